From an optimization exercise on the open Yosys and OpenROAD flow, aimed at small area; shortcuts taken in it are not production practice.
Only simulation tests tie the RTL to the original design; equivalence was not proved.
Order is by start time. A run may have started before the one above it ended, and the first run may already hold edits.
Some runs may be left out. An edit can pass the tests and still lose a function that they never use.
Power figures rest on the tool's default switching activity, not on a simulated workload.

File: run.sh
#!/bin/bash
# synth_recipe.tcl (not shown) runs the flow's synth.tcl, then flattens the netlist and writes it again
# the make line also repeats each setting of config.mk as NAME=value (left out here)
make -C /OpenROAD-flow-scripts/flow DESIGN_CONFIG=/design/flow/config.mk WORK_HOME=/design/flow/orfs CLKGATE_MAP_FILE= SYNTH_SCRIPT=/design/flow/synth_recipe.tcl finish
File: config.mk
export PLATFORM = sky130hd
export DESIGN_NAME = tlb_16
export DESIGN_NICKNAME = tlb_16
export VERILOG_FILES = /design/flow/design.v
export SDC_FILE = /design/flow/constraint.sdc
export NUM_CORES = 4
export LEC_CHECK = 0
export CAP_MARGIN = 20
export CORE_MARGIN = 2
export CORE_UTILIZATION = 30
export SLEW_MARGIN = 30
File: constraint.sdc
create_clock -name core_clock -period 10.0 [get_ports {clk}]
set_input_delay 2.0000 -clock core_clock [delete_from_list [all_inputs] [get_ports {clk}]]
set_output_delay 2.0000 -clock core_clock [all_outputs]
set_load 0.01 [all_outputs]
File: design.v
module tlb_16(
    input clk,
    input rst,
    input   [18:0]  s0_vpn2,
    input           s0_odd_page,
    input   [ 7:0]  s0_asid,
    output          s0_found,
    output  [ 3:0]  s0_index,
    output  [19:0]  s0_pfn,
    output  [ 2:0]  s0_c,
    output          s0_d,
    output          s0_v,
    input   [18:0]  s1_vpn2,
    input           s1_odd_page,
    input   [ 7:0]  s1_asid,
    output          s1_found,
    output  [ 3:0]  s1_index,
    output  [19:0]  s1_pfn,
    output  [ 2:0]  s1_c,
    output          s1_d,
    output          s1_v,   
    input           we, 
    input   [ 3:0]  w_index,
    input   [18:0]  w_vpn2,
    input   [ 7:0]  w_asid,
    input           w_g,
    input   [19:0]  w_pfn0,
    input   [ 2:0]  w_c0,
    input           w_d0,
    input           w_v0,
    input   [19:0]  w_pfn1,
    input   [ 2:0]  w_c1,
    input           w_d1,
    input           w_v1,
    input   [ 3:0]  r_index,
    output  [18:0]  r_vpn2,
    output  [ 7:0]  r_asid,
    output          r_g,
    output  [19:0]  r_pfn0,
    output  [ 2:0]  r_c0,
    output          r_d0,
    output          r_v0,  
    output  [19:0]  r_pfn1,
    output  [ 2:0]  r_c1,
    output          r_d1,
    output          r_v1
);
    parameter TLBNUM = 16;
    (* mem2reg *)
    reg [18:0]  tlb_vpn2    [TLBNUM-1:0];
    (* mem2reg *)
    reg [ 7:0]  tlb_asid    [TLBNUM-1:0];
    (* mem2reg *)
    reg         tlb_g       [TLBNUM-1:0];
    (* mem2reg *)
    reg [19:0]  tlb_pfn0    [TLBNUM-1:0];
    (* mem2reg *)
    reg [ 2:0]  tlb_c0      [TLBNUM-1:0];
    (* mem2reg *)
    reg         tlb_d0      [TLBNUM-1:0];
    (* mem2reg *)
    reg         tlb_v0      [TLBNUM-1:0];
    (* mem2reg *)
    reg [19:0]  tlb_pfn1    [TLBNUM-1:0];
    (* mem2reg *)
    reg [ 2:0]  tlb_c1      [TLBNUM-1:0];
    (* mem2reg *)
    reg         tlb_d1      [TLBNUM-1:0];
    (* mem2reg *)
    reg         tlb_v1      [TLBNUM-1:0];
    wire [15:0]     match0 ;
    wire [15:0]     match1 ;
    integer i;
    assign match0[ 0] = (s0_vpn2==tlb_vpn2[ 0]) && ((s0_asid==tlb_asid[ 0]) || tlb_g[ 0]);
    assign match0[ 1] = (s0_vpn2==tlb_vpn2[ 1]) && ((s0_asid==tlb_asid[ 1]) || tlb_g[ 1]);
    assign match0[ 2] = (s0_vpn2==tlb_vpn2[ 2]) && ((s0_asid==tlb_asid[ 2]) || tlb_g[ 2]);
    assign match0[ 3] = (s0_vpn2==tlb_vpn2[ 3]) && ((s0_asid==tlb_asid[ 3]) || tlb_g[ 3]);
    assign match0[ 4] = (s0_vpn2==tlb_vpn2[ 4]) && ((s0_asid==tlb_asid[ 4]) || tlb_g[ 4]);
    assign match0[ 5] = (s0_vpn2==tlb_vpn2[ 5]) && ((s0_asid==tlb_asid[ 5]) || tlb_g[ 5]);
    assign match0[ 6] = (s0_vpn2==tlb_vpn2[ 6]) && ((s0_asid==tlb_asid[ 6]) || tlb_g[ 6]);
    assign match0[ 7] = (s0_vpn2==tlb_vpn2[ 7]) && ((s0_asid==tlb_asid[ 7]) || tlb_g[ 7]);
    assign match0[ 8] = (s0_vpn2==tlb_vpn2[ 8]) && ((s0_asid==tlb_asid[ 8]) || tlb_g[ 8]);
    assign match0[ 9] = (s0_vpn2==tlb_vpn2[ 9]) && ((s0_asid==tlb_asid[ 9]) || tlb_g[ 9]);
    assign match0[10] = (s0_vpn2==tlb_vpn2[10]) && ((s0_asid==tlb_asid[10]) || tlb_g[10]);
    assign match0[11] = (s0_vpn2==tlb_vpn2[11]) && ((s0_asid==tlb_asid[11]) || tlb_g[11]);
    assign match0[12] = (s0_vpn2==tlb_vpn2[12]) && ((s0_asid==tlb_asid[12]) || tlb_g[12]);
    assign match0[13] = (s0_vpn2==tlb_vpn2[13]) && ((s0_asid==tlb_asid[13]) || tlb_g[13]);
    assign match0[14] = (s0_vpn2==tlb_vpn2[14]) && ((s0_asid==tlb_asid[14]) || tlb_g[14]);
    assign match0[15] = (s0_vpn2==tlb_vpn2[15]) && ((s0_asid==tlb_asid[15]) || tlb_g[15]);
    assign match1[ 0] = (s1_vpn2==tlb_vpn2[ 0]) && ((s1_asid==tlb_asid[ 0]) || tlb_g[ 0]);
    assign match1[ 1] = (s1_vpn2==tlb_vpn2[ 1]) && ((s1_asid==tlb_asid[ 1]) || tlb_g[ 1]);
    assign match1[ 2] = (s1_vpn2==tlb_vpn2[ 2]) && ((s1_asid==tlb_asid[ 2]) || tlb_g[ 2]);
    assign match1[ 3] = (s1_vpn2==tlb_vpn2[ 3]) && ((s1_asid==tlb_asid[ 3]) || tlb_g[ 3]);
    assign match1[ 4] = (s1_vpn2==tlb_vpn2[ 4]) && ((s1_asid==tlb_asid[ 4]) || tlb_g[ 4]);
    assign match1[ 5] = (s1_vpn2==tlb_vpn2[ 5]) && ((s1_asid==tlb_asid[ 5]) || tlb_g[ 5]);
    assign match1[ 6] = (s1_vpn2==tlb_vpn2[ 6]) && ((s1_asid==tlb_asid[ 6]) || tlb_g[ 6]);
    assign match1[ 7] = (s1_vpn2==tlb_vpn2[ 7]) && ((s1_asid==tlb_asid[ 7]) || tlb_g[ 7]);
    assign match1[ 8] = (s1_vpn2==tlb_vpn2[ 8]) && ((s1_asid==tlb_asid[ 8]) || tlb_g[ 8]);
    assign match1[ 9] = (s1_vpn2==tlb_vpn2[ 9]) && ((s1_asid==tlb_asid[ 9]) || tlb_g[ 9]);
    assign match1[10] = (s1_vpn2==tlb_vpn2[10]) && ((s1_asid==tlb_asid[10]) || tlb_g[10]);
    assign match1[11] = (s1_vpn2==tlb_vpn2[11]) && ((s1_asid==tlb_asid[11]) || tlb_g[11]);
    assign match1[12] = (s1_vpn2==tlb_vpn2[12]) && ((s1_asid==tlb_asid[12]) || tlb_g[12]);
    assign match1[13] = (s1_vpn2==tlb_vpn2[13]) && ((s1_asid==tlb_asid[13]) || tlb_g[13]);
    assign match1[14] = (s1_vpn2==tlb_vpn2[14]) && ((s1_asid==tlb_asid[14]) || tlb_g[14]);
    assign match1[15] = (s1_vpn2==tlb_vpn2[15]) && ((s1_asid==tlb_asid[15]) || tlb_g[15]);
    assign s0_found =   (match0[15:0] != 16'b0);
    assign s1_found =   (match1[15:0] != 16'b0);
    assign s0_index = 
            ({4{match0[ 0]}} & 4'd0 ) | ({4{match0[ 1]}} & 4'd1 ) | ({4{match0[ 2]}} & 4'd2 ) |
            ({4{match0[ 3]}} & 4'd3 ) | ({4{match0[ 4]}} & 4'd4 ) | ({4{match0[ 5]}} & 4'd5 ) |
            ({4{match0[ 6]}} & 4'd6 ) | ({4{match0[ 7]}} & 4'd7 ) | ({4{match0[ 8]}} & 4'd8 ) |
            ({4{match0[ 9]}} & 4'd9 ) | ({4{match0[10]}} & 4'd10) | ({4{match0[11]}} & 4'd11) |
            ({4{match0[12]}} & 4'd12) | ({4{match0[13]}} & 4'd13) | ({4{match0[14]}} & 4'd14) |
            ({4{match0[15]}} & 4'd15);
    assign s1_index = 
            ({4{match1[ 0]}} & 4'd0 ) | ({4{match1[ 1]}} & 4'd1 ) | ({4{match1[ 2]}} & 4'd2 ) |
            ({4{match1[ 3]}} & 4'd3 ) | ({4{match1[ 4]}} & 4'd4 ) | ({4{match1[ 5]}} & 4'd5 ) |
            ({4{match1[ 6]}} & 4'd6 ) | ({4{match1[ 7]}} & 4'd7 ) | ({4{match1[ 8]}} & 4'd8 ) |
            ({4{match1[ 9]}} & 4'd9 ) | ({4{match1[10]}} & 4'd10) | ({4{match1[11]}} & 4'd11) |
            ({4{match1[12]}} & 4'd12) | ({4{match1[13]}} & 4'd13) | ({4{match1[14]}} & 4'd14) |
            ({4{match1[15]}} & 4'd15);
    assign s0_pfn = 
        !s0_odd_page ? 
        (
            ({20{match0[ 0]}} & tlb_pfn0[ 0] ) | ({20{match0[ 1]}} & tlb_pfn0[ 1] ) | ({20{match0[ 2]}} & tlb_pfn0[ 2] ) |
            ({20{match0[ 3]}} & tlb_pfn0[ 3] ) | ({20{match0[ 4]}} & tlb_pfn0[ 4] ) | ({20{match0[ 5]}} & tlb_pfn0[ 5] ) |
            ({20{match0[ 6]}} & tlb_pfn0[ 6] ) | ({20{match0[ 7]}} & tlb_pfn0[ 7] ) | ({20{match0[ 8]}} & tlb_pfn0[ 8] ) |
            ({20{match0[ 9]}} & tlb_pfn0[ 9] ) | ({20{match0[10]}} & tlb_pfn0[10] ) | ({20{match0[11]}} & tlb_pfn0[11] ) |
            ({20{match0[12]}} & tlb_pfn0[12] ) | ({20{match0[13]}} & tlb_pfn0[13] ) | ({20{match0[14]}} & tlb_pfn0[14] ) |
            ({20{match0[15]}} & tlb_pfn0[15])
        ) :
        (
            ({20{match0[ 0]}} & tlb_pfn1[ 0] ) | ({20{match0[ 1]}} & tlb_pfn1[ 1] ) | ({20{match0[ 2]}} & tlb_pfn1[ 2] ) |
            ({20{match0[ 3]}} & tlb_pfn1[ 3] ) | ({20{match0[ 4]}} & tlb_pfn1[ 4] ) | ({20{match0[ 5]}} & tlb_pfn1[ 5] ) |
            ({20{match0[ 6]}} & tlb_pfn1[ 6] ) | ({20{match0[ 7]}} & tlb_pfn1[ 7] ) | ({20{match0[ 8]}} & tlb_pfn1[ 8] ) |
            ({20{match0[ 9]}} & tlb_pfn1[ 9] ) | ({20{match0[10]}} & tlb_pfn1[10] ) | ({20{match0[11]}} & tlb_pfn1[11] ) |
            ({20{match0[12]}} & tlb_pfn1[12] ) | ({20{match0[13]}} & tlb_pfn1[13] ) | ({20{match0[14]}} & tlb_pfn1[14] ) |
            ({20{match0[15]}} & tlb_pfn1[15])
        );
    assign s1_pfn = 
        !s1_odd_page ? 
        (
            ({20{match1[ 0]}} & tlb_pfn0[ 0] ) | ({20{match1[ 1]}} & tlb_pfn0[ 1] ) | ({20{match1[ 2]}} & tlb_pfn0[ 2] ) |
            ({20{match1[ 3]}} & tlb_pfn0[ 3] ) | ({20{match1[ 4]}} & tlb_pfn0[ 4] ) | ({20{match1[ 5]}} & tlb_pfn0[ 5] ) |
            ({20{match1[ 6]}} & tlb_pfn0[ 6] ) | ({20{match1[ 7]}} & tlb_pfn0[ 7] ) | ({20{match1[ 8]}} & tlb_pfn0[ 8] ) |
            ({20{match1[ 9]}} & tlb_pfn0[ 9] ) | ({20{match1[10]}} & tlb_pfn0[10] ) | ({20{match1[11]}} & tlb_pfn0[11] ) |
            ({20{match1[12]}} & tlb_pfn0[12] ) | ({20{match1[13]}} & tlb_pfn0[13] ) | ({20{match1[14]}} & tlb_pfn0[14] ) |
            ({20{match1[15]}} & tlb_pfn0[15])
        ) :
        (
            ({20{match1[ 0]}} & tlb_pfn1[ 0] ) | ({20{match1[ 1]}} & tlb_pfn1[ 1] ) | ({20{match1[ 2]}} & tlb_pfn1[ 2] ) |
            ({20{match1[ 3]}} & tlb_pfn1[ 3] ) | ({20{match1[ 4]}} & tlb_pfn1[ 4] ) | ({20{match1[ 5]}} & tlb_pfn1[ 5] ) |
            ({20{match1[ 6]}} & tlb_pfn1[ 6] ) | ({20{match1[ 7]}} & tlb_pfn1[ 7] ) | ({20{match1[ 8]}} & tlb_pfn1[ 8] ) |
            ({20{match1[ 9]}} & tlb_pfn1[ 9] ) | ({20{match1[10]}} & tlb_pfn1[10] ) | ({20{match1[11]}} & tlb_pfn1[11] ) |
            ({20{match1[12]}} & tlb_pfn1[12] ) | ({20{match1[13]}} & tlb_pfn1[13] ) | ({20{match1[14]}} & tlb_pfn1[14] ) |
            ({20{match1[15]}} & tlb_pfn1[15])
        );
    assign s0_c = 
        !s0_odd_page ? 
        (
            ({3{match0[ 0]}} & tlb_c0[ 0] ) | ({3{match0[ 1]}} & tlb_c0[ 1] ) | ({3{match0[ 2]}} & tlb_c0[ 2] ) |
            ({3{match0[ 3]}} & tlb_c0[ 3] ) | ({3{match0[ 4]}} & tlb_c0[ 4] ) | ({3{match0[ 5]}} & tlb_c0[ 5] ) |
            ({3{match0[ 6]}} & tlb_c0[ 6] ) | ({3{match0[ 7]}} & tlb_c0[ 7] ) | ({3{match0[ 8]}} & tlb_c0[ 8] ) |
            ({3{match0[ 9]}} & tlb_c0[ 9] ) | ({3{match0[10]}} & tlb_c0[10] ) | ({3{match0[11]}} & tlb_c0[11] ) |
            ({3{match0[12]}} & tlb_c0[12] ) | ({3{match0[13]}} & tlb_c0[13] ) | ({3{match0[14]}} & tlb_c0[14] ) |
            ({3{match0[15]}} & tlb_c0[15])
        ) :
        (
            ({3{match0[ 0]}} & tlb_c1[ 0] ) | ({3{match0[ 1]}} & tlb_c1[ 1] ) | ({3{match0[ 2]}} & tlb_c1[ 2] ) |
            ({3{match0[ 3]}} & tlb_c1[ 3] ) | ({3{match0[ 4]}} & tlb_c1[ 4] ) | ({3{match0[ 5]}} & tlb_c1[ 5] ) |
            ({3{match0[ 6]}} & tlb_c1[ 6] ) | ({3{match0[ 7]}} & tlb_c1[ 7] ) | ({3{match0[ 8]}} & tlb_c1[ 8] ) |
            ({3{match0[ 9]}} & tlb_c1[ 9] ) | ({3{match0[10]}} & tlb_c1[10] ) | ({3{match0[11]}} & tlb_c1[11] ) |
            ({3{match0[12]}} & tlb_c1[12] ) | ({3{match0[13]}} & tlb_c1[13] ) | ({3{match0[14]}} & tlb_c1[14] ) |
            ({3{match0[15]}} & tlb_c1[15])
        );
    assign s1_c = 
        !s1_odd_page ? 
        (
            ({3{match1[ 0]}} & tlb_c0[ 0] ) | ({3{match1[ 1]}} & tlb_c0[ 1] ) | ({3{match1[ 2]}} & tlb_c0[ 2] ) |
            ({3{match1[ 3]}} & tlb_c0[ 3] ) | ({3{match1[ 4]}} & tlb_c0[ 4] ) | ({3{match1[ 5]}} & tlb_c0[ 5] ) |
            ({3{match1[ 6]}} & tlb_c0[ 6] ) | ({3{match1[ 7]}} & tlb_c0[ 7] ) | ({3{match1[ 8]}} & tlb_c0[ 8] ) |
            ({3{match1[ 9]}} & tlb_c0[ 9] ) | ({3{match1[10]}} & tlb_c0[10] ) | ({3{match1[11]}} & tlb_c0[11] ) |
            ({3{match1[12]}} & tlb_c0[12] ) | ({3{match1[13]}} & tlb_c0[13] ) | ({3{match1[14]}} & tlb_c0[14] ) |
            ({3{match1[15]}} & tlb_c0[15])
        ) :
        (
            ({3{match1[ 0]}} & tlb_c1[ 0] ) | ({3{match1[ 1]}} & tlb_c1[ 1] ) | ({3{match1[ 2]}} & tlb_c1[ 2] ) |
            ({3{match1[ 3]}} & tlb_c1[ 3] ) | ({3{match1[ 4]}} & tlb_c1[ 4] ) | ({3{match1[ 5]}} & tlb_c1[ 5] ) |
            ({3{match1[ 6]}} & tlb_c1[ 6] ) | ({3{match1[ 7]}} & tlb_c1[ 7] ) | ({3{match1[ 8]}} & tlb_c1[ 8] ) |
            ({3{match1[ 9]}} & tlb_c1[ 9] ) | ({3{match1[10]}} & tlb_c1[10] ) | ({3{match1[11]}} & tlb_c1[11] ) |
            ({3{match1[12]}} & tlb_c1[12] ) | ({3{match1[13]}} & tlb_c1[13] ) | ({3{match1[14]}} & tlb_c1[14] ) |
            ({3{match1[15]}} & tlb_c1[15])
        );
    assign s0_d = 
        !s0_odd_page ? 
        (
            ({match0[ 0]} & tlb_d0[ 0] ) | ({match0[ 1]} & tlb_d0[ 1] ) | ({match0[ 2]} & tlb_d0[ 2] ) |
            ({match0[ 3]} & tlb_d0[ 3] ) | ({match0[ 4]} & tlb_d0[ 4] ) | ({match0[ 5]} & tlb_d0[ 5] ) |
            ({match0[ 6]} & tlb_d0[ 6] ) | ({match0[ 7]} & tlb_d0[ 7] ) | ({match0[ 8]} & tlb_d0[ 8] ) |
            ({match0[ 9]} & tlb_d0[ 9] ) | ({match0[10]} & tlb_d0[10] ) | ({match0[11]} & tlb_d0[11] ) |
            ({match0[12]} & tlb_d0[12] ) | ({match0[13]} & tlb_d0[13] ) | ({match0[14]} & tlb_d0[14] ) |
            ({match0[15]} & tlb_d0[15])
        ) :
        (
            ({match0[ 0]} & tlb_d1[ 0] ) | ({match0[ 1]} & tlb_d1[ 1] ) | ({match0[ 2]} & tlb_d1[ 2] ) |
            ({match0[ 3]} & tlb_d1[ 3] ) | ({match0[ 4]} & tlb_d1[ 4] ) | ({match0[ 5]} & tlb_d1[ 5] ) |
            ({match0[ 6]} & tlb_d1[ 6] ) | ({match0[ 7]} & tlb_d1[ 7] ) | ({match0[ 8]} & tlb_d1[ 8] ) |
            ({match0[ 9]} & tlb_d1[ 9] ) | ({match0[10]} & tlb_d1[10] ) | ({match0[11]} & tlb_d1[11] ) |
            ({match0[12]} & tlb_d1[12] ) | ({match0[13]} & tlb_d1[13] ) | ({match0[14]} & tlb_d1[14] ) |
            ({match0[15]} & tlb_d1[15])
        );
    assign s1_d = 
        !s1_odd_page ? 
        (
            ({match1[ 0]} & tlb_d0[ 0] ) | ({match1[ 1]} & tlb_d0[ 1] ) | ({match1[ 2]} & tlb_d0[ 2] ) |
            ({match1[ 3]} & tlb_d0[ 3] ) | ({match1[ 4]} & tlb_d0[ 4] ) | ({match1[ 5]} & tlb_d0[ 5] ) |
            ({match1[ 6]} & tlb_d0[ 6] ) | ({match1[ 7]} & tlb_d0[ 7] ) | ({match1[ 8]} & tlb_d0[ 8] ) |
            ({match1[ 9]} & tlb_d0[ 9] ) | ({match1[10]} & tlb_d0[10] ) | ({match1[11]} & tlb_d0[11] ) |
            ({match1[12]} & tlb_d0[12] ) | ({match1[13]} & tlb_d0[13] ) | ({match1[14]} & tlb_d0[14] ) |
            ({match1[15]} & tlb_d0[15])
        ) :
        (
            ({match1[ 0]} & tlb_d1[ 0] ) | ({match1[ 1]} & tlb_d1[ 1] ) | ({match1[ 2]} & tlb_d1[ 2] ) |
            ({match1[ 3]} & tlb_d1[ 3] ) | ({match1[ 4]} & tlb_d1[ 4] ) | ({match1[ 5]} & tlb_d1[ 5] ) |
            ({match1[ 6]} & tlb_d1[ 6] ) | ({match1[ 7]} & tlb_d1[ 7] ) | ({match1[ 8]} & tlb_d1[ 8] ) |
            ({match1[ 9]} & tlb_d1[ 9] ) | ({match1[10]} & tlb_d1[10] ) | ({match1[11]} & tlb_d1[11] ) |
            ({match1[12]} & tlb_d1[12] ) | ({match1[13]} & tlb_d1[13] ) | ({match1[14]} & tlb_d1[14] ) |
            ({match1[15]} & tlb_d1[15])
        );
    assign s0_v = 
        !s0_odd_page ?
        (
            ({match0[ 0]} & tlb_v0[ 0] ) | ({match0[ 1]} & tlb_v0[ 1] ) | ({match0[ 2]} & tlb_v0[ 2] ) |
            ({match0[ 3]} & tlb_v0[ 3] ) | ({match0[ 4]} & tlb_v0[ 4] ) | ({match0[ 5]} & tlb_v0[ 5] ) |
            ({match0[ 6]} & tlb_v0[ 6] ) | ({match0[ 7]} & tlb_v0[ 7] ) | ({match0[ 8]} & tlb_v0[ 8] ) |
            ({match0[ 9]} & tlb_v0[ 9] ) | ({match0[10]} & tlb_v0[10] ) | ({match0[11]} & tlb_v0[11] ) |
            ({match0[12]} & tlb_v0[12] ) | ({match0[13]} & tlb_v0[13] ) | ({match0[14]} & tlb_v0[14] ) |
            ({match0[15]} & tlb_v0[15])
        ) :
        (
            ({match0[ 0]} & tlb_v1[ 0] ) | ({match0[ 1]} & tlb_v1[ 1] ) | ({match0[ 2]} & tlb_v1[ 2] ) |
            ({match0[ 3]} & tlb_v1[ 3] ) | ({match0[ 4]} & tlb_v1[ 4] ) | ({match0[ 5]} & tlb_v1[ 5] ) |
            ({match0[ 6]} & tlb_v1[ 6] ) | ({match0[ 7]} & tlb_v1[ 7] ) | ({match0[ 8]} & tlb_v1[ 8] ) |
            ({match0[ 9]} & tlb_v1[ 9] ) | ({match0[10]} & tlb_v1[10] ) | ({match0[11]} & tlb_v1[11] ) |
            ({match0[12]} & tlb_v1[12] ) | ({match0[13]} & tlb_v1[13] ) | ({match0[14]} & tlb_v1[14] ) |
            ({match0[15]} & tlb_v1[15])
        );
    assign s1_v = 
        !s1_odd_page ?
        (
            ({match1[ 0]} & tlb_v0[ 0] ) | ({match1[ 1]} & tlb_v0[ 1] ) | ({match1[ 2]} & tlb_v0[ 2] ) |
            ({match1[ 3]} & tlb_v0[ 3] ) | ({match1[ 4]} & tlb_v0[ 4] ) | ({match1[ 5]} & tlb_v0[ 5] ) |
            ({match1[ 6]} & tlb_v0[ 6] ) | ({match1[ 7]} & tlb_v0[ 7] ) | ({match1[ 8]} & tlb_v0[ 8] ) |
            ({match1[ 9]} & tlb_v0[ 9] ) | ({match1[10]} & tlb_v0[10] ) | ({match1[11]} & tlb_v0[11] ) |
            ({match1[12]} & tlb_v0[12] ) | ({match1[13]} & tlb_v0[13] ) | ({match1[14]} & tlb_v0[14] ) |
            ({match1[15]} & tlb_v0[15])
        ) :
        (
            ({match1[ 0]} & tlb_v1[ 0] ) | ({match1[ 1]} & tlb_v1[ 1] ) | ({match1[ 2]} & tlb_v1[ 2] ) |
            ({match1[ 3]} & tlb_v1[ 3] ) | ({match1[ 4]} & tlb_v1[ 4] ) | ({match1[ 5]} & tlb_v1[ 5] ) |
            ({match1[ 6]} & tlb_v1[ 6] ) | ({match1[ 7]} & tlb_v1[ 7] ) | ({match1[ 8]} & tlb_v1[ 8] ) |
            ({match1[ 9]} & tlb_v1[ 9] ) | ({match1[10]} & tlb_v1[10] ) | ({match1[11]} & tlb_v1[11] ) |
            ({match1[12]} & tlb_v1[12] ) | ({match1[13]} & tlb_v1[13] ) | ({match1[14]} & tlb_v1[14] ) |
            ({match1[15]} & tlb_v1[15])
        );
    always @(posedge clk) begin
        if(!rst)
            for(i=0;i<TLBNUM;i=i+1) begin
            tlb_vpn2[i] = 19'd0;
            tlb_asid[i] = 8'd0;
            tlb_g[i]    = 1'b0;
            tlb_pfn0[i] = 20'd0;
            tlb_c0[i]   = 3'd0;
            tlb_d0[i]   = 1'b0;
            tlb_v0[i]   = 1'b0;
            tlb_pfn1[i] = 20'd0;
            tlb_c1[i]   = 3'd0;
            tlb_d1[i]   = 1'b0;
            tlb_v1[i]   = 1'b0;
            end
        else if ( we )
        begin
            tlb_vpn2[w_index] = w_vpn2;
            tlb_asid[w_index] = w_asid;
            tlb_g[w_index]    = w_g;
            tlb_pfn0[w_index] = w_pfn0;
            tlb_c0[w_index]   = w_c0;
            tlb_d0[w_index]   = w_d0;
            tlb_v0[w_index]   = w_v0;
            tlb_pfn1[w_index] = w_pfn1;
            tlb_c1[w_index]   = w_c1;
            tlb_d1[w_index]   = w_d1;
            tlb_v1[w_index]   = w_v1;
        end
    end
    assign r_vpn2 = tlb_vpn2[r_index];
    assign r_asid = tlb_asid[r_index];
    assign r_g    = tlb_g[r_index];
    assign r_pfn0 = tlb_pfn0[r_index];
    assign r_c0   = tlb_c0[r_index];
    assign r_d0   = tlb_d0[r_index];
    assign r_v0   = tlb_v0[r_index];
    assign r_pfn1 = tlb_pfn1[r_index];
    assign r_c1   = tlb_c1[r_index];
    assign r_d1   = tlb_d1[r_index];
    assign r_v1   = tlb_v1[r_index];
endmodule    
module dm_tlb(
    input clk,
    input rst,
    input   [18:0]  s0_vpn2,
    input           s0_odd_page,
    input   [ 7:0]  s0_asid,
    output          s0_found,
    output  [1:0]   s0_index,
    output  [19:0]  s0_pfn,
    output  [ 2:0]  s0_c,
    output          s0_d,
    output          s0_v,
    input   [18:0]  s1_vpn2,
    input           s1_odd_page,
    input   [ 7:0]  s1_asid,
    output          s1_found,
    output  [ 1:0]  s1_index,
    output  [19:0]  s1_pfn,
    output  [ 2:0]  s1_c,
    output          s1_d,
    output          s1_v,
    input           we, 
    input   [ 1:0]  w_index,
    input   [18:0]  w_vpn2,
    input   [ 7:0]  w_asid,
    input           w_g,
    input   [19:0]  w_pfn0,
    input   [ 2:0]  w_c0,
    input           w_d0,
    input           w_v0,
    input   [19:0]  w_pfn1,
    input   [ 2:0]  w_c1,
    input           w_d1,
    input           w_v1,
    input   [ 1:0]  r_index,
    output  [18:0]  r_vpn2,
    output  [ 7:0]  r_asid,
    output          r_g,
    output  [19:0]  r_pfn0,
    output  [ 2:0]  r_c0,
    output          r_d0,
    output          r_v0,
    output  [19:0]  r_pfn1,
    output  [ 2:0]  r_c1,
    output          r_d1,
    output          r_v1
);
    parameter TLBNUM = 4;
    reg [18:0]  tlb_vpn2    [TLBNUM-1:0];
    reg [ 7:0]  tlb_asid    [TLBNUM-1:0];
    reg         tlb_g       [TLBNUM-1:0];
    reg [19:0]  tlb_pfn0    [TLBNUM-1:0];
    reg [ 2:0]  tlb_c0      [TLBNUM-1:0];
    reg         tlb_d0      [TLBNUM-1:0];
    reg         tlb_v0      [TLBNUM-1:0];
    reg [19:0]  tlb_pfn1    [TLBNUM-1:0];
    reg [ 2:0]  tlb_c1      [TLBNUM-1:0];
    reg         tlb_d1      [TLBNUM-1:0];
    reg         tlb_v1      [TLBNUM-1:0];
    assign s0_found = (s0_vpn2==tlb_vpn2[s0_vpn2[1:0]]) && ( (s0_asid==tlb_asid[s0_vpn2[1:0]]) || tlb_g[s0_vpn2[1:0]] );
    assign s0_index = s0_vpn2[1:0];
    assign s0_pfn   = !s0_odd_page ? tlb_pfn0[s0_vpn2[1:0]] : tlb_pfn1[s0_vpn2[1:0]];
    assign s0_c     = !s0_odd_page ? tlb_c0[s0_vpn2[1:0]] : tlb_c1[s0_vpn2[1:0]];
    assign s0_d     = !s0_odd_page ? tlb_d0[s0_vpn2[1:0]] : tlb_d1[s0_vpn2[1:0]];
    assign s0_v     = !s0_odd_page ? tlb_v0[s0_vpn2[1:0]] : tlb_v1[s0_vpn2[1:0]];
    assign s1_found = (s1_vpn2==tlb_vpn2[s1_vpn2[1:0]]) && ( (s1_asid==tlb_asid[s1_vpn2[1:0]]) || tlb_g[s1_vpn2[1:0]]);
    assign s1_index =  s1_vpn2[1:0];
    assign s1_pfn   = !s1_odd_page ? tlb_pfn0[s1_vpn2[1:0]] : tlb_pfn1[s1_vpn2[1:0]];
    assign s1_c     = !s1_odd_page ?   tlb_c0[s1_vpn2[1:0]] :   tlb_c1[s1_vpn2[1:0]];
    assign s1_d     = !s1_odd_page ?   tlb_d0[s1_vpn2[1:0]] :   tlb_d1[s1_vpn2[1:0]];
    assign s1_v     = !s1_odd_page ?   tlb_v0[s1_vpn2[1:0]] :   tlb_v1[s1_vpn2[1:0]];
    integer i;
    always @(posedge clk) begin
        if(!rst)
            for(i=0;i<TLBNUM;i=i+1) begin
            tlb_vpn2[i] = 19'd0;
            tlb_asid[i] = 8'd0;
            tlb_g[i]    = 1'b0;
            tlb_pfn0[i] = 20'd0;
            tlb_c0[i]   = 3'd0;
            tlb_d0[i]   = 1'b0;
            tlb_v0[i]   = 1'b0;
            tlb_pfn1[i] = 20'd0;
            tlb_c1[i]   = 3'd0;
            tlb_d1[i]   = 1'b0;
            tlb_v1[i]   = 1'b0;
            end
        else if ( we )
        begin
            tlb_vpn2[w_vpn2[1:0]] = w_vpn2;
            tlb_asid[w_vpn2[1:0]] = w_asid;
            tlb_g[w_vpn2[1:0]]    = w_g;
            tlb_pfn0[w_vpn2[1:0]] = w_pfn0;
            tlb_c0[w_vpn2[1:0]]   = w_c0;
            tlb_d0[w_vpn2[1:0]]   = w_d0;
            tlb_v0[w_vpn2[1:0]]   = w_v0;
            tlb_pfn1[w_vpn2[1:0]] = w_pfn1;
            tlb_c1[w_vpn2[1:0]]   = w_c1;
            tlb_d1[w_vpn2[1:0]]   = w_d1;
            tlb_v1[w_vpn2[1:0]]   = w_v1;
        end
    end
    assign r_vpn2 = tlb_vpn2[r_index];
    assign r_asid = tlb_asid[r_index];
    assign r_g    = tlb_g[r_index];
    assign r_pfn0 = tlb_pfn0[r_index];
    assign r_c0   = tlb_c0[r_index];
    assign r_d0   = tlb_d0[r_index];
    assign r_v0   = tlb_v0[r_index];
    assign r_pfn1 = tlb_pfn1[r_index];
    assign r_c1   = tlb_c1[r_index];
    assign r_d1   = tlb_d1[r_index];
    assign r_v1   = tlb_v1[r_index];
endmodule
module tlb_4(
    input clk,
    input rst,
    input   [18:0]  s0_vpn2,
    input           s0_odd_page,
    input   [ 7:0]  s0_asid,
    output          s0_found,
    output  [ 1:0]  s0_index,
    output  [19:0]  s0_pfn,
    output  [ 2:0]  s0_c,
    output          s0_d,
    output          s0_v,
    input   [18:0]  s1_vpn2,
    input           s1_odd_page,
    input   [ 7:0]  s1_asid,
    output          s1_found,
    output  [ 1:0]  s1_index,
    output  [19:0]  s1_pfn,
    output  [ 2:0]  s1_c,
    output          s1_d,
    output          s1_v,   
    input           we, 
    input   [ 1:0]  w_index,
    input   [18:0]  w_vpn2,
    input   [ 7:0]  w_asid,
    input           w_g,
    input   [19:0]  w_pfn0,
    input   [ 2:0]  w_c0,
    input           w_d0,
    input           w_v0,
    input   [19:0]  w_pfn1,
    input   [ 2:0]  w_c1,
    input           w_d1,
    input           w_v1,
    input   [ 1:0]  r_index,
    output  [18:0]  r_vpn2,
    output  [ 7:0]  r_asid,
    output          r_g,
    output  [19:0]  r_pfn0,
    output  [ 2:0]  r_c0,
    output          r_d0,
    output          r_v0,  
    output  [19:0]  r_pfn1,
    output  [ 2:0]  r_c1,
    output          r_d1,
    output          r_v1,
    input [3:0]     match1,
    output[3:0]     EX_match1
);
    parameter TLBNUM = 4;
    reg [18:0]  tlb_vpn2    [TLBNUM-1:0];
    reg [ 7:0]  tlb_asid    [TLBNUM-1:0];
    reg         tlb_g       [TLBNUM-1:0];
    reg [19:0]  tlb_pfn0    [TLBNUM-1:0];
    reg [ 2:0]  tlb_c0      [TLBNUM-1:0];
    reg         tlb_d0      [TLBNUM-1:0];
    reg         tlb_v0      [TLBNUM-1:0];
    reg [19:0]  tlb_pfn1    [TLBNUM-1:0];
    reg [ 2:0]  tlb_c1      [TLBNUM-1:0];
    reg         tlb_d1      [TLBNUM-1:0];
    reg         tlb_v1      [TLBNUM-1:0];
    wire [TLBNUM-1:0]     match0 ;
    integer i;
    assign match0[ 0] = (s0_vpn2==tlb_vpn2[ 0]) && ((s0_asid==tlb_asid[ 0]) || tlb_g[ 0]);
    assign match0[ 1] = (s0_vpn2==tlb_vpn2[ 1]) && ((s0_asid==tlb_asid[ 1]) || tlb_g[ 1]);
    assign match0[ 2] = (s0_vpn2==tlb_vpn2[ 2]) && ((s0_asid==tlb_asid[ 2]) || tlb_g[ 2]);
    assign match0[ 3] = (s0_vpn2==tlb_vpn2[ 3]) && ((s0_asid==tlb_asid[ 3]) || tlb_g[ 3]);
    assign EX_match1[ 0] = (s1_vpn2==tlb_vpn2[ 0]) && ((s1_asid==tlb_asid[ 0]) || tlb_g[ 0]);
    assign EX_match1[ 1] = (s1_vpn2==tlb_vpn2[ 1]) && ((s1_asid==tlb_asid[ 1]) || tlb_g[ 1]);
    assign EX_match1[ 2] = (s1_vpn2==tlb_vpn2[ 2]) && ((s1_asid==tlb_asid[ 2]) || tlb_g[ 2]);
    assign EX_match1[ 3] = (s1_vpn2==tlb_vpn2[ 3]) && ((s1_asid==tlb_asid[ 3]) || tlb_g[ 3]);
    assign s0_found =   (match0[3:0] != 16'b0);
    assign s1_found =   (match1[3:0] != 16'b0);
    assign s0_index = 
            ({2{match0[ 0]}} & 2'd0 ) | ({2{match0[ 1]}} & 2'd1 ) | ({2{match0[ 2]}} & 2'd2 ) |
            ({2{match0[ 3]}} & 2'd3 ) ;
    assign s1_index = 
            ({2{match1[ 0]}} & 2'd0 ) | ({2{match1[ 1]}} & 2'd1 ) | ({2{match1[ 2]}} & 2'd2 ) |
            ({2{match1[ 3]}} & 2'd3 ) ;
    assign s0_pfn = 
        !s0_odd_page ? 
        (
            ({20{match0[ 0]}} & tlb_pfn0[ 0] ) | ({20{match0[ 1]}} & tlb_pfn0[ 1] ) | ({20{match0[ 2]}} & tlb_pfn0[ 2] ) |
            ({20{match0[ 3]}} & tlb_pfn0[ 3] )
        ) :
        (
            ({20{match0[ 0]}} & tlb_pfn1[ 0] ) | ({20{match0[ 1]}} & tlb_pfn1[ 1] ) | ({20{match0[ 2]}} & tlb_pfn1[ 2] ) |
            ({20{match0[ 3]}} & tlb_pfn1[ 3] )
        );
    assign s1_pfn = 
        !s1_odd_page ? 
        (
            ({20{match1[ 0]}} & tlb_pfn0[ 0] ) | ({20{match1[ 1]}} & tlb_pfn0[ 1] ) | ({20{match1[ 2]}} & tlb_pfn0[ 2] ) |
            ({20{match1[ 3]}} & tlb_pfn0[ 3] )
        ) :
        (
            ({20{match1[ 0]}} & tlb_pfn1[ 0] ) | ({20{match1[ 1]}} & tlb_pfn1[ 1] ) | ({20{match1[ 2]}} & tlb_pfn1[ 2] ) |
            ({20{match1[ 3]}} & tlb_pfn1[ 3] )
        );
    assign s0_c = 
        !s0_odd_page ? 
        (
            ({3{match0[ 0]}} & tlb_c0[ 0] ) | ({3{match0[ 1]}} & tlb_c0[ 1] ) | ({3{match0[ 2]}} & tlb_c0[ 2] ) |
            ({3{match0[ 3]}} & tlb_c0[ 3] )
        ) :
        (
            ({3{match0[ 0]}} & tlb_c1[ 0] ) | ({3{match0[ 1]}} & tlb_c1[ 1] ) | ({3{match0[ 2]}} & tlb_c1[ 2] ) |
            ({3{match0[ 3]}} & tlb_c1[ 3] )
        );
    assign s1_c = 
        !s1_odd_page ? 
        (
            ({3{match1[ 0]}} & tlb_c0[ 0] ) | ({3{match1[ 1]}} & tlb_c0[ 1] ) | ({3{match1[ 2]}} & tlb_c0[ 2] ) |
            ({3{match1[ 3]}} & tlb_c0[ 3] )
        ) :
        (
            ({3{match1[ 0]}} & tlb_c1[ 0] ) | ({3{match1[ 1]}} & tlb_c1[ 1] ) | ({3{match1[ 2]}} & tlb_c1[ 2] ) |
            ({3{match1[ 3]}} & tlb_c1[ 3] )
        );
    assign s0_d = 
        !s0_odd_page ? 
        (
            ({match0[ 0]} & tlb_d0[ 0] ) | ({match0[ 1]} & tlb_d0[ 1] ) | ({match0[ 2]} & tlb_d0[ 2] ) |
            ({match0[ 3]} & tlb_d0[ 3] )
        ) :
        (
            ({match0[ 0]} & tlb_d1[ 0] ) | ({match0[ 1]} & tlb_d1[ 1] ) | ({match0[ 2]} & tlb_d1[ 2] ) |
            ({match0[ 3]} & tlb_d1[ 3] )
        );
    assign s1_d = 
        !s1_odd_page ? 
        (
            ({match1[ 0]} & tlb_d0[ 0] ) | ({match1[ 1]} & tlb_d0[ 1] ) | ({match1[ 2]} & tlb_d0[ 2] ) |
            ({match1[ 3]} & tlb_d0[ 3] )
        ) :
        (
            ({match1[ 0]} & tlb_d1[ 0] ) | ({match1[ 1]} & tlb_d1[ 1] ) | ({match1[ 2]} & tlb_d1[ 2] ) |
            ({match1[ 3]} & tlb_d1[ 3] ) 
        );
    assign s0_v = 
        !s0_odd_page ?
        (
            ({match0[ 0]} & tlb_v0[ 0] ) | ({match0[ 1]} & tlb_v0[ 1] ) | ({match0[ 2]} & tlb_v0[ 2] ) |
            ({match0[ 3]} & tlb_v0[ 3] ) 
        ) :
        (
            ({match0[ 0]} & tlb_v1[ 0] ) | ({match0[ 1]} & tlb_v1[ 1] ) | ({match0[ 2]} & tlb_v1[ 2] ) |
            ({match0[ 3]} & tlb_v1[ 3] )
        );
    assign s1_v = 
        !s1_odd_page ?
        (
            ({match1[ 0]} & tlb_v0[ 0] ) | ({match1[ 1]} & tlb_v0[ 1] ) | ({match1[ 2]} & tlb_v0[ 2] ) |
            ({match1[ 3]} & tlb_v0[ 3] )
        ) :
        (
            ({match1[ 0]} & tlb_v1[ 0] ) | ({match1[ 1]} & tlb_v1[ 1] ) | ({match1[ 2]} & tlb_v1[ 2] ) |
            ({match1[ 3]} & tlb_v1[ 3] ) 
        );
    always @(posedge clk) begin
        if(!rst)
            for(i=0;i<TLBNUM;i=i+1) begin
            tlb_vpn2[i] = 19'd0;
            tlb_asid[i] = 8'd0;
            tlb_g[i]    = 1'b0;
            tlb_pfn0[i] = 20'd0;
            tlb_c0[i]   = 3'd0;
            tlb_d0[i]   = 1'b0;
            tlb_v0[i]   = 1'b0;
            tlb_pfn1[i] = 20'd0;
            tlb_c1[i]   = 3'd0;
            tlb_d1[i]   = 1'b0;
            tlb_v1[i]   = 1'b0;
            end
        else if ( we )
        begin
            tlb_vpn2[w_index] = w_vpn2;
            tlb_asid[w_index] = w_asid;
            tlb_g[w_index]    = w_g;
            tlb_pfn0[w_index] = w_pfn0;
            tlb_c0[w_index]   = w_c0;
            tlb_d0[w_index]   = w_d0;
            tlb_v0[w_index]   = w_v0;
            tlb_pfn1[w_index] = w_pfn1;
            tlb_c1[w_index]   = w_c1;
            tlb_d1[w_index]   = w_d1;
            tlb_v1[w_index]   = w_v1;
        end
    end
    assign r_vpn2 = tlb_vpn2[r_index];
    assign r_asid = tlb_asid[r_index];
    assign r_g    = tlb_g[r_index];
    assign r_pfn0 = tlb_pfn0[r_index];
    assign r_c0   = tlb_c0[r_index];
    assign r_d0   = tlb_d0[r_index];
    assign r_v0   = tlb_v0[r_index];
    assign r_pfn1 = tlb_pfn1[r_index];
    assign r_c1   = tlb_c1[r_index];
    assign r_d1   = tlb_d1[r_index];
    assign r_v1   = tlb_v1[r_index];
endmodule   
==> impl_metrics.toml, run 1 <==
[timing]
setup_ws_ps = 187
max_freq_mhz = 102
min_period_ps = 9810
rsz0062_at_grt = "no"
drv_slew = 0
maxSlewHeadroom = 0.128
hold_viol = 0
worst_pin_slew_ps = 1270
finClkSkew_ps = 0
setup_violations = 0
fin_crit_sh = 0.981
tns_ps = 0

[synthesis]
yosysTopAreaCellShare = 0.331
ys_seq_elements = 1248
synth_most_common_cell = "nand2_1"
ys_seq_area_frac = 0.331
yosysWarnings = 1
synth_mux_area_frac = 0.000265
synth_compound_area_frac = 0.281
synth_top_family_by_area = "compound AO/OA/AOI/OAI gates"
yosys.area_share.simple = 0.216
netlist_area_um2 = 75400
syn_inst = 9720
yosys.area.top_type = "dfxtp_1"
synth.avg_cell_area_um2 = 7.76
synth_fp_nets = 9865
async_reset_ff_frac = 0
synth_common_cells = "2536 x nand2_1, 1248 x dfxtp_1, 1247 x a21boi_0, 738 x clkbuf_1, 599 x nand4_1"
synthAdderAreaFrac = 0
synth-main-ff-cell = "dfxtp_1"
synth-xor-area-share = 0.100
synth_edf_count = 0
synth.area.top_cells = "dfxtp_1 33%, nand2_1 13%, a21boi_0 12%, xnor2_1 6.1%, a22oi_1 5.8%"
synth_cell_types = 61

[clock_tree]
cts_buffers = 154
tritoncts_num_sinks = 1248
postCtsSetupRepairBufs = 0
clkTransAtPathRegs_ps = 60
post_cts_resized = 0
cts_tree = "done"
postCtsHoldBufs = 0
clockBufferDepth = 3
clock_latency_ps = 840
htree_levels = 4
root_buffer = "clkbuf_16"

[run_status]
status = "complete, no violations"

[die]
die_x_um = 505
die_area_um2 = 255000
fp.dieH_um = 505
start_util = 0.301
coreArea_um2 = 251000
ios = 283
num_rows = 184

[worst_hold_path]
hold_path.class = "register to register"

[place]
port_buffers = 282
place_area_um2 = 83700
dpl_worst_slack_ps = 301
dpl.hpwl_um = 414000
routabilityCongestion = 1.13

[global_routing]
grt_max_degree = 247
overflow = 0
grt_pass1_wl_um = 796000
grt_use_total = 0.458
antenna_found_initial = 55
grt_pass1_vias = 80800

[detailed_routing]
antenna_left = 0
wirelength_um = 616000
wl_per_cell_um = 46.7
dr_total_vias = 91400
drc = 0
firstDrtPassIters = 11
drtIter0Drc = 19800
viasPerCell = 6.93

[pwr]
pwr-share-clk = 0.473
switchingPower_w = 0.00375
ir_drop_uv = 201
intPower_w = 0.00892
comb_power_share = 0.118
swShare = 0.296
sequentialPowerShare = 0.409
leakage_nw = 28.2
p_per_area_nw_per_um2 = 142

[worst_setup_path]
arrival_ps = 7810
startpoint_type = "input port"
required_ps = 8000
critical-path-slowest-cell = "clkdlybuf4s50_1"
end_kind = "output pin"
slowest_delay_ps = 1090
worstPathCellList = "clkdlybuf4s50_1 -> buf_4 -> xnor2_1 -> nand4_1 -> nor4_4 -> buf_4 -> nand3_1 -> buf_4 -> o2111a_1 -> and4_1 -> a22oi_1 -> buf_4 -> clkdlybuf4s50_1"
crit_fanout = 17
crit_type = "input port to output pin"
crit_path_frequent_cell = "buf_4"

[finish]
stdcell_area_um2 = 89000
drive_gt1_frac = 0.0979
nets = 9808
syn2layout_area_growth_pct = 18.0
nFillCells = 25900

[flow_run]
drv_cap = 0
==> critical path: cells and delay by family <==
family | cells | cell delay [ps]
and+or+nand+nor | 4 | 1430
buffers and inverters | 6 | 3000
xor gates and xnor gates | 1 | 170
AOI/OAI and AO/OA | 2 | 1160
==> cell type report <==
type	count	area [um^2]	area share
Multi-Input combinational cell	7220	45900	0.515
Sequential cell	1248	25000	0.281
Timing Repair Buffer	816	7830	0.0879
Clock buffer	219	4470	0.0502
Tap cell	3348	4190	0.0470
Inverter	223	837	0.00940
Clock inverter	58	716	0.00804
Antenna cell	52	130	0.00146
==> sequential cells by signal, summed over array words and instances, names as in the netlist <==
register	count
tlb_asid	128
tlb_c0	48
tlb_c1	48
tlb_d0	16
tlb_d1	16
tlb_g	16
tlb_pfn0	320
tlb_pfn1	320
tlb_v0	16
tlb_v1	16
tlb_vpn2	304
==> cells by family (layout without fill, tap and decap cells) <==
logic type,Yosys count,after routing
and+or+nand+nor,3632,3632
AOI/OAI and AO/OA,2722,2722
buffers and inverters,1252,1316
DFF,1248,1248
xor gates and xnor gates,864,864
muxes,2,2
other,0,52
==> layout by cell type (no fill, tap or decap), drive strengths merged, types with 9 or more instances in the layout <==
master / count
a222oi: 36
xor2: 338
inv: 233
a2111oi: 54
clkinv: 25
o221ai: 48
clkbuf: 220
o2bb2ai: 9
and4: 35
o22ai: 26
o2111ai: 70
nand4: 599
diode: 52
o21ai: 12
nor4: 141
and3: 39
a32oi: 30
a32o: 28
nand2: 2536
a41o: 32
clkdlybuf4s50: 261
nand3: 97
o22a: 46
a221o: 13
a22o: 215
a21oi: 138
nor2: 112
xnor2: 526
dfxtp: 1248
clkinvlp: 10
a22oi: 587
buf: 554
a221oi: 60
bufinv: 13
o2111a: 46
a21boi: 1248
o2bb2a: 9
nor3: 47
==> per-stage QoR <==
step / util / hold slack (ps) / cells / total power [W]
3_3_place_gp: 0.333 / 445 / 12800 / 0.00668
6_report: 0.355 / 459 / 13200 / 0.0127
4_1_cts: 0.354 / 458 / 13100 / 0.0125
2_1_floorplan: - / 435 / 9720 / 0.00589
3_5_place_dp: 0.334 / 450 / 12900 / 0.00667
5_1_grt: 0.355 / 483 / 13100 / 0.0128
==> power by group through the flow <==
stage / combinational, W / sequential (W) / clock (W)
floorplan: 0.000692 / 0.00520 / 0
global placement: 0.00141 / 0.00527 / 0
detailed placement: 0.00140 / 0.00527 / 0
CTS: 0.00141 / 0.00516 / 0.00597
global route: 0.00148 / 0.00517 / 0.00616
finish: 0.00150 / 0.00518 / 0.00599
==> routing by layer <==
metal / wire (um) / track usage / vias to the layer above
li1: - / - / 34500
met5: 1030 / 0.0175 / -
met1: 240000 / 0.595 / 44900
met2: 233000 / 0.607 / 9497
met3: 95900 / 0.209 / 2510
met4: 46700 / 0.277 / 50
==> path summary, 6_finish.rpt <==
check	from	endpoint	slack (ps)	depth (start not counted)
max	s1_vpn2[13]	s1_v	190	13
min	tlb_pfn1[0][18]$_SDFFE_PN0P_	tlb_pfn1[0][18]$_SDFFE_PN0P_	460	2
max reg2reg	tlb_c1[5][1]$_SDFFE_PN0P_	tlb_c1[5][1]$_SDFFE_PN0P_	8730	2
min reg2reg	tlb_pfn1[0][18]$_SDFFE_PN0P_	tlb_pfn1[0][18]$_SDFFE_PN0P_	460	2
==> inputs of run 2 (changes only) <==
==> design.v (replaced) <==
module tlb_16(
    input clk,
    input rst,
    input   [18:0]  s0_vpn2,
    input           s0_odd_page,
    input   [ 7:0]  s0_asid,
    output          s0_found,
    output  [ 3:0]  s0_index,
    output  [19:0]  s0_pfn,
    output  [ 2:0]  s0_c,
    output          s0_d,
    output          s0_v,
    input   [18:0]  s1_vpn2,
    input           s1_odd_page,
    input   [ 7:0]  s1_asid,
    output          s1_found,
    output  [ 3:0]  s1_index,
    output  [19:0]  s1_pfn,
    output  [ 2:0]  s1_c,
    output          s1_d,
    output          s1_v,   
    input           we, 
    input   [ 3:0]  w_index,
    input   [18:0]  w_vpn2,
    input   [ 7:0]  w_asid,
    input           w_g,
    input   [19:0]  w_pfn0,
    input   [ 2:0]  w_c0,
    input           w_d0,
    input           w_v0,
    input   [19:0]  w_pfn1,
    input   [ 2:0]  w_c1,
    input           w_d1,
    input           w_v1,
    input   [ 3:0]  r_index,
    output  [18:0]  r_vpn2,
    output  [ 7:0]  r_asid,
    output          r_g,
    output  [19:0]  r_pfn0,
    output  [ 2:0]  r_c0,
    output          r_d0,
    output          r_v0,  
    output  [19:0]  r_pfn1,
    output  [ 2:0]  r_c1,
    output          r_d1,
    output          r_v1
);
    localparam TLBNUM = 16;
    reg  [26:0] tagn [TLBNUM-1:0];
    reg  [50:0] dat  [TLBNUM-1:0];
    wire [77:0] wdata = {w_vpn2, w_asid, w_g, w_pfn0, w_c0, w_d0, w_v0,
                         w_pfn1, w_c1, w_d1, w_v1} & {78{rst}};
    wire [TLBNUM-1:0] match0, match1, rsel;
    wire [2*TLBNUM-1:0] psel0, psel1;
    wire [2*TLBNUM-1:0] pdata [24:0];
    wire [TLBNUM-1:0]   rdata [77:0];
    wire [24:0] s0_out, s1_out;
    wire [77:0] r_out;
    wire [26:0] key0  = {s0_vpn2, s0_asid};
    wire [26:0] key1  = {s1_vpn2, s1_asid};
    wire [26:0] key0n = ~key0;
    wire [26:0] key1n = ~key1;
    genvar i, b;
    generate
        for (i = 0; i < TLBNUM; i = i + 1) begin : g_ent
            wire        en   = !rst || (we && w_index == i);
            wire        en_n = ~en;
            wire [26:0] tag  = ~tagn[i];
            wire [77:0] ent  = {tag, dat[i]};
            wire [26:0] tnxt;
            wire [50:0] dnxt;
            for (b = 0; b < 27; b = b + 1) begin : g_htag
                tlb_holdn u_h (.q(tag[b]), .d(wdata[51+b]), .en(en), .en_n(en_n), .y(tnxt[b]));
            end
            for (b = 0; b < 51; b = b + 1) begin : g_hdat
                tlb_hold u_h (.q(dat[i][b]), .d(wdata[b]), .en(en), .en_n(en_n), .y(dnxt[b]));
            end
            always @(posedge clk) begin
                tagn[i] <= tnxt;
                dat[i]  <= dnxt;
            end
            tlb_cmp u_cmp0 (.s(key0), .sn(key0n), .t(tag), .tn(tagn[i]), .g(ent[50]), .m(match0[i]));
            tlb_cmp u_cmp1 (.s(key1), .sn(key1n), .t(tag), .tn(tagn[i]), .g(ent[50]), .m(match1[i]));
            assign rsel[i] = (r_index == i);
            assign psel0[2*i]   = match0[i] & ~s0_odd_page;
            assign psel0[2*i+1] = match0[i] &  s0_odd_page;
            assign psel1[2*i]   = match1[i] & ~s1_odd_page;
            assign psel1[2*i+1] = match1[i] &  s1_odd_page;
            for (b = 0; b < 25; b = b + 1) begin : g_pb
                assign pdata[b][2*i]   = ent[25+b];
                assign pdata[b][2*i+1] = ent[b];
            end
            for (b = 0; b < 78; b = b + 1) begin : g_rb
                assign rdata[b][i] = ent[b];
            end
        end
        for (b = 0; b < 25; b = b + 1) begin : g_sout
            tlb_andor32 u_s0 (.sel(psel0), .d(pdata[b]), .y(s0_out[b]));
            tlb_andor32 u_s1 (.sel(psel1), .d(pdata[b]), .y(s1_out[b]));
        end
        for (b = 0; b < 78; b = b + 1) begin : g_rout
            tlb_andor16 u_r (.sel(rsel), .d(rdata[b]), .y(r_out[b]));
        end
    endgenerate
    tlb_found_index u_fi0 (.m(match0), .found(s0_found), .index(s0_index));
    tlb_found_index u_fi1 (.m(match1), .found(s1_found), .index(s1_index));
    assign {s0_pfn, s0_c, s0_d, s0_v} = s0_out;
    assign {s1_pfn, s1_c, s1_d, s1_v} = s1_out;
    assign {r_vpn2, r_asid, r_g, r_pfn0, r_c0, r_d0, r_v0,
            r_pfn1, r_c1, r_d1, r_v1} = r_out;
endmodule
module tlb_cmp(
    input  [26:0] s,
    input  [26:0] sn,
    input  [26:0] t,
    input  [26:0] tn,
    input         g,
    output        m
);
    wire [26:0] eq;
    genvar k;
    generate
        for (k = 0; k < 27; k = k + 1) begin : g_eq
            tlb_eq u (s[k], t[k], sn[k], tn[k], eq[k]);
        end
    endgenerate
    tlb_cmp_and u_and (.eq(eq), .g(g), .m(m));
endmodule
module tlb_cmp_and(
    input  [26:0] eq,
    input         g,
    output        m
);
    assign m = (&eq[26:8]) & ((&eq[7:0]) | g);
endmodule
module tlb_eq(input a1, a2, b1, b2, output y);
    assign y = ~((a1 | a2) & (b1 | b2));
endmodule
module tlb_found_index(
    input  [15:0] m,
    output        found,
    output [ 3:0] index
);
    assign found = |m;
    assign index = {|m[15:8], |{m[15:12], m[7:4]},
                    |{m[15:14], m[11:10], m[7:6], m[3:2]},
                    |{m[15], m[13], m[11], m[9], m[7], m[5], m[3], m[1]}};
endmodule
module tlb_andor16(
    input  [15:0] sel,
    input  [15:0] d,
    output        y
);
    wire [5:0] n;
    wire       a;
    tlb_aoi222 u0 (sel[0],  d[0],  sel[1],  d[1],  sel[2],  d[2],  n[0]);
    tlb_aoi222 u1 (sel[3],  d[3],  sel[4],  d[4],  sel[5],  d[5],  n[1]);
    tlb_aoi222 u2 (sel[6],  d[6],  sel[7],  d[7],  sel[8],  d[8],  n[2]);
    tlb_aoi222 u3 (sel[9],  d[9],  sel[10], d[10], sel[11], d[11], n[3]);
    tlb_aoi222 u4 (sel[12], d[12], sel[13], d[13], sel[14], d[14], n[4]);
    tlb_nand2  u5 (sel[15], d[15], n[5]);
    tlb_and3   u6 (n[0], n[1], n[2], a);
    tlb_nand4  u7 (a, n[3], n[4], n[5], y);
endmodule
module tlb_andor32(
    input  [31:0] sel,
    input  [31:0] d,
    output        y
);
    wire [11:0] n;
    wire [2:0]  h;
    genvar k;
    generate
        for (k = 0; k < 10; k = k + 1) begin : g_aoi
            tlb_aoi222 u (sel[3*k], d[3*k], sel[3*k+1], d[3*k+1], sel[3*k+2], d[3*k+2], n[k]);
        end
    endgenerate
    tlb_nand2 u10 (sel[30], d[30], n[10]);
    tlb_nand2 u11 (sel[31], d[31], n[11]);
    tlb_nand4 u12 (n[0], n[1], n[2],  n[3],  h[0]);
    tlb_nand4 u13 (n[4], n[5], n[6],  n[7],  h[1]);
    tlb_nand4 u14 (n[8], n[9], n[10], n[11], h[2]);
    tlb_or3   u15 (h[0], h[1], h[2], y);
endmodule
module tlb_aoi222(input a1, a2, b1, b2, c1, c2, output y);
    assign y = ~((a1 & a2) | (b1 & b2) | (c1 & c2));
endmodule
module tlb_holdn(input q, d, en, en_n, output y);
    assign y = ~((q | en) & (d | en_n));
endmodule
module tlb_hold(input q, d, en, en_n, output y);
    assign y = (q | en) & (d | en_n);
endmodule
module tlb_nand2(input a, b, output y);
    assign y = ~(a & b);
endmodule
module tlb_nand3(input a, b, c, output y);
    assign y = ~(a & b & c);
endmodule
module tlb_nand4(input a, b, c, d, output y);
    assign y = ~(a & b & c & d);
endmodule
module tlb_and3(input a, b, c, output y);
    assign y = a & b & c;
endmodule
module tlb_or3(input a, b, c, output y);
    assign y = a | b | c;
endmodule
--- a/config.mk
+++ b/config.mk
@@ -7,5 +7,7 @@
 export LEC_CHECK = 0
 export CAP_MARGIN = 20
 export CORE_MARGIN = 2
-export CORE_UTILIZATION = 30
+export CORE_UTILIZATION = 40
 export SLEW_MARGIN = 30
+export SYNTH_HIERARCHICAL = 1
+export SYNTH_MINIMUM_KEEP_SIZE = 0
==> run 2 against run 1 <==
  * Clock skew unchanged
  * Utilization is 14 points higher
  * Wire length is 43% lower
  * Global-route usage is 0.70 points lower
  * Fmax is 5.2% higher
  * Highest routed layer unchanged
  * Critical endpoint unchanged
  * Worst setup slack better by 480 ps
  * Synthesized cell count is 40% lower
  * Critical path depth is 1 lower
==> impl_metrics.toml, run 2 <==
[worst_setup_path]
critical-path-slowest-cell = "clkdlybuf4s50_1"
end_kind = "output pin"
required_ps = 8000
crit_fanout = 17
regToRegSetupSlack_ps = 9150
slowest_delay_ps = 970
crit_type = "input port to output pin"
startpoint_type = "input port"
worstPathCellList = "clkdlybuf4s50_1 -> inv_1 -> o22ai_1 -> nand4_1 -> nor4_1 -> o211a_1 -> nor2b_4 -> buf_12 -> a222oi_1 -> nand4_1 -> or3_1 -> clkdlybuf4s50_1"
arrival_ps = 7330
crit_buf_inv = 4
crit_family = "buffers and inverters"

[synthesis]
synth_most_common_cell = "o22ai_1"
synth_edf_count = 0
syn_inst = 5846
synth_cell_types = 27
ys_seq_area_frac = 0.435
async_reset_ff_frac = 0
netlist_area_um2 = 57400
yosys.area.top_type = "dfxtp_1"
yosysTopAreaCellShare = 0.435
synth.avg_cell_area_um2 = 9.83
ys_seq_elements = 1248
synth.area.top_cells = "dfxtp_1 43%, a222oi_1 16%, o22ai_1 14%, o22a_1 12%, nand4_1 4.6%"
yosysWarnings = 11
synth_fp_nets = 5991
synth-main-ff-cell = "dfxtp_1"
synth_common_cells = "1296 x o22ai_1, 1248 x dfxtp_1, 890 x a222oi_1, 816 x o22a_1, 486 x inv_1"

[clock_tree]
clkTransAtPathRegs_ps = 60
clock_latency_ps = 800
post_cts_resized = 0
htree_levels = 4
clockBufferDepth = 3
tritoncts_num_sinks = 1248
postCtsHoldBufs = 0
cts_buffers = 143
root_buffer = "clkbuf_16"
postCtsSetupRepairBufs = 0
cts_tree = "done"

[global_routing]
grt_use_total = 0.451
antenna_found_initial = 16
overflow = 0
grt_max_degree = 79
grt_pass1_vias = 65100
grt_pass1_wl_um = 483000

[finish]
nFillCells = 13500
drive_gt1_frac = 0.0952
seq_area_um2 = 25000
mostFrequentLayoutCells = "1296 x o22ai_1, 1248 x dfxtp_1, 890 x a222oi_1"
multi_input_area_um2 = 31200
largest_register = "dat"
nets = 6677
final_common_cell = "o22ai_1"
syn2layout_area_growth_pct = 23.2
largest_register_ffs = 816

[pwr]
p_per_area_nw_per_um2 = 195
leakage_nw = 27.2
ir_drop_uv = 143
fin_total_pwr_w = 0.0138

[die]
die_x_um = 383
coreArea_um2 = 143000
start_util = 0.401
ios = 283
num_rows = 139
fp.dieH_um = 383
die_area_um2 = 147000

[timing]
worst_pin_slew_ps = 1150
whs_ps = 527
max_freq_mhz = 107
min_period_ps = 9330
drv_slew = 0
rsz0062_at_grt = "no"
fin_crit_sh = 0.933
tns_ps = 0
maxSlewHeadroom = 0.234
setup_violations = 0
hold_viol = 0
finClkSkew_ps = 0

[run_status]
status = "complete, no violations"

[detailed_routing]
dr_total_vias = 71300
wirelength_um = 349000
firstDrtPassIters = 22
antenna_left = 0
wl_per_cell_um = 40.8
viasPerCell = 8.32
drtIter0Drc = 18300
drc = 0

[place]
port_buffers = 282
routabilityCongestion = 1.06
dpl.hpwl_um = 216000

[flow_run]
drv_cap = 0

[worst_hold_path]
hold_path.class = "register to register"
run 2: final timing paths:
kind,startpoint,endpoint,cells past startpoint
max,s1_vpn2[0],s1_v,12
min,dat[1][46]$_DFF_P_,dat[1][46]$_DFF_P_,1
min reg2reg,dat[1][46]$_DFF_P_,dat[1][46]$_DFF_P_,1
max reg2reg,tagn[3][8]$_DFF_P_,tagn[3][8]$_DFF_P_,2
run 2: cell type report:
| type | instances | share of cell area |
|---|---|---|
| sequential | 1248 | 0.353 |
| clock buffer | 207 | 0.0592 |
| antenna | 22 | 0.000778 |
| timing repair buffer | 565 | 0.0770 |
| tap | 1903 | 0.0336 |
| inverter | 486 | 0.0258 |
| multi-input combinational | 4088 | 0.441 |
| clock inverter | 53 | 0.0100 |
run 2: routing by layer:
layer  share of wire  global-route usage  vias up  wire length [um]
met4           0.082               0.290       10             28500
met3            0.17               0.199     1851             60300
met1            0.36               0.572    34200            125000
met5         0.00054             0.00794        -               189
met2            0.39               0.616     7400            135000
li1                -                   -    27900                 -
run 2: per-stage QoR:
step                      instance area (um^2)  worst slack (ps)  cells  utilization
after floorplan                          57500              1080   5846            -
after global placement                   65700              1030   8285        0.459
after detailed placement                 65700              1030   8285        0.459
after CTS                                70600              1010   8545        0.493
after global routing                     70700               631   8555        0.494
final                                    70800               668   8572        0.495
run 2: modules after synthesis, one instance, submodules excluded, a selection:
module / times used / cells inside
tlb_16: 1 / 1964
tlb_cmp_and: 32 / 10
tlb_hold: 816 / 1
tlb_eq: 864 / 1
tlb_nand4: 228 / 1
tlb_and3: 78 / 1
run 2: power breakdown:
part | total, W | switching (W) | internal [W]
Clock | 0.00551 | 0.00239 | 0.00311
Combinational | 0.00228 | 0.00142 | 0.000859
Sequential | 0.00605 | 0.000546 | 0.00551
Total | 0.0138 | 0.00436 | 0.00948
run 2: cells by family after synthesis:
family / after synthesis / share of synthesized area
AO/OA/AOI/OAI: 3066 / 0.430
buffers and inverters: 510 / 0.0336
flip-flops: 1248 / 0.435
AND/OR/NAND/NOR: 1022 / 0.101
run 2: worst reg2reg max path, stage by stage, from the launching register on:
cell,delay (ps)
dfxtp_1,430
inv_1,160
o22ai_1,180
==> inputs of run 3 (changes only) <==
==> flow/run.sh (new file) <==
#!/bin/bash
# The standard layout, with two changes to how it is built:
#  - port buffers use the smallest buffer (buf_1) instead of the default pick;
#  - clock tree synthesis uses clkbuf_8 leaf clusters of at most 10 sinks
#    within 60 um, and inserts no dummy loads.
# The full make output goes to flow_make.log in this folder; ORFS's own
# per-step logs are under orfs/logs/.
set -euo pipefail
bash standard.sh \
  BUFFER_PORTS_ARGS="-buffer_cell sky130_fd_sc_hd__buf_1" \
  CTS_ARGS="-sink_clustering_enable -repair_clock_nets -dont_use_dummy_load -buf_list sky130_fd_sc_hd__clkbuf_8 -sink_clustering_size 10 -sink_clustering_max_diameter 60" \
  finish > flow_make.log 2>&1
==> standard.sh (new file) <==
#!/bin/bash
# synth_recipe.tcl (not shown) runs the flow's synth.tcl, then flattens the netlist and writes it again
# the make line also repeats each setting of config.mk as NAME=value (left out here)
make -C /OpenROAD-flow-scripts/flow DESIGN_CONFIG=/design/flow/config.mk WORK_HOME=/design/flow/orfs CLKGATE_MAP_FILE= SYNTH_SCRIPT=/design/flow/synth_recipe.tcl "${@:-finish}"
removed: run.sh
==> run 3 against run 2 <==
  * Sequential share of layout area rose by 3.0 points
  * Cell count decreased by 2.4%
  * Clock skew unchanged
  * Clock power down 41%
  * Critical endpoint is now s0_v
==> impl_metrics.toml, run 3 <==
[global_routing]
antenna_found_initial = 26
overflow = 0
grt_pass1_vias = 64100
grt_pass1_wl_um = 473000
grt_use_total = 0.440
grt_max_degree = 79

[pwr]
ir_drop_uv = 99.9
intPower_w = 0.00760
swShare = 0.336
pwr-share-clk = 0.286
comb_power_share = 0.187
switchingPower_w = 0.00384
p_per_area_nw_per_um2 = 175
sequentialPowerShare = 0.528
leakage_nw = 24.7
fin_total_pwr_w = 0.0114

[clock_tree]
cts_buffers = 153
root_buffer = "clkbuf_8"
clockBufferDepth = 3
postCtsHoldBufs = 0
cts_tree = "done"
htree_levels = 4
clkTransAtPathRegs_ps = 70
post_cts_resized = 0
tritoncts_num_sinks = 1248
clock_latency_ps = 940
postCtsSetupRepairBufs = 0

[synthesis]
netlist_area_um2 = 57400
ys_seq_area_frac = 0.435
synth_edf_count = 0
yosys.area.top_type = "dfxtp_1"
synth.area.top_cells = "dfxtp_1 43%, a222oi_1 16%, o22ai_1 14%, o22a_1 12%, nand4_1 4.6%"
yosysWarnings = 11
ys_seq_elements = 1248
synth-main-ff-cell = "dfxtp_1"
synth_common_cells = "1296 x o22ai_1, 1248 x dfxtp_1, 890 x a222oi_1, 816 x o22a_1, 486 x inv_1"
async_reset_ff_frac = 0
synth.avg_cell_area_um2 = 9.83
synth_most_common_cell = "o22ai_1"
synth_cell_types = 27
yosysTopAreaCellShare = 0.435
syn_inst = 5846
synth_fp_nets = 5991

[finish]
largest_register = "dat"
syn2layout_area_growth_pct = 13.7
drive_gt1_frac = 0.0717
stdcell_count = 8368
final_common_cell = "o22ai_1"
nets = 6588
final_util = 0.456
largest_register_ffs = 816
mostFrequentLayoutCells = "1296 x o22ai_1, 1248 x dfxtp_1, 890 x a222oi_1"

[die]
die_x_um = 383
ios = 283
die_area_um2 = 147000
num_rows = 139
coreArea_um2 = 143000
start_util = 0.401
fp.dieH_um = 383

[place]
port_buffers = 282
dp.cells = 8186
dpl.hpwl_um = 211000
routabilityCongestion = 1.05

[worst_setup_path]
crit_buf_inv = 4
crit_family = "simple AND/OR/NAND/NOR gates"
worstPathCellList = "buf_1 -> inv_1 -> o22ai_1 -> nand4_1 -> nor4_1 -> o211a_1 -> and2_2 -> buf_4 -> a222oi_1 -> nand4_1 -> or3_1 -> buf_1"
crit_type = "input port to output pin"
arrival_ps = 7300
critical-path-slowest-cell = "nor4_1"
crit_fanout = 17
end_kind = "output pin"
slowest_delay_ps = 940
startpoint_type = "input port"
required_ps = 8000

[timing]
fin_crit_sh = 0.930
worst_pin_slew_ps = 1210
tns_ps = 0
rsz0062_at_grt = "no"
max_freq_mhz = 108
finClkSkew_ps = 0
min_period_ps = 9300
drv_slew = 0
setup_violations = 0
hold_viol = 0
maxSlewHeadroom = 0.190

[detailed_routing]
wirelength_um = 341000
drtIter0Drc = 17800
drc = 0
firstDrtPassIters = 22
dr_total_vias = 70400
antenna_left = 0
viasPerCell = 8.41
wl_per_cell_um = 40.8

[flow_run]
drv_cap = 0

[worst_hold_path]
hold_path.class = "register to register"

[run_status]
status = "complete, no violations"
-- run 3: changes by cell type in the layout (fill, tap and decap cells not counted), moves of 7 or more --
cell	previous run	this run
clkbuf_8	37	153
buf_4	240	164
clkbuf_2	0	8
buf_1	0	271
clkinv_16	7	0
clkinv_2	24	0
buf_12	36	11
clkbuf_16	144	0
clkdlybuf4s50_1	279	0
clkbuf_1	27	0
-- run 3: final timing paths --
path / from / end / slack (ps) / cells after the start
worst min-delay path: dat[15][32]$_DFF_P_ / dat[15][32]$_DFF_P_ / 530 / 1
worst max-delay path: s0_vpn2[17] / s0_v / 700 / 12
worst max register to register: tagn[13][12]$_DFF_P_ / tagn[13][12]$_DFF_P_ / 9180 / 2
worst min register to register: dat[15][32]$_DFF_P_ / dat[15][32]$_DFF_P_ / 530 / 1
-- run 3: layer usage --
metal | vias up | track usage | part of all wire
met5 | - | 0.00959 | 0.00090
met4 | 20 | 0.315 | 0.091
met3 | 1876 | 0.176 | 0.16
met2 | 7169 | 0.606 | 0.39
met1 | 33800 | 0.552 | 0.36
li1 | 27500 | - | -
-- run 3: layout make-up --
type                    count  area [um^2]
inverters                 486         1820
flip-flops and latches   1248        25000
well taps                1903         2380
clock buffers             153         2110
fillers                 14000        77800
diodes                     24         60.1
multi-input cells        4088        31200
repair buffers            466         2740
-- run 3: through the flow --
| stage | instance area, um^2 | hold slack, ps | setup WS, ps |
|---|---|---|---|
| floorplan | 57500 | 488 | 1080 |
| global placement | 62900 | 498 | 1240 |
| detailed placement | 63000 | 510 | 1280 |
| CTS | 65100 | 528 | 1270 |
| global route | 65300 | 542 | 793 |
| finish | 65300 | 528 | 703 |
-- run 3: modules after synthesis, one instance, submodules excluded, a selection --
| module | cells | flops+latches |
|---|---|---|
| tlb_16 | 1964 | 1248 |
| tlb_found_index | 13 | 0 |
| tlb_cmp_and | 10 | 0 |
| tlb_aoi222 | 1 | 0 |
| tlb_hold | 1 | 0 |
| tlb_and3 | 1 | 0 |
| tlb_eq | 1 | 0 |
| tlb_holdn | 1 | 0 |
| tlb_nand4 | 1 | 0 |
| tlb_or3 | 1 | 0 |
| tlb_nand2 | 1 | 0 |
-- run 3: power by group through the flow --
| stage | clock network (W) | logic [W] | registers, W |
|---|---|---|---|
| floorplan | 0 | 0.00127 | 0.00597 |
| global placement | 0 | 0.00200 | 0.00610 |
| detailed placement | 0 | 0.00202 | 0.00611 |
| CTS | 0.00326 | 0.00203 | 0.00600 |
| global route | 0.00345 | 0.00221 | 0.00609 |
| finish | 0.00327 | 0.00214 | 0.00603 |
-- run 3: logic make-up (layout without fill, tap and decap cells) --
logic type | Yosys count | after routing | share of synthesized area
other | 0 | 24 | 0
AOI/OAI and AO/OA | 3066 | 3066 | 0.430
and+or+nand+nor | 1022 | 1022 | 0.101
buffers and inverters | 510 | 1105 | 0.0336
DFF | 1248 | 1248 | 0.435
-- run 3: worst reg2reg max path, delay by kind of cell (launching register included) --
kind	cells	cell delay, ps
flops	1	420
buf+inv	1	150
compound gates	1	170
==> inputs of run 4 (changes only) <==
==> flow/run.sh (replaced) <==
#!/bin/bash
# The standard layout, with two changes to how it is built:
#  - port buffers use the smallest buffer (buf_1) instead of the default pick;
#  - clock tree synthesis uses clkbuf_8 leaf clusters of at most 12 sinks
#    within 60 um, and inserts no dummy loads.
# The full make output goes to flow_make.log in this folder; ORFS's own
# per-step logs are under orfs/logs/.
set -euo pipefail
bash standard.sh \
  BUFFER_PORTS_ARGS="-buffer_cell sky130_fd_sc_hd__buf_1" \
  CTS_ARGS="-sink_clustering_enable -repair_clock_nets -dont_use_dummy_load -buf_list sky130_fd_sc_hd__clkbuf_8 -sink_clustering_size 12 -sink_clustering_max_diameter 60" \
  finish > flow_make.log 2>&1
==> run 4 against run 3 <==
  * Register-to-register slack about the same
  * Global-route usage decreased by 0.12 points
  * First-iteration DRC count decreased by 2.7%
  * Die area unchanged
  * Cell area decreased by 0.44%
  * Clock-buffer cell count decreased by 16
  * Largest power group unchanged
==> impl_metrics.toml, run 4 <==
[place]
place_area_um2 = 63000
port_buffers = 282
routabilityCongestion = 1.05
dpl.hpwl_um = 211000
dpl_worst_slack_ps = 1280

[synthesis]
netlist_area_um2 = 57400
ys_seq_elements = 1248
synth_cell_types = 27
yosys.area.top_type = "dfxtp_1"
synth_most_common_cell = "o22ai_1"
async_reset_ff_frac = 0
syn_inst = 5846
synth_fp_nets = 5991
synth_common_cells = "1296 x o22ai_1, 1248 x dfxtp_1, 890 x a222oi_1, 816 x o22a_1, 486 x inv_1"
synth.area.top_cells = "dfxtp_1 43%, a222oi_1 16%, o22ai_1 14%, o22a_1 12%, nand4_1 4.6%"
synth.avg_cell_area_um2 = 9.83
yosysWarnings = 11
synth-main-ff-cell = "dfxtp_1"
ys_seq_area_frac = 0.435
synth_edf_count = 0
yosysTopAreaCellShare = 0.435

[clock_tree]
clockBufferDepth = 3
post_cts_resized = 0
cts_buffers = 137
cts_tree = "done"
clock_latency_ps = 920
tritoncts_num_sinks = 1248
postCtsSetupRepairBufs = 0
clkTransAtPathRegs_ps = 80
htree_levels = 4
postCtsHoldBufs = 0
root_buffer = "clkbuf_8"

[worst_hold_path]
holdCritStartpoint = "dat[15][33]$_DFF_P_"
hold-path-cell-count = 1
hold_path.class = "register to register"
min_to = "dat[15][33]$_DFF_P_"

[worst_setup_path]
slowest_delay_ps = 780
reg2reg_depth = 2
worstPathCellList = "buf_1 -> inv_1 -> o22ai_1 -> nand4_1 -> nor4_1 -> o211a_1 -> nor2b_4 -> buf_4 -> a222oi_1 -> nand4_1 -> or3_1 -> buf_1"
end_kind = "output pin"
crit_buf_inv = 4
crit_fanout = 17
critical-path-slowest-cell = "nor4_1"
r2r-end = "tagn[13][12]$_DFF_P_"
crit_family = "simple AND/OR/NAND/NOR gates"
arrival_ps = 7330
r2r-start = "tagn[13][12]$_DFF_P_"
crit_type = "input port to output pin"
required_ps = 8000
regToRegSetupSlack_ps = 9170
path_depth = 12
startpoint_type = "input port"

[finish]
final_util = 0.454
largest_register_ffs = 816
seq_area_um2 = 25000
mostFrequentLayoutCells = "1296 x o22ai_1, 1248 x dfxtp_1, 890 x a222oi_1"
multi_input_area_um2 = 31200
drive_gt1_frac = 0.0693
stdcell_area_um2 = 65000
largest_register = "dat"
final_common_cell = "o22ai_1"
syn2layout_area_growth_pct = 13.2
nets = 6570
nFillCells = 14100

[pwr]
fin_total_pwr_w = 0.0113
sequentialPowerShare = 0.535
leakage_nw = 24.6
pwr-share-clk = 0.275
comb_power_share = 0.190
ir_drop_uv = 110
intPower_w = 0.00746
swShare = 0.338
switchingPower_w = 0.00381
p_per_area_nw_per_um2 = 173

[detailed_routing]
drtIter0Drc = 17300
wirelength_um = 341000
dr_total_vias = 70100
firstDrtPassIters = 22
wl_per_cell_um = 40.8
antenna_left = 0
viasPerCell = 8.40
drc = 0

[run_status]
status = "complete, no violations"

[timing]
rsz0062_at_grt = "no"
worst_pin_slew_ps = 1210
finClkSkew_ps = 0
setup_ws_ps = 674
min_period_ps = 9330
maxSlewHeadroom = 0.192
hold_viol = 0
drv_slew = 0
max_freq_mhz = 107
setup_violations = 0
tns_ps = 0
fin_crit_sh = 0.933

[die]
coreArea_um2 = 143000
start_util = 0.401
ios = 283
die_x_um = 383
die_area_um2 = 147000
num_rows = 139
fp.dieH_um = 383

[global_routing]
grt_max_degree = 79
grt_pass1_vias = 63900
grt_pass1_wl_um = 472000
antenna_found_initial = 24
grt_use_total = 0.439
overflow = 0

[flow_run]
drv_cap = 0
==> run 4: cell counts after synthesis <==
Identical to the previous run, type by type.
==> run 4: worst register-to-register path, delay by kind of cell (launching register included) <==
kind	cells	cell delay [ps]
buf+inv	1	150
compound gates	1	170
flops	1	430
==> run 4: cell families (layout without fill, tap and decap cells) <==
| group | after synthesis | in the layout | synth area share |
|---|---|---|---|
| AO/OA/AOI/OAI | 3066 | 3066 | 0.430 |
| flip-flops | 1248 | 1248 | 0.435 |
| AND/OR/NAND/NOR | 1022 | 1022 | 0.101 |
| buffers and inverters | 510 | 1087 | 0.0336 |
| other | 0 | 19 | 0 |
==> run 4: final cells by class <==
cell class	count	area share
diodes	19	0.000731
clock buffers	137	0.0290
inverters	486	0.0281
multi-input cells	4088	0.480
flip-flops and latches	1248	0.384
well taps	1903	0.0366
repair buffers	464	0.0413
==> run 4: metal layers <==
metal,global-route usage,part of all wire,routed length [um]
met4,0.314,0.088,30100
met5,0.0116,0.00099,336
met3,0.181,0.17,56400
met2,0.604,0.39,133000
met1,0.548,0.36,121000
==> run 4: how the worst max path moves through the flow <==
stage / startpoint / to / slack (ps)
floorplan: r_index[0] / r_asid[0] / 1080
global placement: s1_vpn2[8] / s1_pfn[13] / 1240
detailed placement: s1_vpn2[8] / s1_pfn[13] / 1280
CTS: s1_vpn2[8] / s1_pfn[13] / 1270
global route: s0_vpn2[17] / s0_pfn[9] / 740
finish: s0_vpn2[17] / s0_v / 670
==> run 4: power by group through the flow <==
stage	logic (W)	registers (W)	clock network, W
3_5_place_dp	0.00202	0.00611	0
5_1_grt	0.00221	0.00609	0.00327
2_1_floorplan	0.00127	0.00597	0
4_1_cts	0.00203	0.00600	0.00308
6_report	0.00214	0.00603	0.00310
3_3_place_gp	0.00200	0.00610	0
==> run 4: per-module statistics from Yosys (local to each module, per instance), excerpt <==
module | area [um^2] | copies in the design
tlb_16 | 28200 | 1
tlb_found_index | 77.6 | 2
tlb_cmp_and | 63.8 | 32
tlb_hold | 8.76 | 816
tlb_nand4 | 6.26 | 228
tlb_holdn | 6.26 | 432
tlb_or3 | 6.26 | 50
tlb_nand2 | 3.75 | 178
==> run 4: metrics by stage <==
| step | hold slack (ps) | cells |
|---|---|---|
| after CTS | 529 | 8323 |
| after global placement | 498 | 8182 |
| after global routing | 545 | 8329 |
| after detailed placement | 510 | 8186 |
| after floorplan | 488 | 5846 |
| final | 528 | 8345 |
==> inputs of run 5 (changes only) <==
==> flow/run.sh (replaced) <==
#!/bin/bash
# The standard layout, with two changes to how it is built:
#  - port buffers use the smallest buffer (buf_1) instead of the default pick;
#  - clock tree synthesis uses clkbuf_16 leaf clusters of at most 24 sinks
#    within 100 um, and inserts no dummy loads.
# The full make output goes to flow_make.log in this folder; ORFS's own
# per-step logs are under orfs/logs/.
set -euo pipefail
bash standard.sh \
  BUFFER_PORTS_ARGS="-buffer_cell sky130_fd_sc_hd__buf_1" \
  CTS_ARGS="-sink_clustering_enable -repair_clock_nets -dont_use_dummy_load -buf_list sky130_fd_sc_hd__clkbuf_16 -sink_clustering_size 24 -sink_clustering_max_diameter 100" \
  finish > flow_make.log 2>&1
==> run 5 against run 4 <==
  * Cell count down 0.99%
  * Clock-buffer cell count down 77
  * Clock skew stayed put
  * First-iteration DRC count rose by 2.1%
  * Critical endpoint is now s1_pfn[8]
  * Largest cell class unchanged
  * Power down 2.6%
  * Wire length shrank 0.55%
  * Still clean on timing, DRC and antenna
==> impl_metrics.toml, run 5 <==
[finish]
largest_register = "dat"
largest_register_ffs = 816
nets = 6494
drive_gt1_frac = 0.0581
final_common_cell = "o22ai_1"
mostFrequentLayoutCells = "1296 x o22ai_1, 1248 x dfxtp_1, 890 x a222oi_1"
syn2layout_area_growth_pct = 12.6
final_util = 0.452

[synthesis]
ys_seq_area_frac = 0.435
synth_common_cells = "1296 x o22ai_1, 1248 x dfxtp_1, 890 x a222oi_1, 816 x o22a_1, 486 x inv_1"
syn_inst = 5846
netlist_area_um2 = 57400
synth_edf_count = 0
async_reset_ff_frac = 0
yosysTopAreaCellShare = 0.435
yosys.area.top_type = "dfxtp_1"
yosysWarnings = 11
synth-main-ff-cell = "dfxtp_1"
synth.area.top_cells = "dfxtp_1 43%, a222oi_1 16%, o22ai_1 14%, o22a_1 12%, nand4_1 4.6%"
synth_fp_nets = 5991
synth.avg_cell_area_um2 = 9.83
ys_seq_elements = 1248
synth_cell_types = 27
synth_most_common_cell = "o22ai_1"

[clock_tree]
clkTransAtPathRegs_ps = 90
clock_latency_ps = 760
root_buffer = "clkbuf_16"
cts_tree = "done"
clockBufferDepth = 3
post_cts_resized = 0
postCtsSetupRepairBufs = 0
postCtsHoldBufs = 0
cts_buffers = 60
htree_levels = 2
tritoncts_num_sinks = 1248

[place]
port_buffers = 282
dpl.hpwl_um = 211000
routabilityCongestion = 1.05

[worst_setup_path]
r2r-start = "tagn[13][12]$_DFF_P_"
required_ps = 8000
reg2reg_depth = 2
crit_type = "input port to output pin"
regToRegSetupSlack_ps = 9170
crit_fanout = 17
startpoint = "s1_vpn2[8]"
r2r-end = "tagn[13][12]$_DFF_P_"
startpoint_type = "input port"
end_kind = "output pin"
cp-endpoint = "s1_pfn[8]"
arrival_ps = 7220

[timing]
hold_viol = 0
min_period_ps = 9220
finClkSkew_ps = 0
setup_violations = 0
drv_slew = 0
tns_ps = 0
rsz0062_at_grt = "no"
max_freq_mhz = 108
maxSlewHeadroom = 0.208
fin_crit_sh = 0.922
worst_pin_slew_ps = 1190

[flow_run]
drv_cap = 0

[detailed_routing]
drc = 0
dr_total_vias = 69500
drtIter0Drc = 17700
firstDrtPassIters = 17
antenna_left = 0
wirelength_um = 339000
viasPerCell = 8.41
wl_per_cell_um = 41.0

[pwr]
swShare = 0.334
ir_drop_uv = 166
p_per_area_nw_per_um2 = 170
pwr-share-clk = 0.256
switchingPower_w = 0.00367
leakage_nw = 24.4
comb_power_share = 0.195
intPower_w = 0.00731
sequentialPowerShare = 0.549

[die]
ios = 283
num_rows = 139
die_area_um2 = 147000
start_util = 0.401
coreArea_um2 = 143000
die_x_um = 383
fp.dieH_um = 383

[worst_hold_path]
hold-path-cell-count = 1
hold_path.class = "register to register"

[global_routing]
grt_max_degree = 79
grt_pass1_wl_um = 469000
overflow = 0
antenna_found_initial = 23
grt_pass1_vias = 63200
grt_use_total = 0.435

[run_status]
status = "complete, no violations"
[run 5: cell counts after synthesis]
Identical to the previous run, type by type.
[run 5: per-stage QoR]
step	std cells	worst slack, ps	power (W)	hold WS, ps	area [um^2]
2_1_floorplan	5846	1080	0.00724	488	57500
3_3_place_gp	8182	1240	0.00809	498	62900
3_5_place_dp	8186	1280	0.00813	510	63000
4_1_cts	8246	1270	0.0108	534	64500
5_1_grt	8252	831	0.0113	551	64600
6_report	8262	775	0.0110	534	64700
[run 5: worst min-delay path by stage]
stage                              from                   to  slack, ps
floorplan            dat[0][25]$_DFF_P_   dat[0][25]$_DFF_P_        490
global placement     dat[6][32]$_DFF_P_   dat[6][32]$_DFF_P_        500
detailed placement  dat[15][32]$_DFF_P_  dat[15][32]$_DFF_P_        510
CTS                 dat[15][32]$_DFF_P_  dat[15][32]$_DFF_P_        530
global route        dat[15][47]$_DFF_P_  dat[15][47]$_DFF_P_        550
finish              dat[15][32]$_DFF_P_  dat[15][32]$_DFF_P_        530
[run 5: final cells by class]
class                           instances  area [um^2]
Fill cell                           14100        78500
Multi-Input combinational cell       4088        31200
Sequential cell                      1248        25000
Timing Repair Buffer                  465         2730
Tap cell                             1903         2380
Inverter                              486         1820
Clock buffer                           60         1500
Antenna cell                           12         30.0
[run 5: power by group through the flow]
| stage | logic (W) | clock network [W] | registers, W |
|---|---|---|---|
| 2_1_floorplan | 0.00127 | 0 | 0.00597 |
| 3_3_place_gp | 0.00200 | 0 | 0.00610 |
| 3_5_place_dp | 0.00202 | 0 | 0.00611 |
| 4_1_cts | 0.00203 | 0.00280 | 0.00600 |
| 5_1_grt | 0.00221 | 0.00296 | 0.00609 |
| 6_report | 0.00213 | 0.00281 | 0.00603 |
[run 5: kinds of logic (layout without fill, tap and decap cells)]
group / count (synthesis) / count (layout) / synth area share
other: 0 / 12 / 0
buffers and inverters: 510 / 1011 / 0.0336
flip-flops: 1248 / 1248 / 0.435
AO/OA/AOI/OAI: 3066 / 3066 / 0.430
AND/OR/NAND/NOR: 1022 / 1022 / 0.101
[run 5: layer usage]
metal  GRT usage  routed length (um)
met5     0.00595                 174
met4       0.320               31200
met3       0.168               54900
met2       0.599              132000
met1       0.547              121000
[run 5: worst max-delay path, stage by stage]
cell      delay [ps]
buf_1            640
inv_1            540
o22ai_1          500
nand4_1          370
nor4_1           720
o211a_1          420
nor2b_4          910
buf_4            370
a222oi_1         140
nand4_1          230
or3_1            180
buf_1            170
[run 5: modules after synthesis (local to each module, per instance), excerpt]
module	flops+latches	area [um^2]	copies in the design
tlb_nand4	0	6.26	228
tlb_aoi222	0	10.0	890
tlb_and3	0	6.26	78
tlb_or3	0	6.26	50
tlb_nand2	0	3.75	178
tlb_hold	0	8.76	816
tlb_holdn	0	6.26	432
tlb_found_index	0	77.6	2
tlb_16	1248	28200	1
tlb_eq	0	6.26	864
tlb_cmp_and	0	63.8	32

==> separate check: timing with driven ports <==
How much do the figures lean on ideal ports? The routed layouts below were timed once more, with nothing changed but the port constraints. Step 1 sets driving cells, clkbuf_16 on the clock port and buf_2 on the other inputs (assumed; they add their load-dependent delay and slew). Step 2 also shifts input and output timing later by t, the mid clock arrival at the registers, as if the neighbouring blocks saw the same clock. Three values: ideal, step 1, step 2; two values: the first two.
run	t (ns)	setup WS [ns]	clock arrival spread, ns
run 1	0.976	0.187 / 0.165 / 0.165	0.051 / 0.052
run 2	0.909	0.668 / 0.639 / 0.639	0.074 / 0.073
run 3	0.992	0.703 / 0.670 / 0.670	0.093 / 0.093
run 4	0.974	0.674 / 0.642 / 0.642	0.082 / 0.081
run 5	0.829	0.775 / 0.715 / 0.715	0.114 / 0.114
After both steps every run listed still meets setup and hold. For run 5, which loses most, drivers alone change the setup slack by -0.060 ns; drivers and shift together by -0.060 ns.
